Context: an optimization exercise on an open-source flow, tuned for small area. The choices shown serve that exercise and are no tape-out recipe.
Where RTL was checked, it was by simulation tests only, not by an equivalence proof against the original.
Runs are listed by start time; runs that overlapped did not see each other's results, and the first one shown may already differ from the original design.
Not every run is shown, and edits may drop behaviour that the tests do not exercise.
The RTL of run 4 was laid out without a check of its function.
In runs 5 to 9 the design's own scripts or RTL, not TritonCTS, make the clock network.
No driver is modelled on the clock port, so clock power and skew are understated where the tree is cut down; a real chip needs a root buffer or a tree.
Power is estimated from default activity; no workload was simulated.

`flow/design.v`:
```
module updowncounter(A0, A1,ncs,nwr,nrd,clk,rst,start,din,dout,dout_oe,err,cout,dir,ec);
	input ncs,nwr,nrd, A0, A1,clk,rst,start;
	input [7:0] din;
	output [7:0] dout;
	output dout_oe;
	output reg [7:0] cout;
	output reg dir;
	output err;
	output reg ec;
	wire b1,b2,b3,b4;
    reg [7:0] plr,ulr,llr,ccr,inc_cc;
	wire out2;
	reg out1;
	reg start_pos_hold;
	wire a1,a2,a3,a4,a5,a6,a7,a8,a9;
    wire co1,co2,co3,co4,co5,co6;
	wire c06;
	wire c1,c2,c3,c4,c5,c6,c7,c8;
	wire r5,r6,r7,r8,r9;
	wire i1,i2,i3,i4;
	wire start_posedge;
	wire end1,end2,end3,end4;
	assign b1=((~ncs&&~nwr&&nrd) && ~A1 && ~A0);
	assign b2=((~ncs&&~nwr&&nrd) && ~A1 && A0);
	assign b3=((~ncs&&~nwr&&nrd) && A1 && ~A0);
	assign b4=((~ncs&&~nwr&&nrd) && A1 && A0);
	always@(posedge clk)
	begin
		if (rst) plr<=8'h00;
		else if (b1==1)
		plr<=din;
	end
	always@(posedge clk)
	begin
		if (rst) ulr<=8'hff;
		else if (b2==1)
		ulr<=din;
	end
	always@(posedge clk)
	begin
			if (rst) llr<=8'h00;
			else if (b3==1)
			llr<=din;
	end
	always@(posedge clk)
	begin
		if (rst) ccr<=8'h00;
		else if (b4==1)
		ccr<=din;
	end
	assign dout_oe=(~ncs&&nwr&&~nrd);
	assign dout=(~A1&&~A0)?plr:
	            (A1&&~A0)?ulr:
	            (~A1&&A0)?llr:ccr;
	always @(posedge clk)
	begin
		if (rst)
		out1<=1'b0;
		else
		out1<=start;
	end
    assign start_posedge= start && ~out1;
   assign co1=((plr==llr)&&(plr ==ulr))&&(start_pos_hold==1)&&((~start)&(~dir));
  assign co2=(start_pos_hold==1)&&(dir&&(~start));
  assign co3=(start_pos_hold==1)&&(plr==llr)&&(dir==1);
  assign co4=(start_pos_hold==1)&&((cout==plr)&&(~dir));
  assign co5=(ccr==inc_cc)&&ec;
  assign c06=(plr==0 && llr==0 && ulr==0);
	always@(posedge clk)
	begin
	if(rst) cout<=8'b0;
	else if(err==1) cout<=cout;
	else if ((start_pos_hold==0)&&(start==0)) cout<=cout;
	else if ((start_pos_hold==0)&&(start==1)) cout<=plr;
	else if (ccr==0) cout<=cout;
	else if (co1==1) cout<=cout;
	else if (co2==1) cout<=cout+1;
	else if (co3==1) cout<=cout+1;
	else if (co4==1) cout<=cout-1;
	else if (co5==1) cout<=cout;
	else cout<=cout-1;
	end
	 assign a4 =((plr==ulr)&& (plr==llr))&& ((cout==plr)&& (dir==0)) && (inc_cc== ccr-1);
	 assign a5=((plr==ulr)&&(cout==plr+1))&&(~dir&&(inc_cc==ccr-1));
	 assign a7=(dir&&(cout==plr-1))&&(inc_cc==ccr-1);
	 assign a8 = ((cout==plr+1)&&(plr==llr))&&((inc_cc==ccr-1)&&~dir);
	 assign a9 =(dir&&(cout==plr-1)&&(inc_cc==ccr-1));
	always @ (posedge clk)
	 begin
	   if (rst)
		start_pos_hold<= 1'b0;
	   else if (err==1) start_pos_hold <= 1'b0;
       else if (ccr==0) start_pos_hold <= 1'b0;
	   else if (ec==1) start_pos_hold <= 1'b0;
	   else if (a4==1) start_pos_hold <= 1'b0;
	   else if (a5==1) start_pos_hold <= 1'b1;
       else if (a8==1) start_pos_hold <= 1'b0;
	   else if (a7==1) start_pos_hold <= 1'b0;
	   else if (a9==1) start_pos_hold <= 1'b0;
	   else if (start_posedge==1) start_pos_hold<=1'b1;
	   else start_pos_hold <= start_pos_hold;
	end
	assign c1=((plr==llr)&&(plr==ulr))&&(dir&&(cout==plr));
	assign c2=((ulr==plr+1)&&(llr==plr-1))&&(~dir&&(cout==plr));
	assign c3=(plr==llr)&&~dir&&(cout==plr+1);
	assign c4=(plr==ulr)&&start&&dir;
	assign c5=(plr==ulr)&&(cout==llr+1)&&(dir==0);
	assign c6=((plr==llr)&&(cout==ulr-1))&&(~dir&&start);
	assign c7=((plr==0)&& (ulr==0)&& (llr==0)  );
	always @ (posedge clk)
	begin
		if (rst)
		  dir<=1'b1;
		else if (c1==1) dir<=1;
		else if (c2==1) dir<=1;
		else if (c3==1) dir<=1;
		else if (c4==1) dir<=0;
		else if (c5==1) dir<=1;
		else if (c6==1) dir<=1;
		else if (cout== ulr-1) dir<=0;
		else if (cout ==llr+1) dir<=1;
		else if (c7 ==1 ) dir<=0;
		else   dir<=dir;
	end
    assign i1=((plr==ulr)&&(cout==plr))&&((start_pos_hold==1)&&(~dir))&&(plr==llr);
	assign i2=((plr==llr)&&(cout==plr+1))&&(start_pos_hold==1)&&(~dir);
	assign i3=((plr==ulr)&&(cout==plr-1))&&((dir)&&(start_pos_hold==1));
	assign i4=(cout==plr-1)&&dir&&(start_pos_hold==1);
	always@(posedge clk)
	begin
	if(rst) inc_cc<=8'd0;
	else if(ec==1) inc_cc<=8'd0;
	else if(i1==1) inc_cc<=inc_cc+1;
	else if(i2==1) inc_cc<=inc_cc+1;
	else if(i3==1) inc_cc<=inc_cc+1;
	else if(i4==1) inc_cc<=inc_cc+1;
	else inc_cc<=inc_cc;
	end
	assign end1=(plr==llr)&&((plr==ulr)&&(cout==plr))&&(~dir&&(inc_cc==ccr-1));
	assign end2=((plr==llr)&&(inc_cc==ccr-1))&&((dir==0)&&(cout==plr+1));
	assign end3=((plr==ulr)&(inc_cc==ccr-1))&&((dir)&&(cout==plr-1));
	assign end4=(inc_cc==ccr-1)&&(dir==1)&&(cout==plr-1);
	always@(posedge clk)
	begin
	if (rst) ec<=0;
	else if (inc_cc==ccr) ec<=0;
	else if (end1==1) ec<=1;
	else if (end2==1) ec<=1;
	else if (end3==1) ec<=1;
	else if (end4==1) ec<=1;
	else ec<=0;
	end
	assign err=((plr<llr) || (plr>ulr))?1'b1:1'b0;
	endmodule
```
`flow/run.sh`:
```
#!/bin/bash
# synth_recipe.tcl (not shown) runs the flow's synth.tcl, then flattens the netlist and writes it again
# the make line also repeats each setting of config.mk as NAME=value (left out here)
make -C /OpenROAD-flow-scripts/flow DESIGN_CONFIG=/design/flow/config.mk WORK_HOME=/design/flow/orfs CLKGATE_MAP_FILE= SYNTH_SCRIPT=/design/flow/synth_recipe.tcl finish
```
`flow/config.mk`:
```
export PLATFORM = sky130hd
export DESIGN_NAME = updowncounter
export DESIGN_NICKNAME = updowncounter
export VERILOG_FILES = /design/flow/design.v
export SDC_FILE = /design/flow/constraint.sdc
export NUM_CORES = 4
export LEC_CHECK = 0
export CAP_MARGIN = 20
export CORE_MARGIN = 2
export CORE_UTILIZATION = 40
export SLEW_MARGIN = 20
```
`flow/constraint.sdc`:
```
create_clock -name core_clock -period 5.0 [get_ports {clk}]
set_input_delay 1.0000 -clock core_clock [delete_from_list [all_inputs] [get_ports {clk}]]
set_output_delay 1.0000 -clock core_clock [all_outputs]
set_load 0.01 [all_outputs]
```
==> results of run 1 <==
where the power goes:
part / leakage, nW / internal (W) / total (W) / switching, W
combinational: 1.68 / 0.000128 / 0.000279 / 0.000151
sequential: 0.421 / 0.000425 / 0.000472 / 0.0000464
clock: 0.0719 / 0.000191 / 0.000369 / 0.000178
state kept, by name, summed over array words and instances, names as in the netlist:
name and count:
ccr 8, cout 8, inc_cc 8, llr 8, plr 8, ulr 8, dir 1, ec 1
out1 1, start_pos_hold 1
layout by cell type (no fill, tap or decap), types with 15 or more instances in the layout:
master,synthesis,final
ha_1,25,25
o21ai_0,15,15
inv_1,33,33
mux2i_1,33,33
nand2_1,37,37
clkdlybuf4s50_1,0,34
nor3_1,20,20
nor2_1,61,61
nand4_1,19,19
dfxtp_1,52,52
a21oi_1,21,21
nand3_1,26,26
xnor2_1,29,29
xor2_1,25,25
through the flow:
stage / total power, W / utilization, % / cells / instance area, um^2
after CTS: 0.00112 / 45.4 / 777 / 5450
after detailed placement: 0.000756 / 44.1 / 769 / 5300
after global routing: 0.00118 / 45.4 / 777 / 5450
after floorplan: 0.000655 / - / 629 / 4910
final: 0.00112 / 45.4 / 777 / 5450
after global placement: 0.000753 / 44.1 / 769 / 5300
final cells by class:
| type | count | area (um^2) |
|---|---|---|
| Clock buffer | 5 | 125 |
| Clock inverter | 3 | 27.5 |
| Fill cell | 1205 | 6560 |
| Inverter | 33 | 124 |
| Multi-Input combinational cell | 493 | 3530 |
| Sequential cell | 52 | 1040 |
| Tap cell | 147 | 184 |
| Timing Repair Buffer | 44 | 413 |
layer usage:
| layer | up-vias | wire (um) |
|---|---|---|
| met5 | - | 0 |
| met4 | 0 | 548 |
| met3 | 38 | 1060 |
| met2 | 195 | 7220 |
| met1 | 2321 | 6640 |
| li1 | 2315 | - |
logic make-up after synthesis:
group           share of synthesized area [%]
buf+inv                                  6.81
compound gates                           17.6
simple gates                             27.7
flops                                    21.2
mux                                      10.6
fa+ha+maj                                6.37
xor+xnor                                 9.64
tightest hold or removal path: stages, from the launching register on:
cell	delay [ns]
dfxtp_1	0.36
nand2_1	0.08
mux2i_1	0.06
final timing paths:
kind / startpoint / endpoint / slack [ns] / depth (start not counted)
min: inc_cc[0] / inc_cc[0] / 0.54 / 2
max: plr[3] / err / 0.70 / 7
min reg2reg: inc_cc[0] / inc_cc[0] / 0.54 / 2
max reg2reg: plr[4] / inc_cc[6] / 1.71 / 7
cells in the mapped netlist (9+ instances only):
cell | instances | area, um^2
a21oi_1 | 21 | 105
nand4_1 | 19 | 119
or3_1 | 12 | 75.1
clkbuf_1 | 40 | 150
xnor2_1 | 29 | 254
dfxtp_1 | 52 | 1040
nand2_1 | 37 | 139
ha_1 | 25 | 313
o21ai_0 | 15 | 75.1
nand2b_1 | 13 | 81.3
and3_1 | 12 | 75.1
mux2i_1 | 33 | 330
nor4_1 | 14 | 87.6
a211o_1 | 9 | 78.8
nor3_1 | 20 | 100
nand3_1 | 26 | 130
xor2_1 | 25 | 219
inv_1 | 33 | 124
nor2_1 | 61 | 229
==> reports/results.ini, run 1 <==
[outcome]
status = complete, no violations

[timing]
fmax_ghz = 0.233
fin_ws_ns = 0.702
tns_ns = 0
slew_violations = 0
fin_skew_ns = 0.00679
final-setup-viol-count = 0
rsz0062_at_grt = false
hold_viol = 0
relSlewSlack_pct = 46.1
min_period_ns = 4.30
fin_crit_sh_pct = 86.0
whs_ns = 0.536
tightest_slew_ns = 0.808

[clock_tree]
hold_buffers = 0
clock_path_buffers = 2
clk_latency_ns = 0.31
cts_sinks = 52
htreeDepth = 2
postCtsResizedCells = 0
cts_tree = built
ctsRootBufferMaster = clkbuf_16
clk_pin_slew_ns = 0.07
cts_setup_buffers = 0
cts_inserted_buffers = 5

[synthesis]
ys_seq_elements = 52
syn_avg_cell_area_um2 = 7.80
seq_area_frac_synth_pct = 21.2
ys_warn_count = 1
syn_inst = 629
netlist_area_um2 = 4910
syn_nets = 670
ys_types = 73
synthArstFlopShare_pct = 0
yosys_most_used_dff = dfxtp_1
synth_edf_count = 0

[power_and_ir_drop]
p_per_area_nw_per_um2 = 206
p_leak_nw = 2.17
ir_worst_vdd_uv = 177

[floorplan]
design.core.area_um2 = 12000
die_h_um = 115
start_util_pct = 40.9
die-area_um2 = 13200
ios = 36
num_rows = 40
die_w_um = 115

[setup_path]
crit_chain = ha_1, a21oi_1, a21oi_1, a2111oi_0, o32a_1, inv_1, clkdlybuf4s50_1
cp_num_buf_inv = 2
end_kind = output pin
worst-endpoint-required_ns = 4.00
cp_slowest_cell = dfxtp_1
crit_family = compound AO/OA/AOI/OAI gates
path_common_cell = a21oi_1
arrival_ns = 3.30
crit_path_max_fanout = 21
critPathKind = reg2out
startpoint_type = register
slowest_delay_ns = 0.83

[global_route]
grt_pass1_wl_mm = 25.1
use_met1_pct = 31.8
top_usage_layer = met2
grt_usage_pct = 24.5
grtUsageMet2_pct = 40.2
use_met3_pct = 4.43
grt_max_degree = 35
grt_pass1_vias = 4570
grt_overflow = 0
antenna_found_initial = 0

[finish]
drive_gt1_share_pct = 5.87
syn_to_final_growth_pct = 11.0
n_antenna_cell = 0
nets = 670

[detailed_routing]
antenna_left = 0
drc = 0
detail_route.first_pass.iterations = 5
vias = 4869
drtIter0Drc = 317
vias_per_cell = 6.27
post_drt_wl_per_cell_um = 19.9
drt_wl_total_mm = 15.5

[job]
maxCapViolations = 0

[placement]
hpwl_mm = 11.4
portBuffers = 35
post-place-ws_ns = 0.927
globalplace.congestion = 0.981

[min_path]
hold_class = reg2reg

==> run 2, diff against run 1 <==
==> flow/design.v (replaced) <==
module updowncounter(A0, A1, ncs, nwr, nrd, clk, rst, start, din, dout, dout_oe, err, cout, dir, ec);
	input ncs, nwr, nrd, A0, A1, clk, rst, start;
	input [7:0] din;
	output [7:0] dout;
	output dout_oe;
	output reg [7:0] cout;
	output reg dir;
	output err;
	output reg ec;
	reg [7:0] plr, ulr, llr, ccr, inc_cc;
	reg out1, start_pos_hold;
	wire wr = ~ncs & ~nwr & nrd;
	wire [7:0] dz = din & {8{~rst}};
	wire [7:0] d1 = din | {8{rst}};
	always @(posedge clk) begin
		if (rst | (wr & ~A1 & ~A0)) plr <= dz;
		if (rst | (wr & ~A1 &  A0)) ulr <= d1;
		if (rst | (wr &  A1 & ~A0)) llr <= dz;
		if (rst | (wr &  A1 &  A0)) ccr <= dz;
	end
	assign dout_oe = ~ncs & nwr & ~nrd;
	assign dout = A0 ? (A1 ? ccr : llr) : (A1 ? ulr : plr);
	wire [8:0] cinc = {1'b0, cout} + 9'd1;    
	wire [8:0] cdec = {1'b0, cout} - 9'd1;    
	wire [8:0] iinc = {1'b0, inc_cc} + 9'd1;
	wire pl_eq_ll = (plr == llr);
	wire pl_eq_ul = (plr == ulr);
	wire all_eq = pl_eq_ll & pl_eq_ul;
	wire all_zero = ~|{plr, llr, ulr};
	wire e3 = (cout == plr);                  
	wire e4 = (cdec == {1'b0, plr});          
	wire e5 = (cinc == {1'b0, plr});          
	wire e8 = (cdec == {1'b0, llr});          
	wire e9 = (cinc == {1'b0, ulr});          
	wire ccr_zero = ~|ccr;
	wire e10 = (ccr == inc_cc);
	wire last = (iinc == {1'b0, ccr});        
	assign err = (plr < llr) | (plr > ulr);
	wire start_posedge = start & ~out1;
	wire x = dir ? e5 : (pl_eq_ll & ((pl_eq_ul & e3) | e4));
	always @(posedge clk) begin
		if (rst) out1 <= 1'b0; else out1 <= start;
	end
	wire up = dir & (~start | pl_eq_ll);
	wire hold_eq = ~dir & ~start & all_eq;
	wire hold_ec = ec & e10 & ~up & ~(~dir & e3);
	wire cout_load = ~start_pos_hold & start;
	wire cout_step = start_pos_hold & ~(ccr_zero | hold_eq | hold_ec);
	wire [7:0] cstep = up ? cinc[7:0] : cdec[7:0];
	always @(posedge clk) begin
		if (rst | (~err & (cout_load | cout_step)))
			cout <= rst ? 8'h00 : (start_pos_hold ? cstep : plr);
	end
	always @(posedge clk) begin
		if (rst | err | ccr_zero | ec) start_pos_hold <= 1'b0;
		else if (last & ~dir & ~(all_eq & e3) & pl_eq_ul & e4) start_pos_hold <= 1'b1;
		else if (last & x) start_pos_hold <= 1'b0;
		else if (start_posedge) start_pos_hold <= 1'b1;
	end
	wire dir1_next = (all_eq & e3) | (~(pl_eq_ul & start) & ~e9 & (e8 | ~all_zero));
	wire dir0_next = e9 ? ((pl_eq_ll & e4) | (e3 & e8) | (pl_eq_ul & e8) | (pl_eq_ll & start))
	                    : ((pl_eq_ll & e4) | e8);
	always @(posedge clk) begin
		if (rst) dir <= 1'b1;
		else dir <= dir ? dir1_next : dir0_next;
	end
	always @(posedge clk) begin
		if (rst | ec | (start_pos_hold & x))
			inc_cc <= (rst | ec) ? 8'h00 : iinc[7:0];
	end
	always @(posedge clk) begin
		if (rst) ec <= 1'b0;
		else ec <= last & x;
	end
endmodule
==> flow/flow/run.sh (new file) <==
#!/bin/bash
set -euo pipefail
H=$PWD
sed -e "s#SYNTH_SCRIPT=[^ ]*#SYNTH_SCRIPT=$H/flow/my_synth.tcl#" standard.sh > my_standard.sh
cat >> config.mk <<EOF
export BUFFER_PORTS_ARGS = -buffer_cell sky130_fd_sc_hd__buf_1
export CTS_ARGS = -sink_clustering_enable -repair_clock_nets -dont_use_dummy_load
EOF
export MYABC=$H/flow/area.abc
bash my_standard.sh > make.log 2>&1
==> flow/flow/area.abc (new file) <==
strash
dch -f
amap
topo
==> flow/flow/my_synth.tcl (new file) <==
proc synth {args} { yosys synth -nofsm -noshare {*}$args }
proc abc {args} {
  if {[info exists ::env(MYABC)]} {
    set i [lsearch $args -script]
    set args [lreplace $args [expr {$i+1}] [expr {$i+1}] $::env(MYABC)]
    set j [lsearch $args -D]
    if {$j >= 0} { set args [lreplace $args $j [expr {$j+1}]] }
  }
  puts "MYABC: abc $args"
  yosys abc {*}$args
}
source $::env(SCRIPTS_DIR)/synth.tcl
# left out here: clear keep_hierarchy, flatten, clean up, hide names made inside functions, write 1_2_yosys.v
==> flow/standard.sh (new file) <==
#!/bin/bash
# synth_recipe.tcl (not shown) runs the flow's synth.tcl, then flattens the netlist and writes it again
# the make line also repeats each setting of config.mk as NAME=value (left out here)
make -C /OpenROAD-flow-scripts/flow DESIGN_CONFIG=/design/flow/config.mk WORK_HOME=/design/flow/orfs CLKGATE_MAP_FILE= SYNTH_SCRIPT=/design/flow/synth_recipe.tcl "${@:-finish}"
--- a/flow/config.mk
+++ b/flow/config.mk
@@ -10,2 +10,4 @@
 export CORE_UTILIZATION = 40
 export SLEW_MARGIN = 20
+export BUFFER_PORTS_ARGS = -buffer_cell sky130_fd_sc_hd__buf_1
+export CTS_ARGS = -sink_clustering_enable -repair_clock_nets -dont_use_dummy_load
removed: flow/run.sh
==> reports/results.ini, run 2 <==
[outcome]
status = complete, no violations

[setup_path]
startpoint_type = register
arrival_ns = 4.32
r2r_setup_slack_ns = 0.84
worst-endpoint-required_ns = 5.17
reg2regPathDepth = 17
reg2reg_from = cout[0]
end_kind = register
crit_path_max_fanout = 8
rr_endpoint = start_pos_hold
critPathKind = reg2reg

[synthesis]
ys_seq_elements = 52
synth.most_common_cell = clkinv_1
ys_warn_count = 1
synth_common_cells = clkinv_1, o22ai_1, nor2_1
synth_top_area_share_pct = 40.2
syn_inst = 422
synth_edf_count = 48
ys_types = 33
syn_avg_cell_area_um2 = 8.49
seq_area_frac_synth_pct = 42.5
syn_nets = 457
synth_area_leaders = edfxtp_1, o22ai_1, clkinv_1
netlist_area_um2 = 3580
synth_top_cell_by_area = edfxtp_1
yosys_most_used_dff = edfxtp_1
synthArstFlopShare_pct = 0

[floorplan]
die_w_um = 98.7
num_rows = 34
start_util_pct = 41.1
die_h_um = 98.7
die-area_um2 = 9730
ios = 36
design.core.area_um2 = 8720

[min_path]
worstHoldEndpoint = inc_cc[0]
hold_class = reg2reg
worstHoldPathCells = 1
hold_start = inc_cc[0]

[clock_tree]
ctsRootBufferMaster = clkbuf_8
cts_inserted_buffers = 5
postCtsResizedCells = 0
cts_setup_buffers = 0
cts_sinks = 52
clk_latency_ns = 0.32
clock_path_buffers = 2
htreeDepth = 2
clk_pin_slew_ns = 0.11
cts_tree = built
hold_buffers = 0

[placement]
post-place-ws_ns = 0.971
hpwl_mm = 8.26
placed_area_um2 = 3890
globalplace.congestion = 0.974
portBuffers = 35

[timing]
tightest_slew_ns = 1.05
hold_viol = 0
fmax_ghz = 0.241
fin_ws_ns = 0.845
fin_crit_sh_pct = 83.1
final-setup-viol-count = 0
rsz0062_at_grt = false
tns_ns = 0
slew_violations = 0
min_period_ns = 4.16
relSlewSlack_pct = 29.4
fin_skew_ns = 0.0169

[global_route]
grt_usage_pct = 21.8
antenna_found_initial = 0
grt_max_degree = 24
grt_pass1_wl_mm = 16.8
grt_pass1_vias = 3191
grt_overflow = 0

[finish]
design_area_um2 = 3960
syn_to_final_growth_pct = 10.6
drive_gt1_share_pct = 2.35
nets = 505
fillers = 854
n_antenna_cell = 0
utilization_pct = 45.5
final_cell_mix = clkinv_1, o22ai_1, nor2_1
final_common_cell = clkinv_1

[detailed_routing]
antenna_left = 0
vias_per_cell = 6.16
vias = 3546
drt_wl_total_mm = 10.6
drtIter0Drc = 468
drc = 0
post_drt_wl_per_cell_um = 18.3
detail_route.first_pass.iterations = 5

[job]
maxCapViolations = 0

[power_and_ir_drop]
ir_worst_vdd_uv = 180
p_per_area_nw_per_um2 = 286
finalPower_w = 0.00113
p_leak_nw = 1.28

-- run 2: cell families after synthesis --
| kind of cell | share of synthesized area (%) |
|---|---|
| AO/OA/AOI/OAI | 25.9 |
| flip-flops | 42.5 |
| adder cells (fa/ha/maj) | 6.63 |
| AND/OR/NAND/NOR | 15.6 |
| buffers and inverters | 9.43 |
-- run 2: how the worst max path moves through the flow --
stage                     startpoint             end  cells after the start
after floorplan              cout[0]       inc_cc[0]                     14
after CTS                    cout[0]  start_pos_hold                     17
after global routing         cout[0]  start_pos_hold                     17
final                        cout[0]  start_pos_hold                     17
after global placement       cout[0]       inc_cc[1]                     15
after detailed placement     cout[0]  start_pos_hold                     17
-- run 2: layout make-up --
cell class	count	area [um^2]	area share (%)
flip-flops and latches	52	1520	38.4
inverters	90	338	8.52
clock buffers	5	68.8	1.74
well taps	108	135	3.41
multi-input cells	280	1720	43.5
repair buffers	41	176	4.45
-- run 2: power breakdown --
part           switching [W]  total (W)  internal, W
registers          0.0000575   0.000578     0.000521
clock network       0.000141   0.000232    0.0000910
logic               0.000205   0.000322     0.000117
total               0.000404    0.00113     0.000729
-- run 2: layer usage --
layer  track usage, %  vias up  routed length (um)
li1                 -     1720                   -
met1             31.2     1608                4700
met2             34.0      192                4740
met3             2.98       26                 819
met4             8.01        0                 306
met5                0        -                   0
-- run 2: critical path, stage by stage (launching register included) --
cell and delay [ns]:
edfxtp_1 0.52, clkinv_1 0.16, ha_1 0.20, clkinv_1 0.09, nor3_1 0.27, clkinv_1 0.14, nor2_1 0.18, clkinv_1 0.10
o22ai_1 0.24, clkinv_1 0.18, a2111o_1 0.43, a2111oi_0 0.58, and2_0 0.25, o32ai_1 0.10, nand2b_1 0.17, o21a_1 0.13
a41oi_1 0.19, nor4_1 0.08
-- run 2: per-stage QoR --
step / hold slack (ns) / instances
final: 0.651 / 576
after global routing: 0.677 / 576
after CTS: 0.658 / 576
after global placement: 0.635 / 571
after floorplan: 0.593 / 422
after detailed placement: 0.644 / 571
==> run 3, diff against run 2 <==
--- a/flow/design.v
+++ b/flow/design.v
@@ -10,4 +10,41 @@
 	reg [7:0] plr, ulr, llr, ccr, inc_cc;
 	reg out1, start_pos_hold;
+	function [8:0] inc9;             
+		input [7:0] a;
+		integer i;
+		reg c;
+		begin
+			c = 1'b1;
+			for (i = 0; i < 8; i = i + 1) begin
+				inc9[i] = a[i] ^ c;
+				c = c & a[i];
+			end
+			inc9[8] = c;
+		end
+	endfunction
+	function [8:0] dec9;             
+		input [7:0] a;
+		integer i;
+		reg b;
+		begin
+			b = 1'b1;
+			for (i = 0; i < 8; i = i + 1) begin
+				dec9[i] = a[i] ^ b;
+				b = b & ~a[i];
+			end
+			dec9[8] = b;
+		end
+	endfunction
+	function lt8;                    
+		input [7:0] a, b;
+		integer i;
+		reg l;
+		begin
+			l = 1'b0;
+			for (i = 0; i < 8; i = i + 1)
+				l = (~a[i] & b[i]) | (~(a[i] ^ b[i]) & l);
+			lt8 = l;
+		end
+	endfunction
 	wire wr = ~ncs & ~nwr & nrd;
 	wire [7:0] dz = din & {8{~rst}};
@@ -21,20 +58,20 @@
 	assign dout_oe = ~ncs & nwr & ~nrd;
 	assign dout = A0 ? (A1 ? ccr : llr) : (A1 ? ulr : plr);
-	wire [8:0] cinc = {1'b0, cout} + 9'd1;    
-	wire [8:0] cdec = {1'b0, cout} - 9'd1;    
-	wire [8:0] iinc = {1'b0, inc_cc} + 9'd1;
+	wire [8:0] cinc = inc9(cout);    
+	wire [8:0] cdec = dec9(cout);    
+	wire [8:0] iinc = inc9(inc_cc);
 	wire pl_eq_ll = (plr == llr);
 	wire pl_eq_ul = (plr == ulr);
 	wire all_eq = pl_eq_ll & pl_eq_ul;
 	wire all_zero = ~|{plr, llr, ulr};
-	wire e3 = (cout == plr);                  
-	wire e4 = (cdec == {1'b0, plr});          
-	wire e5 = (cinc == {1'b0, plr});          
-	wire e8 = (cdec == {1'b0, llr});          
-	wire e9 = (cinc == {1'b0, ulr});          
+	wire e3 = (cout == plr);                         
+	wire e4 = ~cdec[8] & (cdec[7:0] == plr);         
+	wire e5 = ~cinc[8] & (cinc[7:0] == plr);         
+	wire e8 = ~cdec[8] & (cdec[7:0] == llr);         
+	wire e9 = ~cinc[8] & (cinc[7:0] == ulr);         
 	wire ccr_zero = ~|ccr;
 	wire e10 = (ccr == inc_cc);
-	wire last = (iinc == {1'b0, ccr});        
-	assign err = (plr < llr) | (plr > ulr);
+	wire last = ~iinc[8] & (iinc[7:0] == ccr);       
+	assign err = lt8(plr, llr) | lt8(ulr, plr);
 	wire start_posedge = start & ~out1;
 	wire x = dir ? e5 : (pl_eq_ll & ((pl_eq_ul & e3) | e4));
==> flow/flow/run.sh (replaced) <==
#!/bin/bash
set -euo pipefail
H=$PWD
sed -e "s#SYNTH_SCRIPT=[^ ]*#SYNTH_SCRIPT=$H/flow/my_synth.tcl ADDER_MAP_FILE=#" standard.sh > my_standard.sh
echo "export BUFFER_PORTS_ARGS = -buffer_cell sky130_fd_sc_hd__buf_1" >> config.mk
if [[ -f flow/extra.mk ]]; then cat flow/extra.mk >> config.mk; fi
export MYABC=$H/flow/area.abc
bash my_standard.sh > make.log 2>&1
==> flow/flow/area.abc (replaced) <==
strash
dch -f
amap
strash
dch -f
amap
topo
==> flow/flow/extra.mk (new file) <==
export CTS_ARGS = -sink_clustering_enable -repair_clock_nets -dont_use_dummy_load
--- a/flow/config.mk
+++ b/flow/config.mk
@@ -6,8 +6,9 @@
 export NUM_CORES = 4
 export LEC_CHECK = 0
-export CAP_MARGIN = 20
+export CAP_MARGIN = 0
 export CORE_MARGIN = 2
 export CORE_UTILIZATION = 40
-export SLEW_MARGIN = 20
+export GPL_TIMING_DRIVEN = 0
+export SLEW_MARGIN = 0
 export BUFFER_PORTS_ARGS = -buffer_cell sky130_fd_sc_hd__buf_1
 export CTS_ARGS = -sink_clustering_enable -repair_clock_nets -dont_use_dummy_load
==> reports/results.ini, run 3 <==
[floorplan]
ios = 36
die_h_um = 95.6
die-area_um2 = 9130
num_rows = 33
start_util_pct = 41.0
die_w_um = 95.6
design.core.area_um2 = 8180

[power_and_ir_drop]
p_sw_w = 0.000366
ir_worst_vdd_uv = 151
combPwrFrac_pct = 24.3
p_per_area_nw_per_um2 = 289
clock_power_share_pct = 21.6
p_leak_nw = 1.11
pwr-share-seq_pct = 54.1
finalPower_w = 0.00106
intPower_w = 0.000698
swShare_pct = 34.4

[synthesis]
yosys_most_used_dff = edfxtp_1
synth_area_leaders = edfxtp_1, nor2_1, clkinv_1
netlist_area_um2 = 3350
synth.most_common_cell = nor2_1
seq_area_frac_synth_pct = 45.4
ys_warn_count = 1
ys_seq_elements = 52
syn_avg_cell_area_um2 = 8.22
synth_edf_count = 48
synth_top_cell_by_area = edfxtp_1
syn_inst = 408
synth_common_cells = nor2_1, clkinv_1, edfxtp_1
synthArstFlopShare_pct = 0
syn_nets = 424
synth_top_area_share_pct = 43.0
ys_types = 28

[clock_tree]
cts_tree = built
htreeDepth = 2
ctsRootBufferMaster = clkbuf_8
cts_sinks = 52
clock_path_buffers = 2
clk_pin_slew_ns = 0.10
cts_inserted_buffers = 5
cts_setup_buffers = 0
clk_latency_ns = 0.31

[timing]
rsz0062_at_grt = false
tightest_slew_ns = 1.32
fmax_ghz = 0.242
fin_skew_ns = 0.0311
slew_violations = 0
fin_crit_sh_pct = 82.6
relSlewSlack_pct = 10.9
hold_viol = 0
tns_ns = 0
final-setup-viol-count = 0
min_period_ns = 4.13

[detailed_routing]
drc = 0
antenna_left = 0
drt_wl_total_mm = 9.89
post_drt_wl_per_cell_um = 17.9
vias_per_cell = 5.97
vias = 3300
drtIter0Drc = 257
detail_route.first_pass.iterations = 5

[setup_path]
crit_end = inc_cc[6]
end_kind = register
critPathKind = reg2reg
worst-endpoint-required_ns = 4.92
reg2reg_from = cout[0]
rr_endpoint = inc_cc[6]
crit_path_max_fanout = 8
crit_path_start = cout[0]
reg2regPathDepth = 14
startpoint_type = register
r2r_setup_slack_ns = 0.87
arrival_ns = 4.05

[job]
maxCapViolations = 0

[placement]
hpwl_mm = 7.51
globalplace.congestion = 0.934
portBuffers = 35

[finish]
final_cell_mix = nor2_1, clkinv_1, edfxtp_1
n_antenna_cell = 0
utilization_pct = 45.1
drive_gt1_share_pct = 1.12
syn_to_final_growth_pct = 9.89
nets = 466
final_common_cell = nor2_1

[outcome]
status = complete, no violations

[global_route]
grt_pass1_vias = 3084
grt_usage_pct = 22.6
antenna_found_initial = 0
grt_max_degree = 22
grt_overflow = 0
grt_pass1_wl_mm = 15.8

[min_path]
hold_class = reg2reg

## run 3: cell types whose count changed after synthesis, sizes merged, moves of 8 or more
cell	change
ha	-19
a21oi	+10
nor2	+25
a22oi	+13
clkinv	-16
o22ai	-26
o21ai	+9
nor3	-8
## run 3: final cells by class
type / instances / area [um^2]
clock buffer: 5 / 68.8
fill: 824 / 4490
multi-input combinational: 282 / 1550
inverter: 74 / 278
sequential: 52 / 1520
tap: 105 / 131
timing repair buffer: 35 / 131
## run 3: critical path, cell delays in order, from the launching register on
cell and delay, ns:
edfxtp_1 0.47, clkinv_1 0.19, nor2_1 0.20, nand2_1 0.12, nor2_1 0.17, nand2_1 0.11
nor2_1 0.16, nand2_1 0.13, o21ai_0 0.22, clkinv_1 0.17, a221oi_1 0.29, o2111ai_1 0.15
a2111oi_0 0.51, o22ai_1 0.22, o21ai_1 0.64
## run 3: timing repair
item / 4_1_cts / 5_1_grt
hold buffers: 0 / 0
resized for setup: 0 / 1
setup endpoints to repair: 0 / 1
## run 3: worst min-delay path by stage
stage,start,endpoint,slack [ns],cells past startpoint
2_1_floorplan,inc_cc[0],inc_cc[0],0.59,1
3_3_place_gp,inc_cc[0],inc_cc[0],0.61,1
3_5_place_dp,inc_cc[0],inc_cc[0],0.62,1
4_1_cts,inc_cc[0],inc_cc[0],0.63,1
5_1_grt,inc_cc[0],inc_cc[0],0.67,1
6_report,inc_cc[0],inc_cc[0],0.64,1
## run 3: layer usage
metal,track usage [%],routed length (um),vias to the layer above
li1,-,-,1636
met1,32.0,4590,1522
met2,36.7,4590,128
met3,2.77,529,14
met4,6.19,183,0
met5,0,0,-
## run 3: kinds of logic after synthesis
group                  after synthesis  share of synthesized area (%)
buffers and inverters               74                           8.28
AO/OA/AOI/OAI                      142                           28.1
flip-flops                          52                           45.4
AND/OR/NAND/NOR                    140                           18.2
## run 3: through the flow
stage	area, um^2	instances	setup WS (ns)	hold slack [ns]
after CTS	3680	553	0.474	0.632
after detailed placement	3620	548	0.508	0.617
final	3680	553	0.869	0.638
after global routing	3680	553	0.387	0.670
after floorplan	3350	408	1.44	0.589
after global placement	3620	548	0.543	0.611
## run 3: power groups by stage
stage | combinational [W] | clock, W | sequential (W)
6_report | 0.000259 | 0.000230 | 0.000575
5_1_grt | 0.000291 | 0.000249 | 0.000582
4_1_cts | 0.000257 | 0.000235 | 0.000574
3_5_place_dp | 0.000256 | 0 | 0.000584
3_3_place_gp | 0.000253 | 0 | 0.000583
2_1_floorplan | 0.000182 | 0 | 0.000567
==> run 4, diff against run 3 <==
--- a/flow/design.v
+++ b/flow/design.v
@@ -64,5 +64,5 @@
 	wire pl_eq_ul = (plr == ulr);
 	wire all_eq = pl_eq_ll & pl_eq_ul;
-	wire all_zero = ~|{plr, llr, ulr};
+	wire all_zero = ~|plr & all_eq;
 	wire e3 = (cout == plr);                         
 	wire e4 = ~cdec[8] & (cdec[7:0] == plr);         
@@ -85,7 +85,8 @@
 	wire cout_step = start_pos_hold & ~(ccr_zero | hold_eq | hold_ec);
 	wire [7:0] cstep = up ? cinc[7:0] : cdec[7:0];
+	wire cchg = ~err & (cout_load | cout_step);
 	always @(posedge clk) begin
-		if (rst | (~err & (cout_load | cout_step)))
-			cout <= rst ? 8'h00 : (start_pos_hold ? cstep : plr);
+		if (rst) cout <= 8'h00;
+		else cout <= (cout & ~{8{cchg}}) | ((start_pos_hold ? cstep : plr) & {8{cchg}});
 	end
 	always @(posedge clk) begin
@@ -103,6 +104,6 @@
 	end
 	always @(posedge clk) begin
-		if (rst | ec | (start_pos_hold & x))
-			inc_cc <= (rst | ec) ? 8'h00 : iinc[7:0];
+		if (rst | ec) inc_cc <= 8'h00;
+		else inc_cc <= inc_cc ^ (iinc[7:0] ^ inc_cc) & {8{start_pos_hold & x}};
 	end
 	always @(posedge clk) begin
==> flow/flow/area.abc (replaced) <==
strash
&get -n
&deepsyn -T 30
&put
dch -f
amap
topo
--- a/flow/config.mk
+++ b/flow/config.mk
@@ -8,5 +8,5 @@
 export CAP_MARGIN = 0
 export CORE_MARGIN = 2
-export CORE_UTILIZATION = 40
+export CORE_UTILIZATION = 60
 export GPL_TIMING_DRIVEN = 0
 export SLEW_MARGIN = 0
==> reports/results.ini, run 4 <==
[outcome]
status = complete, no violations

[synthesis]
synth_compound_area_share_pct = 30.5
ys_types = 36
seq_area_frac_synth_pct = 41.9
syn_nets = 434
yosys_most_used_dff = edfxtp_1
yosys.area_share.simple_pct = 19.3
ys_warn_count = 1
synth_area_leaders = edfxtp_1, dfxtp_1, nor2_1
synth_mux_area_share_pct = 0
synth_top_cell_by_area = edfxtp_1
synth_fa_ha_area_share_pct = 0
syn_inst = 418
synth_common_cells = nor2_1, clkinv_1, o21ai_0
netlist_area_um2 = 3250
synth.most_common_cell = nor2_1
synth_top_area_share_pct = 29.6
synth_edf_count = 32
syn_avg_cell_area_um2 = 7.77
synthArstFlopShare_pct = 0
synth_top_family_by_area = compound AO/OA/AOI/OAI gates
synth_xor_area_share_pct = 0
ys_seq_elements = 52

[clock_tree]
htreeDepth = 2
hold_buffers = 0
ctsRootBufferMaster = clkbuf_8
cts_inserted_buffers = 5
cts_setup_buffers = 0
clk_pin_slew_ns = 0.10
cts_sinks = 52
postCtsResizedCells = 0
clk_latency_ns = 0.31
clock_path_buffers = 2
cts_tree = built

[detailed_routing]
drc = 0
post_drt_wl_per_cell_um = 18.3
drt_wl_total_mm = 9.65
vias_per_cell = 6.55
detail_route.first_pass.iterations = 5
drtIter0Drc = 296
antenna_left = 0
vias = 3458

[finish]
syn_to_final_growth_pct = 9.06
drive_gt1_share_pct = 1.31
n_antenna_cell = 0
final_cell_mix = nor2_1, clkinv_1, o21ai_0
final_common_cell = nor2_1
nets = 476
seq_area_um2 = 1360
fillers = 434
utilization_pct = 68.5
multi_input_area_um2 = 1630

[global_route]
grt_pass1_wl_mm = 15.4
antenna_found_initial = 0
grt_pass1_vias = 3126
grt_overflow = 0
grt_max_degree = 19
grt_usage_pct = 33.0

[floorplan]
die_w_um = 77.6
ios = 36
die-area_um2 = 6020
design.core.area_um2 = 5170
die_h_um = 77.6
start_util_pct = 62.8
num_rows = 26

[power_and_ir_drop]
ir_worst_vdd_uv = 199
intPower_w = 0.000668
swShare_pct = 34.8
pwr-share-seq_pct = 52.1
p_sw_w = 0.000357
finalPower_w = 0.00102
p_per_area_nw_per_um2 = 289
clock_power_share_pct = 21.9
p_leak_nw = 1.06
combPwrFrac_pct = 26.0

[min_path]
hold_class = reg2reg

[timing]
relSlewSlack_pct = 13.6
whs_ns = 0.489
final-setup-viol-count = 0
rsz0062_at_grt = false
fin_crit_sh_pct = 90.2
tns_ns = 0
slew_violations = 0
fin_skew_ns = 0.0180
min_period_ns = 4.51
hold_viol = 0
tightest_slew_ns = 1.28
fmax_ghz = 0.222

[setup_path]
end_kind = register
critPathKind = reg2reg
crit_path_max_fanout = 7
crit_path_start = plr[4]
r2r_setup_slack_ns = 0.49
reg2regPathDepth = 14
reg2reg_from = plr[4]
startpoint_type = register
worst-endpoint-required_ns = 5.23
arrival_ns = 4.74

[placement]
globalplace.congestion = 0.935
portBuffers = 35
hpwl_mm = 7.59

[job]
maxCapViolations = 0

## run 4: how the worst min path moves through the flow
| stage | startpoint | endpoint | slack (ns) | cells past startpoint |
|---|---|---|---|---|
| 2_1_floorplan | register | register | 0.45 | 1 |
| 3_3_place_gp | register | register | 0.47 | 2 |
| 3_5_place_dp | register | register | 0.47 | 2 |
| 4_1_cts | register | register | 0.49 | 2 |
| 5_1_grt | register | register | 0.51 | 2 |
| 6_report | register | register | 0.49 | 2 |
## run 4: critical path, cell delays in order (launching register included)
cell,delay (ns)
edfxtp_1,0.53
clkinv_1,0.24
o22ai_1,0.27
a221o_1,0.19
o221a_1,0.21
o221ai_1,0.14
nor4_1,0.63
o21ai_0,0.50
a31oi_1,0.28
o221ai_1,0.19
nor3_1,0.68
nand2_1,0.26
nor2_1,0.18
nor2_1,0.06
o21ai_0,0.06
## run 4: logic make-up (layout without fill, tap and decap cells)
kind of cell / after synthesis / after routing
DFF: 52 / 52
and+or+nand+nor: 142 / 142
AOI/OAI and AO/OA: 153 / 153
buffers and inverters: 71 / 111
## run 4: area by class of cell
cell class	instances	area share (%)
well taps	70	2.47
flip-flops and latches	52	38.4
clock buffers	5	1.94
inverters	71	7.53
multi-input cells	295	45.9
repair buffers	35	3.71
## run 4: through the flow
| step | worst slack (ns) | instance area (um^2) | std cells |
|---|---|---|---|
| 2_1_floorplan | 1.29 | 3250 | 418 |
| 3_3_place_gp | 0.658 | 3470 | 523 |
| 3_5_place_dp | 0.484 | 3470 | 523 |
| 4_1_cts | 0.475 | 3530 | 528 |
| 5_1_grt | 0.0230 | 3540 | 528 |
| 6_report | 0.492 | 3540 | 528 |
## run 4: power by group through the flow
| stage | combinational, W | sequential [W] | clock, W |
|---|---|---|---|
| floorplan | 0.000186 | 0.000529 | 0 |
| global placement | 0.000254 | 0.000540 | 0 |
| detailed placement | 0.000259 | 0.000541 | 0 |
| CTS | 0.000260 | 0.000531 | 0.000224 |
| global route | 0.000297 | 0.000537 | 0.000239 |
| finish | 0.000266 | 0.000534 | 0.000225 |
## run 4: routing by layer
metal  share of wire, %  vias up  global-route usage [%]  wire length [um]
met5                  0        -                       0                 0
met4                1.6        0                    8.75               154
met3                9.3       16                    3.84               895
li1                   -     1642                       -                 -
met1                 41     1597                    43.9              3960
met2                 48      203                    57.1              4640
==> run 5, diff against run 4 <==
--- a/flow/design.v
+++ b/flow/design.v
@@ -71,5 +71,4 @@
 	wire e9 = ~cinc[8] & (cinc[7:0] == ulr);         
 	wire ccr_zero = ~|ccr;
-	wire e10 = (ccr == inc_cc);
 	wire last = ~iinc[8] & (iinc[7:0] == ccr);       
 	assign err = lt8(plr, llr) | lt8(ulr, plr);
@@ -81,5 +80,5 @@
 	wire up = dir & (~start | pl_eq_ll);
 	wire hold_eq = ~dir & ~start & all_eq;
-	wire hold_ec = ec & e10 & ~up & ~(~dir & e3);
+	wire hold_ec = ec & ~last & ~up;
 	wire cout_load = ~start_pos_hold & start;
 	wire cout_step = start_pos_hold & ~(ccr_zero | hold_eq | hold_ec);
==> flow/flow/run.sh (replaced) <==
#!/bin/bash
set -euo pipefail
H=$PWD
sed -e "s#SYNTH_SCRIPT=[^ ]*#SYNTH_SCRIPT=$H/flow/my_synth.tcl ADDER_MAP_FILE=#" standard.sh > my_standard.sh
echo "export BUFFER_PORTS_ARGS = -buffer_cell sky130_fd_sc_hd__buf_1" >> config.mk
echo "export PRE_CTS_TCL = $H/flow/mycts.tcl" >> config.mk
if [[ -f flow/extra.mk ]]; then cat flow/extra.mk >> config.mk; fi
export MYABC=$H/flow/area.abc
export MY_CLKN=${MY_CLKN:-2}
export MY_CLKBUF=${MY_CLKBUF:-sky130_fd_sc_hd__clkbuf_16}
bash my_standard.sh > make.log 2>&1
==> flow/flow/area.abc (replaced) <==
strash
dch -f
amap -F 3 -A 8
strash
dch -f
amap -F 3 -A 8
topo
==> flow/flow/extra.mk (replaced) <==

==> flow/flow/mycts.tcl (new file) <==
# Replace the CTS tree with MY_CLKN clock buffers fed straight from the clock
# port, each driving one cluster of the clock sinks (k-means on sink location)
# from the cluster's centroid.
proc clock_tree_synthesis {args} { puts "clock_tree_synthesis skipped: clock buffers inserted directly" }
set block [ord::get_db_block]
set clknet [$block findNet clk]
set master [[ord::get_db] findMaster $::env(MY_CLKBUF)]
set k $::env(MY_CLKN)
set sinks {}
foreach it [$clknet getITerms] {
  set b [[$it getInst] getBBox]
  lappend sinks [list $it [expr {([$b xMin] + [$b xMax]) / 2.0}] [expr {([$b yMin] + [$b yMax]) / 2.0}]]
}
set n [llength $sinks]
# initial centres: sinks spread through the list sorted by x
set sorted [lsort -real -index 1 $sinks]
set cx {}; set cy {}
for {set c 0} {$c < $k} {incr c} {
  set s [lindex $sorted [expr {int(($c + 0.5) * $n / $k)}]]
  lappend cx [lindex $s 1]; lappend cy [lindex $s 2]
}
for {set iter 0} {$iter < 50} {incr iter} {
  set asg {}
  foreach s $sinks {
    set best 0; set bd 1e30
    for {set c 0} {$c < $k} {incr c} {
      set d [expr {abs([lindex $s 1] - [lindex $cx $c]) + abs([lindex $s 2] - [lindex $cy $c])}]
      if {$d < $bd} { set bd $d; set best $c }
    }
    lappend asg $best
  }
  set nx {}; set ny {}
  for {set c 0} {$c < $k} {incr c} {
    set sx 0; set sy 0; set m 0
    foreach s $sinks a $asg { if {$a == $c} { set sx [expr {$sx + [lindex $s 1]}]; set sy [expr {$sy + [lindex $s 2]}]; incr m } }
    if {$m > 0} { lappend nx [expr {$sx / $m}]; lappend ny [expr {$sy / $m}] } else { lappend nx [lindex $cx $c]; lappend ny [lindex $cy $c] }
  }
  set cx $nx; set cy $ny
}
for {set c 0} {$c < $k} {incr c} {
  set inst [odb::dbInst_create $block $master clkbuf_leaf_$c]
  set net [odb::dbNet_create $block clknet_leaf_$c]
  $net setSigType CLOCK
  set m 0
  foreach s $sinks a $asg {
    if {$a == $c} { set it [lindex $s 0]; $it disconnect; $it connect $net; incr m }
  }
  [$inst findITerm A] connect $clknet
  [$inst findITerm X] connect $net
  $inst setLocation [expr {int([lindex $cx $c] - [$master getWidth] / 2)}] [expr {int([lindex $cy $c] - [$master getHeight] / 2)}]
  $inst setPlacementStatus PLACED
  puts "clock buffer $c drives $m sinks"
}
detailed_placement
--- a/flow/config.mk
+++ b/flow/config.mk
@@ -12,3 +12,4 @@
 export SLEW_MARGIN = 0
 export BUFFER_PORTS_ARGS = -buffer_cell sky130_fd_sc_hd__buf_1
-export CTS_ARGS = -sink_clustering_enable -repair_clock_nets -dont_use_dummy_load
+export PRE_CTS_TCL = /design/flow/flow/mycts.tcl
+
==> reports/results.ini, run 5 <==
[outcome]
status = complete, no violations

[setup_path]
reg2reg_from = plr[6]
r2r_setup_slack_ns = 0.45
crit_path_max_fanout = 11
arrival_ns = 4.56
end_kind = register
crit_chain = clkinv_1, o22ai_1, or4_1, nand4b_1, a21oi_1, clkinv_1, a311oi_1, a21oi_1, nor2_1, clkinv_1, a22oi_1, nor2_1
startpoint_type = register
path_common_cell = clkinv_1
crit_path_start = plr[6]
slowest_delay_ns = 0.64
cp_num_buf_inv = 3
worst-endpoint-required_ns = 5.02
crit_family = compound AO/OA/AOI/OAI gates
critPathKind = reg2reg
cp_slowest_cell = a21oi_1

[floorplan]
die-area_um2 = 5840
ios = 36
design.core.area_um2 = 5070
start_util_pct = 62.0
die_w_um = 76.4
num_rows = 26
die_h_um = 76.4

[synthesis]
synth_top_cell_by_area = edfxtp_1
ys_types = 38
synth_area_leaders = edfxtp_1, dfxtp_1, o22ai_1
syn_inst = 392
syn_avg_cell_area_um2 = 8.02
seq_area_frac_synth_pct = 43.3
synth_top_area_share_pct = 30.5
yosys_most_used_dff = edfxtp_1
ys_seq_elements = 52
synth_common_cells = clkinv_1, nor2_1, o22ai_1
synth_edf_count = 32
synth.most_common_cell = clkinv_1
syn_nets = 408
netlist_area_um2 = 3150
ys_warn_count = 1
synthArstFlopShare_pct = 0

[placement]
globalplace.congestion = 0.970
post-place-ws_ns = 0.582
hpwl_mm = 6.54
portBuffers = 35
dp_cells = 497
placed_area_um2 = 3360

[clock_tree]
cts_setup_buffers = 0
postCtsResizedCells = 0
clk_latency_ns = 0.16
hold_buffers = 0
clk_pin_slew_ns = 0.10

[finish]
n_antenna_cell = 0
syn_to_final_growth_pct = 8.63
fin_cells = 499
design_area_um2 = 3420
drive_gt1_share_pct = 0.699
nets = 447
final_common_cell = clkinv_1
final_cell_mix = clkinv_1, nor2_1, o22ai_1
utilization_pct = 67.3

[timing]
final-setup-viol-count = 0
fin_ws_ns = 0.453
tns_ns = 0
rsz0062_at_grt = false
min_period_ns = 4.55
fmax_ghz = 0.220
tightest_slew_ns = 1.36
slew_violations = 0
fin_skew_ns = 0.00503
hold_viol = 0
relSlewSlack_pct = 8.54
fin_crit_sh_pct = 90.9

[detailed_routing]
drc = 0
drtIter0Drc = 320
post_drt_wl_per_cell_um = 17.4
vias_per_cell = 6.58
detail_route.first_pass.iterations = 5
vias = 3284
drt_wl_total_mm = 8.66
antenna_left = 0

[power_and_ir_drop]
pwr-share-seq_pct = 54.0
p_sw_w = 0.000332
clock_power_share_pct = 18.2
intPower_w = 0.000657
ir_worst_vdd_uv = 288
p_leak_nw = 1.04
p_per_area_nw_per_um2 = 290
combPwrFrac_pct = 27.8
swShare_pct = 33.6

[job]
maxCapViolations = 0

[global_route]
grt_pass1_vias = 2951
grt_usage_pct = 29.3
antenna_found_initial = 0
grt_pass1_wl_mm = 14.1
grt_max_degree = 27
grt_overflow = 0

[min_path]
hold_start = dir
hold_class = reg2reg

run 5: changes by cell type after synthesis, moves of 7 or more:
| cell | before | now |
|---|---|---|
| o22ai_1 | 31 | 51 |
| a22oi_1 | 5 | 24 |
| nor2_1 | 74 | 58 |
| a31oi_1 | 14 | 1 |
| a211oi_1 | 9 | 2 |
| a21oi_1 | 20 | 27 |
| clkinv_1 | 71 | 64 |
run 5: power by group through the flow:
stage	clock, W	combinational [W]	sequential, W
6_report	0.000180	0.000275	0.000535
3_3_place_gp	0	0.000265	0.000542
2_1_floorplan	0	0.000193	0.000529
4_1_cts	0.000134	0.000267	0.000543
3_5_place_dp	0	0.000266	0.000543
5_1_grt	0.000191	0.000303	0.000539
run 5: cell families after synthesis:
logic type,count (synthesis),synth area share [%]
compound gates,163,33.1
buf+inv,64,7.64
flops,52,43.3
xor+xnor,1,0.278
simple gates,112,15.7
run 5: final cells by class:
cell class / count / area [um^2]
Sequential cell: 52 / 1360
Timing Repair Buffer: 35 / 131
Tap cell: 70 / 87.6
Multi-Input combinational cell: 276 / 1550
Fill cell: 416 / 1660
Buffer: 2 / 50.0
Inverter: 64 / 240
run 5: path summary, 6_finish.rpt:
kind,endpoint,cells after the start
max,register,12
min,dir,2
max reg2reg,register,12
min reg2reg,dir,2
run 5: metal layers:
layer  up-vias  share of wire (%)  global-route usage (%)
met1      1478                 42                    40.2
met2       192                 47                    49.8
li1       1577                  -                       -
met3        37                8.0                    1.54
met4         0                3.7                    10.4
met5         -                  0                       0
run 5: worst min-delay path: stages, from the launching register on:
cell and delay [ns]:
dfxtp_1 0.34, o21ai_0 0.08, nand2b_1 0.05
run 5: stage by stage:
step	hold slack [ns]	power [W]
after CTS	0.494	0.000944
after global routing	0.541	0.00103
final	0.508	0.000989
after global placement	0.483	0.000807
after floorplan	0.463	0.000722
after detailed placement	0.492	0.000809
==> run 6, diff against run 5 <==
--- a/flow/flow/run.sh
+++ b/flow/flow/run.sh
@@ -2,4 +2,8 @@
 set -euo pipefail
 H=$PWD
+R=orfs/results/sky130hd/updowncounter/base
+# the standard synthesis, for the register names only
+sed -e "s#WORK_HOME=[^ ]*#WORK_HOME=$H/std#" standard.sh > std_synth.sh
+bash std_synth.sh synth > std_synth.log 2>&1
 sed -e "s#SYNTH_SCRIPT=[^ ]*#SYNTH_SCRIPT=$H/flow/my_synth.tcl ADDER_MAP_FILE=#" standard.sh > my_standard.sh
 echo "export BUFFER_PORTS_ARGS = -buffer_cell sky130_fd_sc_hd__buf_1" >> config.mk
@@ -9,3 +13,5 @@
 export MY_CLKN=${MY_CLKN:-2}
 export MY_CLKBUF=${MY_CLKBUF:-sky130_fd_sc_hd__clkbuf_16}
+bash my_standard.sh $H/$R/1_2_yosys.v > make_synth.log 2>&1
+python3 flow/rename_regs.py std/results/sky130hd/updowncounter/base/1_2_yosys.v $R/1_2_yosys.v > rename.log 2>&1
 bash my_standard.sh > make.log 2>&1
==> flow/flow/rename_regs.py (new file) <==
#!/usr/bin/env python3
"""Give this flow's flip-flops the instance names the standard synthesis gives them.

usage: rename_regs.py STANDARD_NETLIST NETLIST   (NETLIST is rewritten in place)

Flip-flops are paired by the net their Q output drives.  Yosys leaves some
registers with numbered names (_123_) whose numbers depend on the whole
netlist, so they differ between the two syntheses.  This flow's own numbered
names are first moved out of the way (_123_ -> _n123_) so that the standard
names cannot clash with them.
"""
import re, sys

FF = re.compile(r'^\s*(sky130_fd_sc_hd__\w*df\w*)\s+(\\\S+ |\S+)\s*\((.*?)\);', re.M | re.S)
Q = re.compile(r'\.Q\(\s*(\\\S+ |[^\s()]+)\s*\)')

def flops(text):
    out = {}
    for m in FF.finditer(text):
        q = Q.search(m.group(3))
        if not q:
            sys.exit('no Q on %s' % m.group(2))
        out[q.group(1).strip()] = (m.group(1), m.group(2).strip())
    return out

std_text = open(sys.argv[1]).read()
text = open(sys.argv[2]).read()
text = re.sub(r'(?<![\w$\\])_(\d+)_(?![\w$])', r'_n\1_', text)
std = flops(std_text)
mine = flops(text)
if set(std) != set(mine):
    sys.exit('flip-flop Q nets differ: %s' % sorted(set(std) ^ set(mine)))
for qn, (cell, name) in mine.items():
    scell, sname = std[qn]
    if scell.rsplit('_', 1)[0] != cell.rsplit('_', 1)[0]:
        sys.exit('cell type differs for %s: %s vs %s' % (qn, cell, scell))
    if name != sname:
        new = sname + ' ' if sname.startswith('\\') else sname
        old = name + ' ' if name.startswith('\\') else name
        text, n = re.subn(r'(%s\s+)%s(\s*\()' % (re.escape(cell), re.escape(old.rstrip())), lambda m: m.group(1) + new.rstrip() + (' ' if new.endswith(' ') else '') + m.group(2), text)
        if n != 1:
            sys.exit('could not rename %s' % name)
        print('renamed %s -> %s' % (name, sname))
open(sys.argv[2], 'w').write(text)
--- a/flow/config.mk
+++ b/flow/config.mk
@@ -13,3 +13,2 @@
 export BUFFER_PORTS_ARGS = -buffer_cell sky130_fd_sc_hd__buf_1
 export PRE_CTS_TCL = /design/flow/flow/mycts.tcl
-
removed: flow/flow/extra.mk
==> reports/results.ini, run 6 <==
[finish]
syn_to_final_growth_pct = 8.95
nets = 449
drive_gt1_share_pct = 0.928
utilization_pct = 67.5
fillers = 445
final_common_cell = clkinv_1
design_area_um2 = 3430
n_antenna_cell = 0
final_cell_mix = clkinv_1, nor2_1, o22ai_1

[global_route]
antenna_found_initial = 0
grtUsageMet2_pct = 50.5
grt_overflow = 0
use_met3_pct = 2.25
use_met1_pct = 40.0
grt_pass1_wl_mm = 14.0
grt_pass1_vias = 2937
top_usage_layer = met2
grt_usage_pct = 29.2
grt_max_degree = 27

[synthesis]
synth_top_cell_by_area = edfxtp_1
synth.most_common_cell = clkinv_1
syn_inst = 392
synth_area_leaders = edfxtp_1, dfxtp_1, o22ai_1
syn_nets = 408
synthArstFlopShare_pct = 0
yosys_most_used_dff = edfxtp_1
synth_edf_count = 32
synth_common_cells = clkinv_1, nor2_1, o22ai_1
ys_seq_elements = 52
seq_area_frac_synth_pct = 43.3
syn_avg_cell_area_um2 = 8.02
netlist_area_um2 = 3150
synth_top_area_share_pct = 30.5
ys_warn_count = 1
ys_types = 38

[placement]
portBuffers = 35
hpwl_mm = 6.60
globalplace.congestion = 1.01
placed_area_um2 = 3360

[power_and_ir_drop]
p_leak_nw = 1.05
finalPower_w = 0.000982
p_per_area_nw_per_um2 = 287
ir_worst_vdd_uv = 221

[detailed_routing]
antenna_left = 0
drtIter0Drc = 372
post_drt_wl_per_cell_um = 17.6
vias = 3318
drc = 0
detail_route.first_pass.iterations = 6
drt_wl_total_mm = 8.81
vias_per_cell = 6.62

[clock_tree]
clk_pin_slew_ns = 0.10
postCtsResizedCells = 0
hold_buffers = 0
cts_setup_buffers = 0
clk_latency_ns = 0.16

[timing]
min_period_ns = 4.72
slew_violations = 0
final-setup-viol-count = 0
fmax_ghz = 0.212
fin_crit_sh_pct = 94.4
tightest_slew_ns = 1.39
fin_skew_ns = 0.00278
tns_ns = 0
relSlewSlack_pct = 6.67
hold_viol = 0
rsz0062_at_grt = false

[setup_path]
critPathKind = reg2reg
startpoint_type = register
end_kind = register
crit_path_max_fanout = 11
worst-endpoint-required_ns = 5.02
arrival_ns = 4.74

[floorplan]
num_rows = 26
die_w_um = 76.4
die-area_um2 = 5840
ios = 36
design.core.area_um2 = 5070
start_util_pct = 62.0
die_h_um = 76.4

[min_path]
hold_class = reg2reg

[job]
maxCapViolations = 0

[outcome]
status = complete, no violations

## run 6: area by class of cell
type / instances / area (um^2) / share of cell area (%)
Multi-Input combinational cell: 276 / 1540 / 45.1
Tap cell: 70 / 87.6 / 2.56
Inverter: 64 / 240 / 7.01
Buffer: 2 / 50.0 / 1.46
Timing Repair Buffer: 37 / 144 / 4.20
Sequential cell: 52 / 1360 / 39.7
## run 6: final timing paths
check,start,endpoint,slack (ns),cells past startpoint
setup / recovery,plr[6],register,0.28,12
setup reg to reg,plr[6],register,0.28,12
hold / removal,inc_cc[0],inc_cc[0],0.51,1
hold reg to reg,inc_cc[0],inc_cc[0],0.51,1
## run 6: layer usage
metal  share of wire (%)  vias up  wire (um)
met5                   0        -          0
met4                 2.4        0        215
met3                 8.6       24        758
met2                  47      188       4160
met1                  42     1516       3690
li1                    -     1590          -
## run 6: per-stage QoR
stage          instances  worst slack (ns)  hold slack [ns]
4_1_cts              499             0.452            0.490
6_report             501             0.280            0.509
5_1_grt              501             0.115            0.531
2_1_floorplan        392              1.65            0.463
3_5_place_dp         497             0.458            0.487
3_3_place_gp         497             0.547            0.483
## run 6: cell families after synthesis
logic type | after synthesis | share of synthesized area [%]
flip-flops | 52 | 43.3
AND/OR/NAND/NOR | 112 | 15.7
AO/OA/AOI/OAI | 163 | 33.1
XOR/XNOR | 1 | 0.278
buffers and inverters | 64 | 7.64
## run 6: where the power goes
part / internal, W / leakage [nW] / total [W] / switching (W)
clock network: 0.0000737 / 0.0246 / 0.000176 / 0.000102
registers: 0.000489 / 0.474 / 0.000536 / 0.0000474
logic: 0.0000950 / 0.554 / 0.000270 / 0.000175
total: 0.000658 / 1.05 / 0.000982 / 0.000325
## run 6: critical path, stage by stage, from the launching register on
cell	delay, ns
edfxtp_1	0.51
clkinv_1	0.23
o22ai_1	0.15
or4_1	0.55
nand4b_1	0.29
a21oi_1	0.69
clkinv_1	0.48
a311oi_1	0.35
a21oi_1	0.07
nor2_1	0.47
clkinv_1	0.45
a22oi_1	0.27
nor2_1	0.06
==> run 7, diff against run 6 <==
--- a/flow/flow/run.sh
+++ b/flow/flow/run.sh
@@ -11,6 +11,4 @@
 if [[ -f flow/extra.mk ]]; then cat flow/extra.mk >> config.mk; fi
 export MYABC=$H/flow/area.abc
-export MY_CLKN=${MY_CLKN:-2}
-export MY_CLKBUF=${MY_CLKBUF:-sky130_fd_sc_hd__clkbuf_16}
 bash my_standard.sh $H/$R/1_2_yosys.v > make_synth.log 2>&1
 python3 flow/rename_regs.py std/results/sky130hd/updowncounter/base/1_2_yosys.v $R/1_2_yosys.v > rename.log 2>&1
==> flow/flow/area.abc (replaced) <==
strash
dch -f
amap -F 6 -A 16 -C 1000
strash
dch -f
amap -F 6 -A 16 -C 1000
topo
==> flow/flow/mycts.tcl (replaced) <==
# Replace the CTS tree with a few clock buffers fed straight from the clock
# port. The flip-flops are split into equal-sized groups by recursive
# bisection of their locations; each group gets one buffer at its centroid.
# Candidate trees are tried from the smallest total buffer area up, and the
# first whose worst estimated clock-pin slew is at most MY_CLK_SLEW (ns) is kept.
proc clock_tree_synthesis {args} { puts "clock_tree_synthesis skipped: clock buffers inserted directly" }

proc my_groups {sinks k} {
  if {$k <= 1} { return [list $sinks] }
  set xs {}; set ys {}
  foreach s $sinks { lappend xs [lindex $s 1]; lappend ys [lindex $s 2] }
  set xs [lsort -real $xs]; set ys [lsort -real $ys]
  set idx [expr {([lindex $xs end] - [lindex $xs 0]) >= ([lindex $ys end] - [lindex $ys 0]) ? 1 : 2}]
  set sorted [lsort -real -index $idx $sinks]
  set k1 [expr {$k / 2}]
  set n1 [expr {int(round([llength $sorted] * double($k1) / $k))}]
  return [concat [my_groups [lrange $sorted 0 [expr {$n1 - 1}]] $k1] \
                 [my_groups [lrange $sorted $n1 end] [expr {$k - $k1}]]]
}

set block [ord::get_db_block]
set clknet [$block findNet clk]
set sinks {}
foreach it [$clknet getITerms] {
  set b [[$it getInst] getBBox]
  lappend sinks [list $it [expr {([$b xMin] + [$b xMax]) / 2.0}] [expr {([$b yMin] + [$b yMax]) / 2.0}]]
}
set limit [expr {[info exists ::env(MY_CLK_SLEW)] ? $::env(MY_CLK_SLEW) : 0.110}]
set cands {{3 sky130_fd_sc_hd__clkbuf_8} {4 sky130_fd_sc_hd__clkbuf_8} {2 sky130_fd_sc_hd__clkbuf_16} {3 sky130_fd_sc_hd__clkbuf_16} {4 sky130_fd_sc_hd__clkbuf_16}}
set cands [lsort -real -command {apply {{a b} {
  set ma [[ord::get_db] findMaster [lindex $a 1]]; set mb [[ord::get_db] findMaster [lindex $b 1]]
  expr {[lindex $a 0] * [$ma getWidth] - [lindex $b 0] * [$mb getWidth]}}}} $cands]
set done 0
foreach cand $cands {
  lassign $cand k mname
  set master [[ord::get_db] findMaster $mname]
  set made {}
  set c 0
  foreach g [my_groups $sinks $k] {
    set inst [odb::dbInst_create $block $master clkbuf_leaf_$c]
    set net [odb::dbNet_create $block clknet_leaf_$c]
    $net setSigType CLOCK
    set sx 0; set sy 0
    foreach s $g { set it [lindex $s 0]; $it disconnect; $it connect $net; set sx [expr {$sx + [lindex $s 1]}]; set sy [expr {$sy + [lindex $s 2]}] }
    [$inst findITerm A] connect $clknet
    [$inst findITerm X] connect $net
    set n [llength $g]
    $inst setLocation [expr {int($sx / $n - [$master getWidth] / 2)}] [expr {int($sy / $n - [$master getHeight] / 2)}]
    $inst setPlacementStatus PLACED
    lappend made [list $inst $net]
    incr c
  }
  set_propagated_clock [all_clocks]
  estimate_parasitics -placement
  set mx 0
  foreach s $sinks {
    set p [get_pins -of_objects [get_cells [[[lindex $s 0] getInst] getName]] -filter "direction == input && name == CLK"]
    set sl [get_property $p slew_max]
    if {$sl > $mx} { set mx $sl }
  }
  puts "clock tree candidate: $k x $mname, worst estimated clock-pin slew $mx ns"
  if {$mx <= $limit || $cand eq [lindex $cands end]} { set done 1; break }
  foreach s $sinks { set it [lindex $s 0]; $it disconnect; $it connect $clknet }
  foreach m $made { odb::dbInst_destroy [lindex $m 0]; odb::dbNet_destroy [lindex $m 1] }
}
unset_propagated_clock [all_clocks]
detailed_placement
==> reports/results.ini, run 7 <==
[job]
maxCapViolations = 0

[global_route]
grt_pass1_vias = 3012
grt_pass1_wl_mm = 14.5
antenna_found_initial = 0
grt_max_degree = 27
grt_usage_pct = 30.2
grt_overflow = 0

[synthesis]
synth_top_area_share_pct = 30.7
yosys_most_used_dff = edfxtp_1
syn_nets = 402
synth_edf_count = 32
ys_seq_elements = 52
syn_inst = 386
ys_types = 38
ys_warn_count = 1
synth_area_leaders = edfxtp_1, dfxtp_1, o22ai_1
synthArstFlopShare_pct = 0
seq_area_frac_synth_pct = 43.5
synth.most_common_cell = clkinv_1
netlist_area_um2 = 3130
synth_top_cell_by_area = edfxtp_1
synth_common_cells = clkinv_1, o22ai_1, nor2_1
syn_avg_cell_area_um2 = 8.11

[detailed_routing]
detail_route.first_pass.iterations = 5
vias = 3278
drtIter0Drc = 332
vias_per_cell = 6.64
drt_wl_total_mm = 8.75
drc = 0
antenna_left = 0
post_drt_wl_per_cell_um = 17.7

[min_path]
worstHoldPathCells = 2
hold_class = reg2reg

[setup_path]
end_kind = register
startpoint_type = register
arrival_ns = 4.44
reg2regPathDepth = 11
worst-endpoint-required_ns = 5.02
crit_path_max_fanout = 10
reg2reg_from = plr[6]
r2r_setup_slack_ns = 0.58
critPathKind = reg2reg

[timing]
min_period_ns = 4.42
fin_crit_sh_pct = 88.3
rsz0062_at_grt = false
relSlewSlack_pct = 11.5
fin_skew_ns = 0.00690
tightest_slew_ns = 1.31
slew_violations = 0
hold_viol = 0
final-setup-viol-count = 0
tns_ns = 0
fmax_ghz = 0.226

[clock_tree]
hold_buffers = 0
cts_setup_buffers = 0
clk_latency_ns = 0.16
clk_pin_slew_ns = 0.10

[placement]
globalplace.congestion = 0.967
hpwl_mm = 6.45
dp_cells = 491
portBuffers = 35

[floorplan]
design.core.area_um2 = 5070
num_rows = 26
die_h_um = 76.2
ios = 36
die_w_um = 76.2
die-area_um2 = 5810
start_util_pct = 61.7

[finish]
fin_cells = 494
syn_to_final_growth_pct = 8.95
fillers = 443
final_common_cell = clkinv_1
nets = 442
n_antenna_cell = 0
drive_gt1_share_pct = 0.943
utilization_pct = 67.2
final_cell_mix = clkinv_1, o22ai_1, nor2_1

[power_and_ir_drop]
p_per_area_nw_per_um2 = 297
p_leak_nw = 1.04
ir_worst_vdd_uv = 190

[outcome]
status = complete, no violations

run 7: changes by cell type after synthesis, moves of 3 or more:
cell	previous run	this run
nor2_1	58	54
a21oi_1	27	22
a221oi_1	4	7
o221ai_1	4	7
or4_1	4	1
o22ai_1	51	58
a22oi_1	24	13
run 7: worst max path at each step:
stage | from | to | slack [ns] | cells after the start
after floorplan | register | inc_cc[0] | 1.54 | 16
after global placement | plr[6] | register | 0.45 | 11
after detailed placement | plr[6] | register | 0.43 | 11
after CTS | plr[6] | register | 0.42 | 11
after global routing | register | inc_cc[0] | 0.08 | 16
final | plr[6] | register | 0.58 | 11
run 7: layout make-up:
class	count	area, um^2	share of cell area (%)
inverters	64	240	7.04
plain buffers	2	50.0	1.47
repair buffers	36	139	4.07
multi-input cells	270	1530	45.0
well taps	70	87.6	2.57
flip-flops and latches	52	1360	39.9
run 7: metrics by stage:
step                      hold slack (ns)  power (W)  setup WS (ns)  area (um^2)
after floorplan                     0.472   0.000741           1.54         3130
after global placement              0.491   0.000823          0.447         3350
after detailed placement            0.508   0.000830          0.434         3350
after CTS                           0.509   0.000966          0.419         3400
after global routing                0.568    0.00106         0.0772         3410
final                               0.529    0.00101          0.584         3410
run 7: power by group:
part           switching [W]  internal, W  total [W]
combinational       0.000190     0.000102   0.000291
clock               0.000107    0.0000739   0.000181
sequential         0.0000495     0.000491   0.000540
total               0.000346     0.000666    0.00101
run 7: timing repair:
item | in CTS | in global routing
endpoints found under the setup margin | 0 | 10
endpoints found under the hold margin | 0 | 0
resized for setup | 0 | 2
run 7: layer usage:
layer / track usage, % / wire (um) / share of wire, % / up-vias
li1: - / - / - / 1570
met3: 2.13 / 650 / 7.4 / 16
met4: 8.00 / 182 / 2.1 / 0
met5: 0 / 0 / 0 / -
met1: 42.0 / 3750 / 43 / 1541
met2: 51.7 / 4170 / 48 / 151
run 7: cells by family (layout without fill, tap and decap cells):
family,count (synthesis),in the layout,synth area share [%]
buffers and inverters,64,102,7.67
AO/OA/AOI/OAI,162,162,33.6
AND/OR/NAND/NOR,106,106,14.7
flip-flops,52,52,43.5
XOR/XNOR,2,2,0.559
run 7: critical path, cell delays in order (launching register included):
cell and delay [ns]:
edfxtp_1 0.53, clkinv_1 0.19, o22ai_1 0.13, or4_1 0.53
a2111oi_1 0.70, o21ai_0 0.59, a31oi_1 0.34, a21oi_1 0.06
nor2_1 0.42, clkinv_1 0.43, o22ai_1 0.28, nor2_1 0.06
==> run 8, diff against run 7 <==
--- a/flow/config.mk
+++ b/flow/config.mk
@@ -8,5 +8,5 @@
 export CAP_MARGIN = 0
 export CORE_MARGIN = 2
-export CORE_UTILIZATION = 60
+export CORE_UTILIZATION = 75
 export GPL_TIMING_DRIVEN = 0
 export SLEW_MARGIN = 0
==> reports/results.ini, run 8 <==
[detailed_routing]
detail_route.first_pass.iterations = 9
drc = 0
drtIter0Drc = 668
post_drt_wl_per_cell_um = 19.9
antenna_left = 0
vias_per_cell = 7.40
drt_wl_total_mm = 9.40
vias = 3501

[power_and_ir_drop]
finalPower_w = 0.00102
combPwrFrac_pct = 28.8
swShare_pct = 34.6
p_leak_nw = 1.03
ir_worst_vdd_uv = 253
p_per_area_nw_per_um2 = 302
intPower_w = 0.000666
clock_power_share_pct = 17.9
pwr-share-seq_pct = 53.3
p_sw_w = 0.000352

[synthesis]
yosys.area_share.simple_pct = 14.7
synth_edf_count = 32
seq_area_frac_synth_pct = 43.5
ys_seq_elements = 52
yosys_most_used_dff = edfxtp_1
ys_warn_count = 1
syn_nets = 402
synth_area_leaders = edfxtp_1, dfxtp_1, o22ai_1
netlist_area_um2 = 3130
synthArstFlopShare_pct = 0
synth_xor_area_share_pct = 0.559
synth_mux_area_share_pct = 0
synth.most_common_cell = clkinv_1
synth_common_cells = clkinv_1, o22ai_1, nor2_1
ys_types = 38
syn_avg_cell_area_um2 = 8.11
synth_top_family_by_area = compound AO/OA/AOI/OAI gates
synth_top_cell_by_area = edfxtp_1
synth_fa_ha_area_share_pct = 0
syn_inst = 386
synth_compound_area_share_pct = 33.6
synth_top_area_share_pct = 30.7

[setup_path]
end_kind = register
critPathKind = reg2reg
startpoint_type = register
worst-endpoint-required_ns = 5.02
r2r_setup_slack_ns = 0.46
arrival_ns = 4.56
crit_path_max_fanout = 10

[placement]
portBuffers = 35
globalplace.congestion = 0.976
hpwl_mm = 6.84
dp_cells = 471

[timing]
hold_viol = 0
final-setup-viol-count = 0
fin_skew_ns = 0.00350
tns_ns = 0
tightest_slew_ns = 1.32
slew_violations = 0
relSlewSlack_pct = 11.2
min_period_ns = 4.54
rsz0062_at_grt = false
fmax_ghz = 0.220
fin_crit_sh_pct = 90.8

[clock_tree]
clk_pin_slew_ns = 0.10
clk_latency_ns = 0.16
cts_setup_buffers = 0
postCtsResizedCells = 0
hold_buffers = 0

[floorplan]
die_h_um = 68.6
ios = 36
die_w_um = 68.6
die-area_um2 = 4710
design.core.area_um2 = 4000
num_rows = 23
start_util_pct = 78.3

[finish]
syn_to_final_growth_pct = 7.79
final_cell_mix = clkinv_1, o22ai_1, nor2_1
final_common_cell = clkinv_1
drive_gt1_share_pct = 0.473
fin_cells = 473
utilization_pct = 84.4
n_antenna_cell = 0
nets = 441

[global_route]
grt_pass1_vias = 3004
grt_max_degree = 27
grt_overflow = 0
grt_pass1_wl_mm = 14.5
grt_usage_pct = 41.1
antenna_found_initial = 0

[job]
maxCapViolations = 0

[outcome]
status = complete, no violations

[min_path]
hold_class = reg2reg

==> run 8: cell counts after synthesis <==
No cell type changed its count.
==> run 8: final cells by class <==
cell class | count | area (um^2)
repair buffers | 35 | 131
plain buffers | 2 | 50.0
well taps | 50 | 62.6
flip-flops and latches | 52 | 1360
multi-input cells | 270 | 1530
fillers | 237 | 624
inverters | 64 | 240
==> run 8: per-stage QoR <==
stage | area (um^2) | setup slack, ns | hold WS, ns
after floorplan | 3130 | 1.54 | 0.472
after global placement | 3330 | 0.631 | 0.490
after detailed placement | 3330 | 0.648 | 0.510
after CTS | 3380 | 0.664 | 0.511
after global routing | 3380 | 0.0178 | 0.559
final | 3380 | 0.460 | 0.528
==> run 8: power groups by stage <==
stage | sequential [W] | clock (W) | combinational, W
after global routing | 0.000545 | 0.000190 | 0.000324
after detailed placement | 0.000548 | 0 | 0.000281
final | 0.000542 | 0.000183 | 0.000293
after floorplan | 0.000535 | 0 | 0.000206
after CTS | 0.000548 | 0.000134 | 0.000283
after global placement | 0.000544 | 0 | 0.000272
==> run 8: kinds of logic (layout without fill, tap and decap cells) <==
| kind of cell | count (synthesis) | in the layout |
|---|---|---|
| flip-flops | 52 | 52 |
| buffers and inverters | 64 | 101 |
| AO/OA/AOI/OAI | 162 | 162 |
| AND/OR/NAND/NOR | 106 | 106 |
| XOR/XNOR | 2 | 2 |
==> run 8: metal layers <==
layer | vias to the layer above | routed length [um] | GRT usage (%) | share of wire (%)
li1 | 1564 | - | - | -
met1 | 1549 | 3440 | 54.3 | 37
met2 | 324 | 4520 | 71.2 | 48
met3 | 64 | 1040 | 3.08 | 11
met4 | 0 | 403 | 14.5 | 4.3
met5 | - | 0 | 0 | 0
==> run 8: final timing paths <==
check / cells past startpoint / from / end
hold / removal: 2 / register / register
hold reg to reg: 2 / register / register
setup / recovery: 11 / plr[6] / register
setup reg to reg: 11 / plr[6] / register
==> run 8: worst max-delay path: stages, from the launching register on <==
cell and delay [ns]:
edfxtp_1 0.55, clkinv_1 0.21, o22ai_1 0.12, or4_1 0.55, a2111oi_0 0.83, o21ai_0 0.61, a31oi_1 0.34, a21oi_1 0.06
nor2_1 0.40, clkinv_1 0.41, o22ai_1 0.26, nor2_1 0.06
==> run 9, diff against run 8 <==
--- a/flow/config.mk
+++ b/flow/config.mk
@@ -10,4 +10,5 @@
 export CORE_UTILIZATION = 75
 export GPL_TIMING_DRIVEN = 0
+export PLACE_DENSITY = 0.9
 export SLEW_MARGIN = 0
 export BUFFER_PORTS_ARGS = -buffer_cell sky130_fd_sc_hd__buf_1
==> reports/results.ini, run 9 <==
[synthesis]
netlist_area_um2 = 3130
synth_edf_count = 32
synth_top_cell_by_area = edfxtp_1
synth.most_common_cell = clkinv_1
synth_top_area_share_pct = 30.7
yosys_most_used_dff = edfxtp_1
synth_area_leaders = edfxtp_1, dfxtp_1, o22ai_1
syn_nets = 402
ys_seq_elements = 52
syn_inst = 386
ys_types = 38
synthArstFlopShare_pct = 0
ys_warn_count = 1
seq_area_frac_synth_pct = 43.5
syn_avg_cell_area_um2 = 8.11
synth_common_cells = clkinv_1, o22ai_1, nor2_1

[global_route]
use_met3_pct = 3.08
grtUsageMet2_pct = 71.2
grt_pass1_wl_mm = 14.5
grt_pass1_vias = 3004
grt_usage_pct = 41.1
grt_max_degree = 27
grt_overflow = 0
antenna_found_initial = 0
use_met1_pct = 54.3
top_usage_layer = met2

[detailed_routing]
detail_route.first_pass.iterations = 9
drc = 0
antenna_left = 0
vias = 3501
drt_wl_total_mm = 9.40
vias_per_cell = 7.40
post_drt_wl_per_cell_um = 19.9
drtIter0Drc = 668

[finish]
utilization_pct = 84.4
n_antenna_cell = 0
syn_to_final_growth_pct = 7.79
nets = 441
fin_cells = 473
final_cell_mix = clkinv_1, o22ai_1, nor2_1
drive_gt1_share_pct = 0.473
final_common_cell = clkinv_1

[timing]
hold_viol = 0
tightest_slew_ns = 1.32
fin_crit_sh_pct = 90.8
final-setup-viol-count = 0
slew_violations = 0
rsz0062_at_grt = false
whs_ns = 0.528
min_period_ns = 4.54
relSlewSlack_pct = 11.2
fin_skew_ns = 0.00350
fmax_ghz = 0.220
tns_ns = 0

[floorplan]
num_rows = 23
design.core.area_um2 = 4000
ios = 36
die_h_um = 68.6
die-area_um2 = 4710
start_util_pct = 78.3
die_w_um = 68.6

[clock_tree]
cts_setup_buffers = 0
hold_buffers = 0
postCtsResizedCells = 0
clk_latency_ns = 0.16
clk_pin_slew_ns = 0.10

[setup_path]
critPathKind = reg2reg
startpoint_type = register
end_kind = register
worst-endpoint-required_ns = 5.02
crit_path_max_fanout = 10
arrival_ns = 4.56

[power_and_ir_drop]
ir_worst_vdd_uv = 253
p_leak_nw = 1.03
p_per_area_nw_per_um2 = 302

[placement]
hpwl_mm = 6.84
portBuffers = 35
dp_cells = 471
globalplace.congestion = 0.976

[outcome]
status = complete, no violations

[job]
maxCapViolations = 0

[min_path]
hold_class = reg2reg

==> run 9: power by group <==
group / internal (W) / switching (W)
Combinational: 0.000101 / 0.000192
Sequential: 0.000491 / 0.0000512
Clock: 0.0000740 / 0.000109
Total: 0.000666 / 0.000352
==> run 9: area by class of cell <==
cell class / instances / area, um^2
Fill cell: 237 / 624
Multi-Input combinational cell: 270 / 1530
Timing Repair Buffer: 35 / 131
Tap cell: 50 / 62.6
Buffer: 2 / 50.0
Sequential cell: 52 / 1360
Inverter: 64 / 240
==> run 9: final timing paths <==
check | cells past startpoint | slack, ns | start | end
max | 11 | 0.46 | plr[6] | register
min | 2 | 0.53 | register | register
max reg2reg | 11 | 0.46 | plr[6] | register
min reg2reg | 2 | 0.53 | register | register
==> run 9: per-layer routing <==
metal  share of wire [%]  routed length [um]
met5                   0                   0
met4                 4.3                 403
met3                  11                1040
met2                  48                4520
met1                  37                3440
==> run 9: stage by stage <==
stage	power [W]	setup WS (ns)	area (um^2)
floorplan	0.000741	1.54	3130
global placement	0.000816	0.631	3330
detailed placement	0.000829	0.648	3330
CTS	0.000966	0.664	3380
global route	0.00106	0.0178	3380
finish	0.00102	0.460	3380
==> run 9: cell families (layout without fill, tap and decap cells) <==
| logic type | Yosys count | after routing | synth area share [%] |
|---|---|---|---|
| buffers and inverters | 64 | 101 | 7.67 |
| AND/OR/NAND/NOR | 106 | 106 | 14.7 |
| XOR/XNOR | 2 | 2 | 0.559 |
| flip-flops | 52 | 52 | 43.5 |
| AO/OA/AOI/OAI | 162 | 162 | 33.6 |
==> run 9: worst max-delay path: stages, from the launching register on <==
cell       delay, ns
edfxtp_1        0.55
clkinv_1        0.21
o22ai_1         0.12
or4_1           0.55
a2111oi_0       0.83
o21ai_0         0.61
a31oi_1         0.34
a21oi_1         0.06
nor2_1          0.40
clkinv_1        0.41
o22ai_1         0.26
nor2_1          0.06

## port drivers added, routing unchanged
In the flow no input, the clock included, has a driving cell. The finished layouts below were timed again as built, in two steps.
Step 1 (the two cells are an assumption about what drives the block):
set clk [get_ports {clk}]
set_driving_cell -lib_cell sky130_fd_sc_hd__clkbuf_16 $clk
set_driving_cell -lib_cell sky130_fd_sc_hd__buf_2 [delete_from_list [all_inputs] $clk]
Step 2 also shifts input and output timing later by t, the mid clock arrival at the registers, as if the neighbouring blocks saw the same clock.
Slacks: no drivers / after step 1 / after step 2; pairs: no drivers / after step 1.
run | t (ns) | slack for setup (ns) | worst hold slack (ns)
run 1 | 0.347 | 0.702 / 0.661 / 0.886 | 0.536 / 0.536 / 0.536
run 2 | 0.341 | 0.845 / 0.845 / 0.845 | 0.651 / 0.651 / 0.651
run 3 | 0.332 | 0.869 / 0.869 / 0.869 | 0.638 / 0.638 / 0.638
run 4 | 0.333 | 0.492 / 0.492 / 0.492 | 0.489 / 0.489 / 0.489
run 5 | 0.211 | 0.453 / 0.453 / 0.453 | 0.508 / 0.508 / 0.508
run 6 | 0.204 | 0.280 / 0.280 / 0.280 | 0.509 / 0.509 / 0.509
run 7 | 0.206 | 0.584 / 0.584 / 0.584 | 0.529 / 0.529 / 0.529
run 8 | 0.207 | 0.460 / 0.460 / 0.460 | 0.528 / 0.528 / 0.528
run 9 | 0.207 | 0.460 / 0.460 / 0.460 | 0.528 / 0.528 / 0.528
After both steps setup and hold are still met in every run listed.
